This design comes from an exercise in tuning for small area on the open sky130 flow, not from production work. RTL that was checked went through simulation tests only; none was proved equivalent to the original. The runs stand in the order in which they began. Some may have run side by side, so a run need not build on the results above it, and the first need not be the original design. Some runs may be left out. An edit can pass the tests and still lose a function that they never use. Function not checked in runs 4 to 7: the RTL went through the layout flow alone. No activity file was given, so power comes from the tool's default toggle rates.

### design.v
`timescale 1ns / 1ps
	module vending_machine(CARD_IN,VALID_TRAN,ITEM_CODE,KEY_PRESS,DOOR_OPEN,RELOAD,CLK,RESET,
	VEND,INVALID_SEL,FAILED_TRAN,COST
		 );
		input CARD_IN,VALID_TRAN,KEY_PRESS,DOOR_OPEN,RELOAD,CLK,RESET;
		input [3:0] ITEM_CODE;
		output reg VEND,INVALID_SEL,FAILED_TRAN;
		output reg [2:0] COST;
		reg [3:0] current_state,next_state;
		reg valid;
		reg [19:0][3:0] item_counter;  
		reg [19:0][3:0] item_counter_q;  
		reg VEND_q,INVALID_SEL_q,FAILED_TRAN_q;  
		reg [2:0] COST_q;
		integer i;
		reg [2:0] KEY_PRESS_counter,valid_counter,door_counter;  
		reg [3:0] key1_temp, key2_temp;  
		reg decrement_counter;  
		parameter idle=4'b0000,reloading=4'b0001,trans=4'b0010,read_key1=4'b0011,wait_key2=4'b0100;
		parameter read_key2=4'b0101,check_code=4'b0110,wait_trans=4'b0111,vending=4'b1000,check_door=4'b1001;
	always @ (posedge CLK)
	begin
		if (RESET)
		current_state<=idle;
		else
		current_state<=next_state;
	end
	always @ (*)
	begin
		next_state<=idle;
		case(current_state)
		idle: begin
		if (CARD_IN==1 && RELOAD==0) next_state<=trans;
			else if (RELOAD==1) next_state<=reloading;
		end
		reloading: begin
		if (RELOAD==1) next_state<=reloading;
			else next_state<=idle;
		end
		trans:begin
		if (KEY_PRESS_counter==0) next_state<=idle;
			else if (KEY_PRESS_counter>0 && KEY_PRESS==0) next_state<=trans;
			else if (KEY_PRESS==1) next_state<=read_key1;
		end
		read_key1:begin
		if (KEY_PRESS==1) next_state<=read_key1;
			else  next_state<=wait_key2;
		end
		wait_key2: begin
		if (KEY_PRESS_counter>0 && KEY_PRESS==0) next_state<=wait_key2;
			else if (KEY_PRESS_counter==0) next_state<=idle;
			else if (KEY_PRESS_counter>0 && KEY_PRESS==1) next_state<=read_key2;
		end
		read_key2: begin
		if (KEY_PRESS==1) next_state<=read_key2;
			else next_state<=check_code;
		end
		check_code:begin
		if (valid==0) next_state<=idle;
			else  next_state<=wait_trans;
		end
		wait_trans:begin
		if (valid_counter>0 && VALID_TRAN==0) next_state<=wait_trans;
			else if (valid_counter==0 && VALID_TRAN==0) next_state<=idle;
			else if(valid_counter>0 && VALID_TRAN==1) next_state<=vending;  
		end
		vending:begin
		if (door_counter==0 && DOOR_OPEN==0)  next_state<=idle;
			else if (door_counter>0 && DOOR_OPEN==0) next_state<=vending;
			else if (door_counter>0 && DOOR_OPEN==1)  next_state<=check_door;
		end
		check_door:begin
		if (DOOR_OPEN==1)  next_state<=check_door;
		else  next_state<=idle;
		end
		endcase
	end
	always @ (posedge CLK)
	begin
		if (current_state==read_key1) key1_temp<=ITEM_CODE;
		if (current_state==read_key2) key2_temp<=ITEM_CODE;
	end
	always @ (posedge CLK)
	begin
		if (RESET)
		decrement_counter<=0;
		else
		decrement_counter<=(current_state==wait_trans && next_state==vending);
	end
	always @ (*)
	begin
	valid=0;  
	if ((key1_temp==0 || key1_temp==1) && (key2_temp>=0 && key2_temp<=9)) 
	begin
		if (key1_temp==0 && key2_temp==0) if  (item_counter[0]>0) valid=1; else valid=0;
		else if(key1_temp==0 && key2_temp==1)  if  (item_counter[1]>0) valid=1; else valid=0;
		else if(key1_temp==0 && key2_temp==2)  if  (item_counter[2]>0) valid=1; else valid=0;
		else if(key1_temp==0 && key2_temp==3)  if  (item_counter[3]>0) valid=1; else valid=0;
		else if(key1_temp==0 && key2_temp==4)  if  (item_counter[4]>0) valid=1; else valid=0;
		else if(key1_temp==0 && key2_temp==5)  if  (item_counter[5]>0) valid=1; else valid=0;
		else if(key1_temp==0 && key2_temp==6)  if  (item_counter[6]>0) valid=1; else valid=0;
		else if(key1_temp==0 && key2_temp==7)  if  (item_counter[7]>0) valid=1; else valid=0;
		else if(key1_temp==0 && key2_temp==8)  if  (item_counter[8]>0) valid=1; else valid=0;
		else if(key1_temp==0 && key2_temp==9)  if  (item_counter[9]>0) valid=1; else valid=0;
		else if(key1_temp==1 && key2_temp==0)  if  (item_counter[10]>0) valid=1; else valid=0;
		else if(key1_temp==1 && key2_temp==1)  if  (item_counter[11]>0) valid=1; else valid=0;
		else if(key1_temp==1 && key2_temp==2)  if  (item_counter[12]>0) valid=1; else valid=0;
		else if(key1_temp==1 && key2_temp==3)  if  (item_counter[13]>0) valid=1; else valid=0;
		else if(key1_temp==1 && key2_temp==4)  if  (item_counter[14]>0) valid=1; else valid=0;
		else if(key1_temp==1 && key2_temp==5)  if  (item_counter[15]>0) valid=1; else valid=0;
		else if(key1_temp==1 && key2_temp==6)  if  (item_counter[16]>0) valid=1; else valid=0;
		else if(key1_temp==1 && key2_temp==7)  if  (item_counter[17]>0) valid=1; else valid=0;
		else if(key1_temp==1 && key2_temp==8)  if  (item_counter[18]>0) valid=1; else valid=0;
		else if(key1_temp==1 && key2_temp==9)  if  (item_counter[19]>0) valid=1; else valid=0;
	end
	else
	begin
		valid=0;
	end
	end
	always @ (posedge CLK)
	begin
	if (RESET)
	begin
		KEY_PRESS_counter<=4;
		valid_counter<=4;
		door_counter<=4;
	end
	else 
	begin
	case (current_state)
		idle: begin
		KEY_PRESS_counter<=4;
		valid_counter<=4;
		door_counter<=4;
		end
		trans:begin
		KEY_PRESS_counter<=KEY_PRESS_counter-1;  
		end
		read_key1:begin
		KEY_PRESS_counter<=4;  
		end
		wait_key2:begin
		KEY_PRESS_counter<=KEY_PRESS_counter-1;  
		end
		wait_trans: begin
		valid_counter<=valid_counter-1;  
		end
		vending: begin
		door_counter<=door_counter-1;  
		end
		endcase 
	end
	end
	always @ (posedge CLK)
	begin
		VEND_q<=VEND;
		INVALID_SEL_q<=INVALID_SEL;
		FAILED_TRAN_q<=FAILED_TRAN;
		COST_q<=COST;
		for (i=0; i<20; i=i+1) item_counter_q[i]<=item_counter[i];
	end
	always @(*)
	begin
		VEND=VEND_q;
		INVALID_SEL=INVALID_SEL_q;
		FAILED_TRAN=FAILED_TRAN_q;
		COST=COST_q;
		for (i=0; i<20; i=i+1) item_counter[i]=item_counter_q[i];
	if (RESET==1)
	begin
		VEND=0;
		INVALID_SEL=0;
		FAILED_TRAN=0;
		COST=0;
		item_counter[0]=0;
		item_counter[1]=0;
		item_counter[2]=0;
		item_counter[3]=0;
		item_counter[4]=0;
		item_counter[5]=0;
		item_counter[6]=0;
		item_counter[7]=0;
		item_counter[8]=0;
		item_counter[9]=0;
		item_counter[10]=0;
		item_counter[11]=0;
		item_counter[12]=0;
		item_counter[13]=0;
		item_counter[14]=0;
		item_counter[15]=0;
		item_counter[16]=0;
		item_counter[17]=0;
		item_counter[18]=0;
		item_counter[19]=0;
	end
	else begin
	case (current_state)
	idle:begin
		VEND=0;
		INVALID_SEL=0;
		FAILED_TRAN=0;
		COST=0;
	end
	wait_key2:begin
	if(KEY_PRESS_counter==0) INVALID_SEL=0;
	end
	reloading: begin
		item_counter[0]=10;
		item_counter[1]=10;
		item_counter[2]=10;
		item_counter[3]=10;
		item_counter[4]=10;
		item_counter[5]=10;
		item_counter[6]=10;
		item_counter[7]=10;
		item_counter[8]=10;
		item_counter[9]=10;
		item_counter[10]=10;
		item_counter[11]=10;
		item_counter[12]=10;
		item_counter[13]=10;
		item_counter[14]=10;
		item_counter[15]=10;
		item_counter[16]=10;
		item_counter[17]=10;
		item_counter[18]=10;
		item_counter[19]=10;
	end
	check_code:begin
	if (valid==0) INVALID_SEL=1;
	else begin
		if (key1_temp==0 && (key2_temp>=0 && key2_temp<=3)) COST=1;  		 
		else if (key1_temp==0 && (key2_temp>=4 && key2_temp<=7)) COST=2;  
		else if (key1_temp==0 && (key2_temp>=8 && key2_temp<=9)) COST=3;  
		else if (key1_temp==1 && (key2_temp>=0 && key2_temp<=1)) COST=3;  
		else if (key1_temp==1 && (key2_temp>=2 && key2_temp<=5)) COST=4;  
		else if (key1_temp==1 && (key2_temp>=6 && key2_temp<=7)) COST=5;  
		else if (key1_temp==1 && (key2_temp>=8 && key2_temp<=9)) COST=6;  
	end
	end 
	wait_trans: begin
	if (VALID_TRAN==0 &&  valid_counter==0) FAILED_TRAN=1;
	end
	vending: begin
	VEND=1;
	if (decrement_counter==1)
	begin
		if (key1_temp==0 && key2_temp==0) item_counter[0]=item_counter[0]-1;
		else if(key1_temp==0 && key2_temp==1) item_counter[1]=item_counter[1]-1;
		else if(key1_temp==0 && key2_temp==2) item_counter[2]=item_counter[2]-1;
		else if(key1_temp==0 && key2_temp==3) item_counter[3]=item_counter[3]-1;
		else if(key1_temp==0 && key2_temp==4) item_counter[4]=item_counter[4]-1;
		else if(key1_temp==0 && key2_temp==5) item_counter[5]=item_counter[5]-1;
		else if(key1_temp==0 && key2_temp==6) item_counter[6]=item_counter[6]-1;
		else if(key1_temp==0 && key2_temp==7) item_counter[7]=item_counter[7]-1;
		else if(key1_temp==0 && key2_temp==8) item_counter[8]=item_counter[8]-1;
		else if(key1_temp==0 && key2_temp==9) item_counter[9]=item_counter[9]-1;
		else if(key1_temp==1 && key2_temp==0) item_counter[10]=item_counter[10]-1;
		else if(key1_temp==1 && key2_temp==1) item_counter[11]=item_counter[11]-1;
		else if(key1_temp==1 && key2_temp==2) item_counter[12]=item_counter[12]-1;
		else if(key1_temp==1 && key2_temp==3) item_counter[13]=item_counter[13]-1;
		else if(key1_temp==1 && key2_temp==4) item_counter[14]=item_counter[14]-1;
		else if(key1_temp==1 && key2_temp==5) item_counter[15]=item_counter[15]-1;
		else if(key1_temp==1 && key2_temp==6) item_counter[16]=item_counter[16]-1;
		else if(key1_temp==1 && key2_temp==7) item_counter[17]=item_counter[17]-1;
		else if(key1_temp==1 && key2_temp==8) item_counter[18]=item_counter[18]-1;
		else if(key1_temp==1 && key2_temp==9) item_counter[19]=item_counter[19]-1;
		end
	end
	endcase
	end
	end
	endmodule
### config.mk
export PLATFORM = sky130hd
export DESIGN_NAME = vending_machine
export DESIGN_NICKNAME = vending_machine
export VERILOG_FILES = /design/flow/design.v
export SDC_FILE = /design/flow/constraint.sdc
export NUM_CORES = 4
export LEC_CHECK = 0
export CAP_MARGIN = 20
export CORE_MARGIN = 2
export CORE_UTILIZATION = 40
export SLEW_MARGIN = 20
### run.sh
#!/bin/bash
# synth_recipe.tcl (not shown) runs the flow's synth.tcl, then flattens the netlist and writes it again
# the make line also repeats each setting of config.mk as NAME=value (left out here)
make -C /OpenROAD-flow-scripts/flow DESIGN_CONFIG=/design/flow/config.mk WORK_HOME=/design/flow/orfs CLKGATE_MAP_FILE= SYNTH_SCRIPT=/design/flow/synth_recipe.tcl finish
### constraint.sdc
create_clock -name core_clock -period 10.0 [get_ports {CLK}]
set_input_delay 2.0000 -clock core_clock [delete_from_list [all_inputs] [get_ports {CLK}]]
set_output_delay 2.0000 -clock core_clock [all_outputs]
set_load 0.01 [all_outputs]
==> impl_results.md, run 1 <==
* Status: finished clean
* Clk pin slew, worst setup/hold paths at 0.08 ns
* # DRC at 0
* Combinational power share at 0.119
* DR vias/cell at ~6
* Average cell area after synthesis at ~8 um^2
* Post-synthesis cell count at 876
* P&R area growth vs syn at 9.16%
* Hold WC Path Type: reg2reg
* Final instance area at ~7600 um^2
* Least-Margin Pin Slew at 1.06 ns
* P_leak at roughly 2.6 nW
* Layout Skew at ~0.014 ns
* Die Y-Extent at around 140 um
* Reg-to-reg endpoint: INVALID_SEL_q
* Post-synthesis mux area share at 0.0327
* Fillers at around 1700
* Largest net degree at the start of global routing at 36
* Initial core utilization at 0.407
* Top FF cell, synth: dfxtp_1
* Max Cap Viol at 0
* Setup CP Type: reg2out
* Area of the multi-input gates at roughly 4300 um^2
* Maximum vdd drop at roughly 0.000096 V
* DR WL/cell at about 19 um
* Min Tclk post-route at 7.28 ns
* Pins over their slew limit at 0
* Sequential power share at 0.490
* Final setup violation count at 0
* Crit path DAT at between 5 and 6 ns
* Post-synthesis xor/xnor area fraction at 0.0287
* Crit end category: output pin
* Layout Nets at approximately 890
* Initial DRT Pass Iterations at 5
* CP startpoint: current_state[3]
* Register area share after synthesis at 0.320
* Number of port buffers at 16
* Adder-Cell Fraction of Synth Area at 0.0464
* Routability cong. at slightly below 0.9
* I/O pins at 17
* Clock Sinks at between 100 and 150
* Synthesized cell area at 7010 um^2
* Synth Register Bits at approximately 110
* Post-synth EDFFs at 8
* Reg2Reg Launch Point: current_state[3]
* Final wirelength at roughly 21000 um
* Rows at 48
* Via count at 6533
* Synth Area in Simple Gates at 0.284
* Worst-path fanout max at 29
* Synth Warn # at 1
* Cts repair resizes at 0
* Met3 GRT Util at 0.0459
* RSZ-0062 raised after global routing: false
* Ranking of synthesized cells by area: dfxtp_1 (29%), ha_1 (4.6%), a21oi_1 (4.2%), nor2_1 (3.8%), edfxtp_1 (3.4%)
* Sw Ratio at 0.273
* All-Layer GR Usage at 0.232
* Power density cells at approximately 120 nW/um^2
* Netlist cell types at 79
* # diodes at 0
* Area of the core at 17200 um^2
* Sw Pwr at about 260 uW
* GR Overflow Total at 0
* Crit share post-route at 0.728
* Worst Hold Depth at 1
* Max-slew headroom at 0.290
* Worst Reg-to-Reg Cells at 10
* Syn nets at just over 900
* Routing usage on met1 at 0.314
* Routed Antenna Nets at 0
* Post-route setup TNS at 0 ns
* Clock root buffer: clkbuf_16
* Layout cells sized above 1 at 0.0894
* Initial drt markers at ~440
* Total die area at 18600 um^2
* Final Hold Fails at 0
* Clk buf depth at 2
* Critical path launch point type: flop
* Largest family of logic cells by synthesized area: simple AND/OR/NAND/NOR gates
* FF-to-FF setup slack at ~5.5 ns
* CTS Hold Bufs at 0
* Critical Path RT at approximately 8.0 ns
* FF/Latch Area at about 2200 um^2
* Clock power frac at 0.392
* Met2 usage at 0.372
* H-tree levels at 3
* CTS tree: done
* Dpl hpwl at between 10000 and 15000 um
* Postcts setup bufs at 0
* Dpl cell area at about 7300 um^2
* Die X at between 100 and 150 um
* Setup crit end: COST[2]
* TritonCTS Buffers at 9
* Yosys top cell area share at 0.286
* P_int at 690 uW
* First-pass GRT wire length at 33300 um
* Most Used Layer, Global Route: met2
* Compound-Gate Fraction of Synth Area at 0.213
* Clock latency on the worst-skew pair at around 0.37 ns
* Synth area leader: dfxtp_1
* FMAX at 137 MHz
* Ys async rst share at 0
* Vias in the first global route at 6154
* Initial antenna violation count at 0
==> cell type report <==
| cell class | count | share of cell area |
|---|---|---|
| Inverter | 60 | 0.0294 |
| Tap cell | 225 | 0.0368 |
| Sequential cell | 108 | 0.293 |
| Multi-Input combinational cell | 637 | 0.558 |
| Clock buffer | 10 | 0.0299 |
| Clock inverter | 6 | 0.00851 |
| Timing Repair Buffer | 40 | 0.0438 |
==> cells in the mapped netlist (6+ instances only) <==
| master | count |
|---|---|
| or4b_1 | 8 |
| clkbuf_1 | 43 |
| ha_1 | 26 |
| or4_1 | 9 |
| nor3b_1 | 6 |
| nand2b_1 | 9 |
| inv_1 | 60 |
| edfxtp_1 | 8 |
| xor2_1 | 9 |
| and2_1 | 19 |
| nor3_1 | 37 |
| nand2_1 | 52 |
| o21ai_0 | 31 |
| xnor2_1 | 14 |
| a21oi_1 | 59 |
| a31oi_1 | 22 |
| or3_1 | 18 |
| nand4_1 | 18 |
| nor4_1 | 12 |
| nand3_1 | 43 |
| dfxtp_1 | 100 |
| a211oi_1 | 14 |
| buf_2 | 16 |
| nor2_1 | 71 |
| o31ai_1 | 10 |
| a311oi_1 | 11 |
| mux2i_1 | 15 |
| o21a_1 | 8 |
| o211ai_1 | 15 |
| and3_1 | 8 |
| buf_1 | 8 |
| mux2_2 | 7 |
==> cells by family (layout without fill, tap and decap cells) <==
logic type | Yosys count | after routing
compound gates | 218 | 218
xor+xnor | 23 | 23
fa+ha+maj | 26 | 26
buf+inv | 131 | 116
flops | 108 | 108
mux | 22 | 22
simple gates | 348 | 348
==> per-stage QoR <==
step	utilization	total power, mW	cells	hold WS [ns]	setup WS (ns)
2_1_floorplan	-	0.553	876	0.451	3.74
3_3_place_gp	0.426	0.586	1070	0.452	2.83
3_5_place_dp	0.426	0.586	1070	0.463	2.78
4_1_cts	0.443	0.957	1086	0.479	2.72
5_1_grt	0.444	0.986	1086	0.495	2.39
6_report	0.444	0.949	1086	0.472	2.72
==> flip-flops by register name, indices dropped and copies added, names as in the netlist <==
signal / cells
item_counter_q: 80
valid_counter: 3
COST_q: 3
door_counter: 3
key1_temp: 4
decrement_counter: 1
current_state: 4
FAILED_TRAN_q: 1
key2_temp: 4
INVALID_SEL_q: 1
VEND_q: 1
KEY_PRESS_counter: 3
==> worst min path at each step <==
stage / start / end / slack (ns)
6_report: FAILED_TRAN_q / FAILED_TRAN_q / 0.47
5_1_grt: FAILED_TRAN_q / FAILED_TRAN_q / 0.50
4_1_cts: FAILED_TRAN_q / FAILED_TRAN_q / 0.48
3_3_place_gp: FAILED_TRAN_q / FAILED_TRAN_q / 0.45
3_5_place_dp: FAILED_TRAN_q / FAILED_TRAN_q / 0.46
2_1_floorplan: valid_counter[2] / valid_counter[2] / 0.45
==> power groups by stage <==
stage / registers, mW / clock network [mW] / logic (mW)
after floorplan: 0.471 / 0 / 0.0828
after global placement: 0.475 / 0 / 0.111
after detailed placement: 0.475 / 0 / 0.111
after CTS: 0.465 / 0.380 / 0.112
after global routing: 0.467 / 0.393 / 0.126
final: 0.465 / 0.372 / 0.113
==> cell usage in the layout (no fill, tap or decap), drive strengths merged, types with 19 or more instances in the layout <==
cell	n
inv	60
a31oi	23
nor2	74
a21oi	59
buf	25
o21ai	31
dfxtp	100
nor3	38
nand3	43
and2	19
ha	26
nand2	52
==> worst max-delay path, stage by stage (launching register included) <==
cell	delay, ns
dfxtp_1	0.98
or4b_1	0.54
nor2_2	0.65
buf_4	0.37
nand2_1	0.11
or4_1	0.50
nand3_1	0.10
o21ai_0	0.08
a31oi_1	0.47
o2111ai_4	0.27
mux2i_1	0.25
clkdlybuf4s50_1	0.56
==> metal layers <==
layer / vias to the layer above / share of wire
met1: 3094 / 0.46
met2: 205 / 0.46
met3: 34 / 0.058
met5: - / 0
li1: 3200 / -
met4: 0 / 0.019
==> run 2: changes to the inputs <==
==> design.v (replaced) <==
`timescale 1ns / 1ps
module vending_machine(CARD_IN,VALID_TRAN,ITEM_CODE,KEY_PRESS,DOOR_OPEN,RELOAD,CLK,RESET,
	VEND,INVALID_SEL,FAILED_TRAN,COST);
	input CARD_IN,VALID_TRAN,KEY_PRESS,DOOR_OPEN,RELOAD,CLK,RESET;
	input [3:0] ITEM_CODE;
	output VEND,INVALID_SEL,FAILED_TRAN;
	output [2:0] COST;
	localparam [3:0] idle=4'd0, reloading=4'd1, trans=4'd2, read_key1=4'd3, wait_key2=4'd4,
		read_key2=4'd5, check_code=4'd6, wait_trans=4'd7, vending=4'd8, check_door=4'd9;
	reg [3:0] state, next_state;
	reg [2:0] timer;           
	reg k1_ok, k1_lsb;         
	reg [3:0] k2;              
	reg empty_all;             
	reg dec;                   
	reg [79:0] stock;
	wire t_zero = (timer == 3'd0);
	wire k2_ok = (k2 <= 4'd9);
	wire [19:0] sel;
	genvar gi;
	generate for (gi = 0; gi < 20; gi = gi + 1) begin : g_sel
		assign sel[gi] = (k1_lsb == (gi / 10)) && (k2 == (gi % 10));
	end endgenerate
	wire [19:0] nz;
	generate for (gi = 0; gi < 20; gi = gi + 1) begin : g_nz
		assign nz[gi] = stock[4*gi+3] | stock[4*gi];
	end endgenerate
	wire valid = !empty_all && k1_ok && k2_ok && |(sel & nz);
	always @(*) begin
		next_state = idle;
		case (state)
		idle:       if (RELOAD) next_state = reloading; else if (CARD_IN) next_state = trans;
		reloading:  if (RELOAD) next_state = reloading;
		trans:      if (!t_zero) next_state = KEY_PRESS ? read_key1 : trans;
		read_key1:  next_state = KEY_PRESS ? read_key1 : wait_key2;
		wait_key2:  if (!t_zero) next_state = KEY_PRESS ? read_key2 : wait_key2;
		read_key2:  next_state = KEY_PRESS ? read_key2 : check_code;
		check_code: if (valid) next_state = wait_trans;
		wait_trans: if (!t_zero) next_state = VALID_TRAN ? vending : wait_trans;
		vending:    if (!t_zero) next_state = DOOR_OPEN ? check_door : vending;
		check_door: if (DOOR_OPEN) next_state = check_door;
		default:    next_state = idle;
		endcase
	end
	wire counting = (state == trans) || (state == wait_key2) || (state == wait_trans) || (state == vending);
	always @(posedge CLK) begin
		if (RESET) state <= idle; else state <= next_state;
		if (counting && next_state == state) timer <= timer - 3'd1; else timer <= 3'd4;
		if (state == read_key1) begin k1_ok <= (ITEM_CODE[3:1] == 3'd0); k1_lsb <= ITEM_CODE[0]; end
		if (state == read_key2) k2 <= ITEM_CODE;
		if (RESET) empty_all <= 1'b1; else if (state == reloading) empty_all <= 1'b0;
		dec <= !RESET && state == wait_trans && next_state == vending;
	end
	wire reload = (state == reloading);
	generate for (gi = 0; gi < 20; gi = gi + 1) begin : g_stock
		wire [3:0] c = stock[4*gi+3:4*gi];
		always @(posedge CLK) begin
			if (reload) stock[4*gi+3:4*gi] <= 4'b1000;
			else if (dec && sel[gi]) stock[4*gi+3:4*gi] <= {c[2:0], ~(c[3] & c[0])};
		end
	end endgenerate
	reg [2:0] price;
	always @(*) begin
		case ({k1_lsb, k2})
		5'h00, 5'h01, 5'h02, 5'h03: price = 3'd1;
		5'h04, 5'h05, 5'h06, 5'h07: price = 3'd2;
		5'h08, 5'h09, 5'h10, 5'h11: price = 3'd3;
		5'h12, 5'h13, 5'h14, 5'h15: price = 3'd4;
		5'h16, 5'h17: price = 3'd5;
		5'h18, 5'h19: price = 3'd6;
		default: price = 3'bxxx;
		endcase
	end
	wire show_cost = (state == check_code && valid) || state == wait_trans || state == vending || state == check_door;
	assign VEND = !RESET && (state == vending || state == check_door);
	assign INVALID_SEL = !RESET && state == check_code && !valid;
	assign FAILED_TRAN = !RESET && state == wait_trans && t_zero && !VALID_TRAN;
	assign COST = (!RESET && show_cost) ? price : 3'd0;
endmodule
==> impl_results.md, run 2 <==
* First-pass GRT wire length at 14800 um
* DR WL/cell at 13.8 um
* CP Cell Sequence: clkdlybuf4s50_1, or3_1, a21oi_1, clkdlybuf4s50_1
* Post-synth EDFFs at 6
* Biggest regs: stock: 80 flops, k2: 4 flops, state: 4 flops
* Netlist cell types at 58
* Post-synthesis cell count at 500
* Rows at 37
* Register bank with the most flops: stock
* Via count at roughly 3400
* Total die area at 11400 um^2
* Synth Register Bits at 95
* Max-slew headroom at 0.507
* Power density cells at 141 nW/um^2
* Routability cong. at roughly 0.82
* P_leak at 1.61 nW
* Hold WC Path Type: reg2reg
* Clock root buffer: clkbuf_8
* Commonest non-fill, non-tap cell in the layout: dfxtp_1
* Pins over their slew limit at 0
* Cts repair resizes at 0
* CP max-delay cell: clkdlybuf4s50_1
* Dpl hpwl at about 6000 um
* CTS tree: done
* Die Y-Extent at around 110 um
* All-Layer GR Usage at 0.162
* Fillers at approximately 1000
* Routed Antenna Nets at 0
* Crit path DAT at 3.64 ns
* Final Core Density at 0.449
* P&R area growth vs syn at 9.49%
* Initial drt markers at about 150
* GR Overflow Total at 0
* Postcts setup bufs at 0
* # diodes at 0
* Crit end category: output pin
* Layout Skew at 0.00677 ns
* Average cell area after synthesis at 8.47 um^2
* Initial core utilization at 0.410
* Most common cell in the netlist: dfxtp_1
* Commonest non-fill, non-tap cells in the layout: dfxtp_1 (89), nor2_1 (71), nand2_1 (60)
* Ys async rst share at 0
* Register area share after synthesis at 0.463
* Final setup violation count at 0
* Delay-heaviest family, CP: buffers and inverters
* Critical Path Most Common Cell: clkdlybuf4s50_1
* Critical path launch point type: input port
* Top FF cell, synth: dfxtp_1
* Status: finished clean
* Min Tclk post-route at 5.64 ns
* TritonCTS Buffers at 9
* Area of the core at around 10000 um^2
* Synth area leader: dfxtp_1
* Worst-path fanout max at 8
* Max Cap Viol at 0
* H-tree levels at 3
* Number of port buffers at 16
* RSZ-0062 raised after global routing: false
* I/O pins at 17
* Maximum vdd drop at roughly 0.000075 V
* WP buf/inv at 2
* Die X at about 110 um
* Synthesized cell area at around 4200 um^2
* Final Non-Filler Cells at ~640
* # DRC at 0
* Yosys top cell area share at 0.421
* Syn nets at 514
* Final Hold Fails at 0
* Post-route setup TNS at 0 ns
* Clk pin slew, worst setup/hold paths at approximately 0.08 ns
* Hold_ws at between 0.4 and 0.5 ns
* Layout Nets at about 520
* Largest register FFs at 80
* Critical Path Max Stage Delay at approximately 0.57 ns
* Post-synth top cells: dfxtp_1 (89), nor2_1 (71), nand2_1 (60)
* Cells after DPL at between 600 and 700
* DR vias/cell at around 5.3
* CTS Hold Bufs at 0
* FMAX at around 180 MHz
* Critical Path RT at approximately 8.0 ns
* Clock latency on the worst-skew pair at roughly 0.35 ns
* Vias in the first global route at 3111
* Setup CP Type: in2out
* Least-Margin Pin Slew at between 0.7 and 0.8 ns
* Layout cells sized above 1 at 0.0531
* Clock Sinks at 95
* Crit share post-route at 0.564
* Ranking of synthesized cells by area: dfxtp_1 (42%), mux2i_1 (9.2%), nor2_1 (6.3%), nand2_1 (5.3%), nand3_1 (4.6%)
* Clk buf depth at 2
* Synth Warn # at 1
* Largest net degree at the start of global routing at 56
* Initial antenna violation count at 0
* Initial DRT Pass Iterations at 5
* Final wirelength at about 9000 um
[run 2: layout make-up]
class,count,area [um^2],area share
repair buffers,18,175,0.0378
flip-flops and latches,95,1960,0.423
inverters,11,41.3,0.00891
multi-input cells,368,2110,0.455
clock buffers,13,159,0.0343
well taps,136,170,0.0367
clock inverters,3,17.5,0.00378
[run 2: path summary, 6_finish.rpt]
kind,start,to,slack [ns],depth (start not counted)
worst max-delay path,RESET,COST[2],4.36,4
worst min-delay path,timer[0],timer[0],0.43,1
worst max register to register,k1_lsb,state[0],7.39,6
worst min register to register,timer[0],timer[0],0.43,1
[run 2: routing by layer]
layer  up-vias  global-route usage  part of all wire
li1       1773                   -                 -
met1      1618               0.222              0.50
met2        44               0.252              0.46
met3         7              0.0456             0.032
met4         0              0.0427             0.011
met5         -                   0                 0
[run 2: kinds of logic after synthesis]
family	Yosys count	share of synthesized area
compound gates	98	0.139
xor+xnor	1	0.00207
fa+ha+maj	3	0.00887
buf+inv	37	0.0396
flops	95	0.463
mux	39	0.0922
simple gates	227	0.254
[run 2: through the flow]
stage          power, mW  cell area (um^2)  setup WS (ns)
2_1_floorplan      0.421              4230           5.44
3_3_place_gp       0.432              4460           4.41
3_5_place_dp       0.432              4460           4.37
4_1_cts            0.663              4640           4.36
5_1_grt            0.681              4640           4.26
6_report           0.652              4640           4.36
[run 2: power breakdown]
part	total, mW	switching [mW]	leakage (nW)	internal (mW)
Sequential	0.389	0.00474	0.773	0.384
Combinational	0.0346	0.0216	0.750	0.0130
Clock	0.229	0.125	0.0894	0.104
Total	0.652	0.151	1.61	0.500
==> run 3: changes to the inputs <==
--- a/design.v
+++ b/design.v
@@ -13,18 +13,34 @@
 	reg [3:0] k2;              
 	reg empty_all;             
-	reg dec;                   
-	reg [79:0] stock;
+	reg pend;                  
+	reg sweep;                 
+	reg [2:0] phase;           
+	reg [19:0] ring [0:3];     
 	wire t_zero = (timer == 3'd0);
 	wire k2_ok = (k2 <= 4'd9);
-	wire [19:0] sel;
-	genvar gi;
-	generate for (gi = 0; gi < 20; gi = gi + 1) begin : g_sel
-		assign sel[gi] = (k1_lsb == (gi / 10)) && (k2 == (gi % 10));
-	end endgenerate
-	wire [19:0] nz;
-	generate for (gi = 0; gi < 20; gi = gi + 1) begin : g_nz
-		assign nz[gi] = stock[4*gi+3] | stock[4*gi];
-	end endgenerate
-	wire valid = !empty_all && k1_ok && k2_ok && |(sel & nz);
+	wire [1:0] r_sel = {k1_lsb, k2[0]};
+	wire [2:0] q_sel = k2[3:1];
+	reg [2:0] k_sel;
+	always @(*) begin
+		case (phase)
+		3'd0: k_sel = q_sel;
+		3'd1: k_sel = (q_sel == 3'd0) ? 3'd4 : q_sel - 3'd1;
+		3'd2: k_sel = (q_sel <= 3'd1) ? q_sel + 3'd3 : q_sel - 3'd2;
+		3'd3: k_sel = (q_sel <= 3'd2) ? q_sel + 3'd2 : q_sel - 3'd3;
+		default: k_sel = (q_sel <= 3'd3) ? q_sel + 3'd1 : 3'd0;
+		endcase
+	end
+	wire [19:0] rs = ring[r_sel];
+	reg [3:0] cs;
+	always @(*) begin
+		case (k_sel)
+		3'd0: cs = rs[3:0];
+		3'd1: cs = rs[7:4];
+		3'd2: cs = rs[11:8];
+		3'd3: cs = rs[15:12];
+		default: cs = rs[19:16];
+		endcase
+	end
+	wire valid = !empty_all && k1_ok && k2_ok && (cs[3] | cs[0]);
 	always @(*) begin
 		next_state = idle;
@@ -44,4 +60,6 @@
 	end
 	wire counting = (state == trans) || (state == wait_key2) || (state == wait_trans) || (state == vending);
+	wire reload = (state == reloading);
+	wire at_head = (phase == q_sel);
 	always @(posedge CLK) begin
 		if (RESET) state <= idle; else state <= next_state;
@@ -49,13 +67,17 @@
 		if (state == read_key1) begin k1_ok <= (ITEM_CODE[3:1] == 3'd0); k1_lsb <= ITEM_CODE[0]; end
 		if (state == read_key2) k2 <= ITEM_CODE;
-		if (RESET) empty_all <= 1'b1; else if (state == reloading) empty_all <= 1'b0;
-		dec <= !RESET && state == wait_trans && next_state == vending;
+		if (RESET) empty_all <= 1'b1; else if (reload) empty_all <= 1'b0;
+		pend <= !RESET && ((state == wait_trans && next_state == vending) || (pend && !at_head && !reload));
+		sweep <= reload || (sweep && phase != 3'd3);
+		phase <= (reload || phase == 3'd4) ? 3'd0 : phase + 3'd1;
 	end
-	wire reload = (state == reloading);
-	generate for (gi = 0; gi < 20; gi = gi + 1) begin : g_stock
-		wire [3:0] c = stock[4*gi+3:4*gi];
+	wire fill = reload || sweep;
+	genvar gr;
+	generate for (gr = 0; gr < 4; gr = gr + 1) begin : g_ring
+		wire [3:0] h = ring[gr][3:0];
+		wire take = pend && at_head && (r_sel == gr);
 		always @(posedge CLK) begin
-			if (reload) stock[4*gi+3:4*gi] <= 4'b1000;
-			else if (dec && sel[gi]) stock[4*gi+3:4*gi] <= {c[2:0], ~(c[3] & c[0])};
+			ring[gr][15:0] <= ring[gr][19:4];
+			ring[gr][19:16] <= fill ? 4'b1000 : take ? {h[2:0], ~(h[3] & h[0])} : h;
 		end
 	end endgenerate
==> impl_results.md, run 3 <==
* Maximum vdd drop at around 0.00012 V
* Compound-Gate Fraction of Synth Area at 0.139
* RSZ-0062 raised after global routing: false
* FF-to-FF setup slack at between 6 and 7 ns
* Max Cap Viol at 0
* Final setup violation count at 0
* Crit end category: output pin
* Synthesized cell area at 3670 um^2
* # DRC at 0
* Commonest non-fill, non-tap cell in the layout: dfxtp_1
* Min Tclk post-route at 5.84 ns
* Synth Area in Simple Gates at 0.151
* Worst-path fanout max at 10
* Rows at 34
* Clock power frac at 0.320
* Layout Nets at between 300 and 400
* Netlist cell types at slightly above 60
* First-pass GRT wire length at roughly 11000 um
* Adder-Cell Fraction of Synth Area at 0.0681
* I/O pins at 17
* Dpl hpwl at just under 5000 um
* Met2 usage at 0.228
* Setup CP Type: reg2out
* Postcts setup bufs at 0
* Most common cell in the netlist: dfxtp_1
* WP buf/inv at 2
* Layout Skew at roughly 0.01 ns
* Register bank with the most flops: ring
* Post-route setup TNS at 0 ns
* Largest net degree at the start of global routing at 26
* Placement Setup Slack at 4.43 ns
* Delay-heaviest family, CP: compound AO/OA/AOI/OAI gates
* Sequential power share at 0.547
* Clock Sinks at 99
* Total die area at around 10000 um^2
* Synth area leader: dfxtp_1
* Status: finished clean
* Commonest non-fill, non-tap cells in the layout: dfxtp_1 (93), nor2_1 (33), ha_1 (20)
* Combinational power share at 0.133
* Critical Path RT at 8.00 ns
* Final Hold Fails at 0
* Area of the core at between 8000 and 9000 um^2
* Crit path DAT at between 3 and 4 ns
* Initial DRT Pass Iterations at 4
* Post-synth EDFFs at 6
* Initial core utilization at 0.417
* CP Cell Sequence: inv_1, ha_1, and2b_1, a21oi_2, a2111oi_4, o22ai_1, a211oi_2, o31ai_2, a2111oi_2, clkdlybuf4s50_1
* TritonCTS Buffers at 9
* CTS tree: done
* Average cell area after synthesis at 10.8 um^2
* Yosys top cell area share at 0.507
* Critical path launch point type: flop
* Least-Margin Pin Slew at just over 0.8 ns
* Ys async rst share at 0
* All-Layer GR Usage at 0.141
* Power density cells at about 190 nW/um^2
* Biggest regs: ring: 80 flops, k2: 4 flops, state: 4 flops
* Pins over their slew limit at 0
* DR WL/cell at 14.2 um
* Largest family of logic cells by synthesized area: simple AND/OR/NAND/NOR gates
* Final wirelength at about 6700 um
* Final worst slack at 4.16 ns
* Crit share post-route at 0.584
* Post-synthesis mux area share at 0.0415
* CP max-delay cell: edfxtp_1
* P_leak at roughly 1.6 nW
* FMAX at 171 MHz
* Synth Register Bits at between 90 and 100
* Post-synth top cells: dfxtp_1 (93), nor2_1 (33), ha_1 (20)
* Dpl cell area at between 3000 and 4000 um^2
* Via count at 2440
* Clk buf depth at 2
* CTS Hold Bufs at 0
* Routing usage on met1 at 0.181
* Final instance area at between 4000 and 5000 um^2
* Vias in the first global route at 2356
* Met3 GRT Util at 0.0397
* Syn nets at 372
* Synth Warn # at 2
* Die Y-Extent at between 90 and 100 um
* Ranking of synthesized cells by area: dfxtp_1 (51%), ha_1 (6.8%), edfxtp_1 (4.9%), mux2i_1 (3.5%), nor2_1 (3.4%)
* Most Used Layer, Global Route: met2
* Largest register FFs at 80
* Cts repair resizes at 0
* Die X at between 90 and 100 um
* Sw Ratio at 0.275
* Clock root buffer: clkbuf_8
* Initial antenna violation count at 0
* H-tree levels at 3
* Sw Pwr at 210 uW
* P_int at approximately 560 uW
* Hold WC Path Type: reg2reg
* Clk pin slew, worst setup/hold paths at 0.09 ns
* Routed Antenna Nets at 0
* Top FF cell, synth: dfxtp_1
* Post-synthesis xor/xnor area fraction at 0.00953
* Initial drt markers at 65
* Post-synthesis cell count at around 340
* # diodes at 0
* Routability cong. at between 0.8 and 0.9
* Critical Path Max Stage Delay at ~0.6 ns
* Fillers at around 840
* Max-slew headroom at 0.449
* Layout cells sized above 1 at 0.0803
* DR vias/cell at 5.20
* GR Overflow Total at 0
* Register area share after synthesis at 0.556
* Number of port buffers at 16
* P&R area growth vs syn at 11.6%
* Clock latency on the worst-skew pair at about 0.36 ns
run 3: cell count changes after synthesis, sizes merged, moves of 7 or more:
cell,before,now
mux2i,39,13
nand3,40,4
nor2,71,33
ha,3,20
a31oi,8,1
o21ai,40,8
inv,11,18
nand2,60,19
a211oi,0,9
a21oi,25,13
clkbuf,14,7
buf,12,5
run 3: logic make-up (layout without fill, tap and decap cells):
| logic type | after synthesis | count (layout) |
|---|---|---|
| compound gates | 65 | 65 |
| xor+xnor | 4 | 4 |
| fa+ha+maj | 20 | 20 |
| buf+inv | 30 | 50 |
| flops | 99 | 99 |
| mux | 15 | 15 |
| simple gates | 108 | 108 |
run 3: power by group through the flow:
stage	registers, mW	clock network, mW	logic (mW)
2_1_floorplan	0.422	0	0.0828
3_3_place_gp	0.428	0	0.101
3_5_place_dp	0.428	0	0.102
4_1_cts	0.419	0.252	0.103
5_1_grt	0.421	0.267	0.114
6_report	0.419	0.245	0.102
run 3: metal layers:
metal / vias to the layer above / share of wire / wire, um
li1: 1232 / - / -
met1: 1152 / 0.49 / 3230
met2: 44 / 0.46 / 3060
met3: 12 / 0.038 / 251
met4: 0 / 0.017 / 113
met5: - / 0 / 0
run 3: final cells by class:
| class | count | area (um^2) | share of cell area |
|---|---|---|---|
| Clock buffer | 11 | 141 | 0.0345 |
| Clock inverter | 5 | 51.3 | 0.0125 |
| Inverter | 18 | 67.6 | 0.0165 |
| Multi-Input combinational cell | 212 | 1510 | 0.367 |
| Sequential cell | 99 | 2040 | 0.498 |
| Tap cell | 108 | 135 | 0.0329 |
| Timing Repair Buffer | 16 | 160 | 0.0390 |
run 3: worst paths after layout:
kind	startpoint	to	cells after the start
hold / removal	ring[2][18]	ring[2][14]	0
setup / recovery	k2[3]	COST[2]	10
hold reg to reg	ring[2][18]	ring[2][14]	0
setup reg to reg	k2[3]	state[0]	9
run 3: worst register-to-register path, stage by stage, from the launching register on:
cell and delay [ns]:
edfxtp_1 0.60, inv_1 0.25, ha_1 0.27, and2b_1 0.29
a21oi_2 0.11, a2111oi_4 0.38, o221ai_1 0.19, and4bb_1 0.25
o31ai_2 0.44, a21oi_1 0.12
run 3: metrics by stage:
stage	std cells	power (mW)	hold slack (ns)	util
floorplan	341	0.505	0.310	-
global placement	453	0.529	0.311	0.444
detailed placement	453	0.530	0.312	0.444
CTS	469	0.774	0.336	0.466
global route	469	0.803	0.341	0.466
finish	469	0.765	0.334	0.466
==> run 4: changes to the inputs <==
--- a/design.v
+++ b/design.v
@@ -21,26 +21,18 @@
 	wire [1:0] r_sel = {k1_lsb, k2[0]};
 	wire [2:0] q_sel = k2[3:1];
-	reg [2:0] k_sel;
+	reg [4:0] s_sel;
 	always @(*) begin
-		case (phase)
-		3'd0: k_sel = q_sel;
-		3'd1: k_sel = (q_sel == 3'd0) ? 3'd4 : q_sel - 3'd1;
-		3'd2: k_sel = (q_sel <= 3'd1) ? q_sel + 3'd3 : q_sel - 3'd2;
-		3'd3: k_sel = (q_sel <= 3'd2) ? q_sel + 3'd2 : q_sel - 3'd3;
-		default: k_sel = (q_sel <= 3'd3) ? q_sel + 3'd1 : 3'd0;
+		case ({phase, q_sel})
+		6'o00: s_sel = 5'b00001; 6'o01: s_sel = 5'b00010; 6'o02: s_sel = 5'b00100; 6'o03: s_sel = 5'b01000; 6'o04: s_sel = 5'b10000;
+		6'o10: s_sel = 5'b10000; 6'o11: s_sel = 5'b00001; 6'o12: s_sel = 5'b00010; 6'o13: s_sel = 5'b00100; 6'o14: s_sel = 5'b01000;
+		6'o20: s_sel = 5'b01000; 6'o21: s_sel = 5'b10000; 6'o22: s_sel = 5'b00001; 6'o23: s_sel = 5'b00010; 6'o24: s_sel = 5'b00100;
+		6'o30: s_sel = 5'b00100; 6'o31: s_sel = 5'b01000; 6'o32: s_sel = 5'b10000; 6'o33: s_sel = 5'b00001; 6'o34: s_sel = 5'b00010;
+		6'o40: s_sel = 5'b00010; 6'o41: s_sel = 5'b00100; 6'o42: s_sel = 5'b01000; 6'o43: s_sel = 5'b10000; 6'o44: s_sel = 5'b00001;
+		default: s_sel = 5'bxxxxx;
 		endcase
 	end
 	wire [19:0] rs = ring[r_sel];
-	reg [3:0] cs;
-	always @(*) begin
-		case (k_sel)
-		3'd0: cs = rs[3:0];
-		3'd1: cs = rs[7:4];
-		3'd2: cs = rs[11:8];
-		3'd3: cs = rs[15:12];
-		default: cs = rs[19:16];
-		endcase
-	end
-	wire valid = !empty_all && k1_ok && k2_ok && (cs[3] | cs[0]);
+	wire [4:0] nz_s = {rs[19] | rs[16], rs[15] | rs[12], rs[11] | rs[8], rs[7] | rs[4], rs[3] | rs[0]};
+	wire valid = !empty_all && k1_ok && k2_ok && |(s_sel & nz_s);
 	always @(*) begin
 		next_state = idle;
@@ -64,5 +56,9 @@
 	always @(posedge CLK) begin
 		if (RESET) state <= idle; else state <= next_state;
-		if (counting && next_state == state) timer <= timer - 3'd1; else timer <= 3'd4;
+		if (counting && next_state == state)
+			case (timer)
+			3'd4: timer <= 3'd3; 3'd3: timer <= 3'd2; 3'd2: timer <= 3'd1; default: timer <= 3'd0;
+			endcase
+		else timer <= 3'd4;
 		if (state == read_key1) begin k1_ok <= (ITEM_CODE[3:1] == 3'd0); k1_lsb <= ITEM_CODE[0]; end
 		if (state == read_key2) k2 <= ITEM_CODE;
@@ -70,5 +66,8 @@
 		pend <= !RESET && ((state == wait_trans && next_state == vending) || (pend && !at_head && !reload));
 		sweep <= reload || (sweep && phase != 3'd3);
-		phase <= (reload || phase == 3'd4) ? 3'd0 : phase + 3'd1;
+		if (reload) phase <= 3'd0;
+		else case (phase)
+			3'd0: phase <= 3'd1; 3'd1: phase <= 3'd2; 3'd2: phase <= 3'd3; 3'd3: phase <= 3'd4; default: phase <= 3'd0;
+		endcase
 	end
 	wire fill = reload || sweep;
--- a/config.mk
+++ b/config.mk
@@ -9,3 +9,5 @@
 export CORE_MARGIN = 2
 export CORE_UTILIZATION = 40
+export CTS_BUF_LIST = sky130_fd_sc_hd__clkbuf_4 sky130_fd_sc_hd__clkbuf_8
+export GPL_TIMING_DRIVEN = 0
 export SLEW_MARGIN = 20
==> impl_results.md, run 4 <==
* Status: finished clean
* Fillers at approximately 810
* Max-slew headroom at 0.656
* Critical path launch point type: input port
* Commonest non-fill, non-tap cells in the layout: dfxtp_1 (93), nor2_1 (32), nor3_1 (23)
* P&R area growth vs syn at 13.9%
* TritonCTS Buffers at 9
* Ranking of synthesized cells by area: dfxtp_1 (54%), edfxtp_1 (5.2%), mux2i_1 (4.0%), nor2_1 (3.5%), nor3_1 (3.3%)
* H-tree levels at 3
* Least-Margin Pin Slew at roughly 0.51 ns
* All-Layer GR Usage at 0.149
* Ys async rst share at 0
* Initial core utilization at 0.418
* DR WL/cell at roughly 14 um
* Max Cap Viol at 0
* Power density cells at a little under 200 nW/um^2
* Final wirelength at 6660 um
* Layout Skew at between 0.015 and 0.02 ns
* Rows at 33
* Register bank with the most flops: ring
* Post-route setup TNS at 0 ns
* Hold EP: ring[3][2]
* Synth area leader: dfxtp_1
* Commonest non-fill, non-tap cell in the layout: dfxtp_1
* M1 WL at about 3500 um
* Hold_ws at roughly 0.32 ns
* DR WL met2 at ~2900 um
* Setup CP Type: in2out
* # diodes at 0
* Crit end category: output pin
* Synth Register Bits at 99
* Min Tclk post-route at about 5.9 ns
* Clock root buffer: clkbuf_8
* GR Overflow Total at 0
* Yosys top cell area share at 0.537
* Post-synth EDFFs at 6
* Die Y-Extent at about 97 um
* Maximum vdd drop at about 0.000075 V
* FMAX at 170 MHz
* Crit share post-route at 0.589
* Clock latency on the worst-skew pair at between 0.3 and 0.4 ns
* Netlist cell types at 56
* Syn nets at roughly 340
* RSZ-0062 raised after global routing: false
* Final Hold Fails at 0
* Largest net degree at the start of global routing at 19
* # DRC at 0
* Postcts setup bufs at 0
* Crit path DAT at approximately 3.9 ns
* Post-synthesis cell count at 323
* Worst Hold Depth at 0
* CTS tree: done
* Routability cong. at about 0.87
* First-pass GRT wire length at roughly 11000 um
* CTS Hold Bufs at 0
* Clk buf depth at 2
* Routed Antenna Nets at 0
* Reg-to-reg endpoint: state[2]
* Die X at 97.1 um
* DR top layer: met4
* Largest register FFs at 80
* Final setup violation count at 0
* Layout Nets at approximately 370
* FF-to-FF setup slack at roughly 7.9 ns
* Critical Path RT at roughly 8.0 ns
* Vias in the first global route at around 2200
* Pins over their slew limit at 0
* Clock Sinks at a little under 100
* Synth Warn # at 2
* Worst hold start: ring[3][6]
* Metal3 WL at approximately 130 um
* Cts repair resizes at 0
* Area of the core at ~8300 um^2
* Hold WC Path Type: reg2reg
* DR vias/cell at 4.97
* Via count at 2287
* P_leak at between 1 and 1.5 nW
* Initial antenna violation count at 0
* Biggest regs: ring: 80 flops, k2: 4 flops, state: 4 flops
* Number of port buffers at 16
* Worst Reg-to-Reg Cells at 8
* Post-synth top cells: dfxtp_1 (93), nor2_1 (32), nor3_1 (23)
* Layout cells sized above 1 at 0.127
* Most common cell in the netlist: dfxtp_1
* Reg2Reg Launch Point: k2[2]
* Clk pin slew, worst setup/hold paths at around 0.10 ns
* Total die area at ~9400 um^2
* I/O pins at 17
* Top FF cell, synth: dfxtp_1
* Register area share after synthesis at 0.589
* Initial drt markers at 67
* Dpl hpwl at 4860 um
* Initial DRT Pass Iterations at 4
* Synthesized cell area at approximately 3500 um^2
* Average cell area after synthesis at roughly 11 um^2
* Worst-path fanout max at 6
[run 4: cell count changes in the layout (fill, tap and decap cells not counted), sizes merged, moves of 4 or more]
cell    change
a211oi      -6
and2        -4
buf        +13
ha         -16
inv        -13
nand2b      +4
nor2b       -4
nor3        +8
or3         +4
[run 4: how the worst max path moves through the flow]
stage	from	to	slack [ns]	cells past startpoint
6_report	RESET	COST[1]	4.11	6
5_1_grt	RESET	COST[1]	4.03	6
2_1_floorplan	RESET	COST[1]	5.19	4
4_1_cts	RESET	COST[2]	4.10	6
3_3_place_gp	RESET	COST[1]	4.12	6
3_5_place_dp	RESET	COST[2]	4.10	6
[run 4: routing by layer]
layer  track usage  up-vias
met5             0        -
met2         0.218       25
met3        0.0302        9
li1              -     1195
met1         0.213     1058
met4        0.0650        0
[run 4: final cells by class]
type                            count  area (um^2)  area share
Sequential cell                    99         2040       0.517
Inverter                            6         22.5     0.00570
Clock inverter                      6         53.8      0.0136
Clock buffer                       10          138      0.0349
Multi-Input combinational cell    203         1310       0.332
Timing Repair Buffer               16          160      0.0406
Tap cell                          105          131      0.0333
Buffer                             15         90.1      0.0228
[run 4: through the flow]
stage	std cells	power [mW]	utilization	worst slack, ns	cell area (um^2)
floorplan	323	0.512	-	5.19	3470
global placement	444	0.541	0.453	4.12	3760
detailed placement	444	0.541	0.453	4.10	3760
CTS	460	0.781	0.476	4.10	3950
global route	460	0.812	0.476	4.03	3950
finish	460	0.774	0.476	4.11	3950
[run 4: report_power, final]
part           internal (mW)  switching, mW
Clock                  0.102          0.139
Sequential             0.407        0.00797
Combinational         0.0479         0.0697
[run 4: cells by family after synthesis]
logic type               Yosys count  share of synthesized area
AO/OA/AOI/OAI                     54                      0.108
XOR/XNOR                           5                     0.0126
adder cells (fa/ha/maj)            4                     0.0144
buffers and inverters             21                     0.0325
flip-flops                        99                      0.589
multiplexers                      15                     0.0448
AND/OR/NAND/NOR                  125                      0.199
[run 4: critical path, cell delays in order]
cell	delay, ns
clkdlybuf4s50_1	0.51
or3_1	0.41
a31oi_1	0.19
a211oi_2	0.10
a21oi_1	0.13
clkdlybuf4s50_1	0.54
==> run 5: changes to the inputs <==
--- a/config.mk
+++ b/config.mk
@@ -9,5 +9,3 @@
 export CORE_MARGIN = 2
 export CORE_UTILIZATION = 40
-export CTS_BUF_LIST = sky130_fd_sc_hd__clkbuf_4 sky130_fd_sc_hd__clkbuf_8
-export GPL_TIMING_DRIVEN = 0
 export SLEW_MARGIN = 20
==> impl_results.md, run 5 <==
* CP Cell Sequence: clkdlybuf4s50_1, or3_1, a31oi_1, a211oi_2, a21oi_1, clkdlybuf4s50_1
* Least-Margin Pin Slew at 0.820 ns
* Pins over their slew limit at 0
* Worst hold start: ring[0][14]
* Layout cells sized above 1 at 0.0941
* GR Overflow Total at 0
* Post-synthesis cell count at between 300 and 400
* Largest register FFs at 80
* Initial drt markers at roughly 190
* Hold WC Path Type: reg2reg
* Number of port buffers at 16
* Routability cong. at slightly below 0.9
* Ranking of synthesized cells by area: dfxtp_1 (54%), edfxtp_1 (5.2%), mux2i_1 (4.0%), nor2_1 (3.5%), nor3_1 (3.3%)
* Critical path launch point type: input port
* Status: finished clean
* Commonest non-fill, non-tap cells in the layout: dfxtp_1 (93), nor2_1 (32), nor3_1 (23)
* Final setup violation count at 0
* Power density cells at ~200 nW/um^2
* Hold EP: ring[0][10]
* H-tree levels at 3
* Critical Path RT at about 8.0 ns
* Fillers at ~800
* Cells after DPL at ~430
* Clock Sinks at ~100
* Yosys top cell area share at 0.537
* Routing usage on met1 at 0.212
* TritonCTS Buffers at 9
* Max Cap Viol at 0
* Placement Setup Slack at about 4 ns
* Routed Antenna Nets at 0
* Crit path DAT at 4.12 ns
* Synth Register Bits at between 90 and 100
* Synth area leader: dfxtp_1
* # diodes at 0
* Clk pin slew, worst setup/hold paths at roughly 0.09 ns
* CTS tree: done
* RSZ-0062 raised after global routing: false
* Clock root buffer: clkbuf_8
* First-pass GRT wire length at 11000 um
* Biggest regs: ring: 80 flops, k2: 4 flops, state: 4 flops
* Largest net degree at the start of global routing at 21
* Post-synth EDFFs at 6
* Commonest non-fill, non-tap cell in the layout: dfxtp_1
* Initial core utilization at 0.418
* Worst Reg-to-Reg Cells at 6
* Reg2Reg Launch Point: k1_lsb
* Rows at 33
* Initial DRT Pass Iterations at 4
* P_leak at about 1.4 nW
* Critical Path Max Stage Delay at around 0.7 ns
* Delay-heaviest family, CP: buffers and inverters
* CTS Hold Bufs at 0
* Met2 usage at 0.215
* Min Tclk post-route at ~6.1 ns
* Final Hold Fails at 0
* Cts repair resizes at 0
* Die X at ~97 um
* All-Layer GR Usage at 0.148
* # DRC at 0
* Vias in the first global route at between 2000 and 2500
* Average cell area after synthesis at between 10 and 15 um^2
* Final wirelength at 6500 um
* Synth Warn # at 2
* Postcts setup bufs at 0
* Dpl hpwl at 4580 um
* Layout Skew at roughly 0.011 ns
* Register bank with the most flops: ring
* Total die area at roughly 9400 um^2
* FF-to-FF setup slack at between 7 and 8 ns
* Worst Hold Depth at 0
* DR WL/cell at roughly 15 um
* Ys async rst share at 0
* Final worst slack at ~3.9 ns
* Clk buf depth at 2
* Die Y-Extent at 97.1 um
* Post-route setup TNS at 0 ns
* WP buf/inv at 2
* Crit end category: output pin
* DR vias/cell at around 5
* Met3 GRT Util at 0.0475
* I/O pins at 17
* Initial antenna violation count at 0
* Reg-to-reg endpoint: state[2]
* Post-synth top cells: dfxtp_1 (93), nor2_1 (32), nor3_1 (23)
* FMAX at 163 MHz
* P&R area growth vs syn at 11.5%
* Critical Path Most Common Cell: clkdlybuf4s50_1
* Top FF cell, synth: dfxtp_1
* Maximum vdd drop at about 0.000093 V
* Clock latency on the worst-skew pair at approximately 0.35 ns
* Setup CP Type: in2out
* Netlist cell types at 56
* Register area share after synthesis at 0.589
* Max-slew headroom at 0.454
* Synthesized cell area at approximately 3500 um^2
* CP max-delay cell: clkdlybuf4s50_1
* Via count at 2287
* Layout Nets at 350
* Final Non-Filler Cells at ~450
* Most Used Layer, Global Route: met2
* Crit share post-route at 0.612
* Syn nets at around 340
* Area of the core at between 8000 and 9000 um^2
* Most common cell in the netlist: dfxtp_1
* Worst-path fanout max at 15
## run 5: cell counts after synthesis
Identical to the previous run, type by type.
## run 5: cell families after synthesis
logic type	synth area share
flops	0.589
fa+ha+maj	0.0144
mux	0.0448
simple gates	0.199
xor+xnor	0.0126
buf+inv	0.0325
compound gates	0.108
## run 5: area by class of cell
| type | instances | area, um^2 | share of cell area |
|---|---|---|---|
| flip-flops and latches | 99 | 2040 | 0.528 |
| multi-input cells | 203 | 1310 | 0.339 |
| repair buffers | 16 | 160 | 0.0415 |
| well taps | 105 | 131 | 0.0340 |
| clock buffers | 9 | 124 | 0.0321 |
| clock inverters | 7 | 72.6 | 0.0188 |
| inverters | 6 | 22.5 | 0.00583 |
## run 5: how the worst max path moves through the flow
stage,start,endpoint,depth (start not counted)
final,RESET,COST[1],6
after global routing,RESET,COST[1],6
after CTS,RESET,COST[1],6
after detailed placement,RESET,COST[1],6
after global placement,RESET,COST[1],6
after floorplan,RESET,COST[1],4
## run 5: per-layer routing
| layer | part of all wire | vias to the layer above |
|---|---|---|
| li1 | - | 1166 |
| met1 | 0.51 | 1063 |
| met2 | 0.43 | 52 |
| met3 | 0.051 | 6 |
| met4 | 0.0071 | 0 |
| met5 | 0 | - |
## run 5: stage by stage
step / area (um^2) / power (mW) / util / hold WS [ns]
6_report: 3860 / 0.777 / 0.466 / 0.328
5_1_grt: 3860 / 0.818 / 0.466 / 0.335
4_1_cts: 3860 / 0.787 / 0.466 / 0.329
3_5_place_dp: 3670 / 0.534 / 0.442 / 0.312
3_3_place_gp: 3670 / 0.532 / 0.442 / 0.310
2_1_floorplan: 3470 / 0.512 / - / 0.310
## run 5: power by group
part | switching, mW | internal, mW
sequential | 0.0252 | 0.407
combinational | 0.0518 | 0.0406
clock | 0.135 | 0.118
total | 0.212 | 0.565
==> run 6: changes to the inputs <==
--- a/config.mk
+++ b/config.mk
@@ -9,3 +9,5 @@
 export CORE_MARGIN = 2
 export CORE_UTILIZATION = 40
+export CTS_CLUSTER_DIAMETER = 200
+export CTS_CLUSTER_SIZE = 50
 export SLEW_MARGIN = 20
==> impl_results.md, run 6 <==
* Setup CP Type: in2out
* CP Cell Sequence: clkdlybuf4s50_1, or3_1, a31oi_1, a211oi_2, a21oi_1, clkdlybuf4s50_1
* Clock root buffer: clkbuf_8
* Cells after DPL at about 430
* Initial antenna violation count at 0
* Final Hold Fails at 0
* TritonCTS Buffers at 9
* Post-synthesis cell count at 323
* Average cell area after synthesis at about 11 um^2
* Final Core Density at 0.466
* Reg2Reg Launch Point: k1_lsb
* Worst Hold Depth at 0
* Max-slew headroom at 0.454
* Critical Path Max Stage Delay at around 0.7 ns
* Netlist cell types at 56
* DR vias/cell at 5.14
* Total die area at 9430 um^2
* Initial drt markers at 185
* Ranking of synthesized cells by area: dfxtp_1 (54%), edfxtp_1 (5.2%), mux2i_1 (4.0%), nor2_1 (3.5%), nor3_1 (3.3%)
* Hold_ws at 0.328 ns
* RSZ-0062 raised after global routing: false
* Crit end category: output pin
* Syn nets at 338
* Number of port buffers at 16
* # DRC at 0
* Reg-to-reg endpoint: state[2]
* Postcts setup bufs at 0
* Largest register FFs at 80
* P&R area growth vs syn at 11.5%
* Layout Nets at 350
* CTS tree: done
* Worst Reg-to-Reg Cells at 6
* Synth area leader: dfxtp_1
* Synth Register Bits at about 100
* DR WL/cell at 14.6 um
* Largest net degree at the start of global routing at 21
* Initial DRT Pass Iterations at 4
* Placement Setup Slack at just under 4 ns
* Yosys top cell area share at 0.537
* Final instance area at between 3000 and 4000 um^2
* WP buf/inv at 2
* P_leak at between 1 and 1.5 nW
* Commonest non-fill, non-tap cells in the layout: dfxtp_1 (93), nor2_1 (32), nor3_1 (23)
* Die X at around 97 um
* Pins over their slew limit at 0
* # diodes at 0
* Clk pin slew, worst setup/hold paths at around 0.09 ns
* Biggest regs: ring: 80 flops, k2: 4 flops, state: 4 flops
* Routability cong. at roughly 0.87
* Vias in the first global route at between 2000 and 2500
* Post-synth top cells: dfxtp_1 (93), nor2_1 (32), nor3_1 (23)
* Layout Skew at between 0.01 and 0.015 ns
* Register bank with the most flops: ring
* Most common cell in the netlist: dfxtp_1
* CP max-delay cell: clkdlybuf4s50_1
* Status: finished clean
* Register area share after synthesis at 0.589
* Rows at 33
* Worst hold start: ring[0][14]
* Crit path DAT at slightly above 4 ns
* Final worst slack at 3.88 ns
* Hold EP: ring[0][10]
* Hold WC Path Type: reg2reg
* Dpl cell area at about 3700 um^2
* Crit share post-route at 0.612
* Final Non-Filler Cells at ~450
* Post-route setup TNS at 0 ns
* Area of the core at 8300 um^2
* Initial core utilization at 0.418
* Ys async rst share at 0
* CTS Hold Bufs at 0
* Clk buf depth at 2
* Final setup violation count at 0
* Critical Path RT at 8.00 ns
* FF-to-FF setup slack at a little under 8 ns
* Dpl hpwl at roughly 4600 um
* Post-synth EDFFs at 6
* All-Layer GR Usage at 0.148
* FMAX at 163 MHz
* Commonest non-fill, non-tap cell in the layout: dfxtp_1
* Critical path launch point type: input port
* Delay-heaviest family, CP: buffers and inverters
* Max Cap Viol at 0
* Layout cells sized above 1 at 0.0941
* Clock Sinks at a little under 100
* GR Overflow Total at 0
* Final wirelength at about 6500 um
* I/O pins at 17
* Top FF cell, synth: dfxtp_1
* H-tree levels at 3
* Routed Antenna Nets at 0
* Fillers at just under 800
* Clock latency on the worst-skew pair at 0.35 ns
* First-pass GRT wire length at 11000 um
* Min Tclk post-route at between 6 and 7 ns
* Die Y-Extent at just under 100 um
* Critical Path Most Common Cell: clkdlybuf4s50_1
* Worst-path fanout max at 15
* Maximum vdd drop at between 0.00009 and 0.0001 V
* Synthesized cell area at roughly 3500 um^2
* Least-Margin Pin Slew at about 0.8 ns
* Via count at about 2300
* Total power at ~800 uW
* Power density cells at 201 nW/um^2
* Synth Warn # at 2
* Cts repair resizes at 0
## run 6: cell counts in the layout (fill, tap and decap cells not counted)
No cell type changed its count.
## run 6: worst max path at each step
stage	startpoint	endpoint	cells after the start
5_1_grt	RESET	COST[1]	6
3_5_place_dp	RESET	COST[1]	6
3_3_place_gp	RESET	COST[1]	6
6_report	RESET	COST[1]	6
2_1_floorplan	RESET	COST[1]	4
4_1_cts	RESET	COST[1]	6
## run 6: logic make-up (layout without fill, tap and decap cells)
group,Yosys count,after routing,share of synthesized area
XOR/XNOR,5,5,0.0126
adder cells (fa/ha/maj),4,4,0.0144
flip-flops,99,99,0.589
AO/OA/AOI/OAI,54,54,0.108
AND/OR/NAND/NOR,125,125,0.199
buffers and inverters,21,38,0.0325
multiplexers,15,15,0.0448
## run 6: routing by layer
layer	wire length, um	GRT usage	vias up
met1	3340	0.212	1063
met3	328	0.0475	6
met2	2780	0.215	52
met5	0	0	-
met4	46	0.0390	0
li1	-	-	1166
## run 6: layout make-up
class                           instances  area [um^2]  area share
Multi-Input combinational cell        203         1310       0.339
Timing Repair Buffer                   16          160      0.0415
Tap cell                              105          131      0.0340
Clock inverter                          7         72.6      0.0188
Clock buffer                            9          124      0.0321
Inverter                                6         22.5     0.00583
Sequential cell                        99         2040       0.528
## run 6: where the power goes
group          switching, mW  internal [mW]  total (mW)
Sequential            0.0252          0.407       0.432
Clock                  0.135          0.118       0.252
Combinational         0.0518         0.0406      0.0924
Total                  0.212          0.565       0.777
==> run 7: changes to the inputs <==
--- a/config.mk
+++ b/config.mk
@@ -10,4 +10,4 @@
 export CORE_UTILIZATION = 40
 export CTS_CLUSTER_DIAMETER = 200
-export CTS_CLUSTER_SIZE = 50
+export CTS_CLUSTER_SIZE = 30
 export SLEW_MARGIN = 20
==> impl_results.md, run 7 <==
* Most common cell in the netlist: dfxtp_1
* Post-route setup TNS at 0 ns
* Final setup violation count at 0
* Area of the core at 8300 um^2
* Critical path launch point type: input port
* Vias in the first global route at about 2200
* Post-synthesis cell count at about 320
* Maximum vdd drop at 0.0000929 V
* All-Layer GR Usage at 0.148
* Synthesized cell area at 3470 um^2
* Register bank with the most flops: ring
* Average cell area after synthesis at around 11 um^2
* Crit share post-route at 0.612
* Die Y-Extent at around 97 um
* Number of port buffers at 16
* Syn nets at about 340
* GR Overflow Total at 0
* Initial core utilization at 0.418
* P_leak at 1.39 nW
* Worst Hold Depth at 0
* DR vias/cell at 5.14
* Layout Skew at around 0.011 ns
* Setup CP Type: in2out
* Ys async rst share at 0
* Clock root buffer: clkbuf_8
* Power density cells at 201 nW/um^2
* Max Cap Viol at 0
* Worst-path fanout max at 15
* Layout Nets at 350
* Critical Path RT at roughly 8.0 ns
* Routability cong. at a little under 0.9
* Min Tclk post-route at roughly 6 ns
* Initial antenna violation count at 0
* DR WL/cell at 14.6 um
* Final Hold Fails at 0
* Post-synth EDFFs at 6
* Post-synth top cells: dfxtp_1 (93), nor2_1 (32), nor3_1 (23)
* Total die area at 9430 um^2
* RSZ-0062 raised after global routing: false
* Rows at 33
* Netlist cell types at between 50 and 60
* Clk buf depth at 2
* Layout cells sized above 1 at 0.0941
* CTS Hold Bufs at 0
* Synth area leader: dfxtp_1
* Commonest non-fill, non-tap cells in the layout: dfxtp_1 (93), nor2_1 (32), nor3_1 (23)
* Register area share after synthesis at 0.589
* Synth Register Bits at 99
* Final Core Density at 0.466
* Dpl hpwl at about 4600 um
* Ranking of synthesized cells by area: dfxtp_1 (54%), edfxtp_1 (5.2%), mux2i_1 (4.0%), nor2_1 (3.5%), nor3_1 (3.3%)
* Via count at 2287
* Crit path DAT at approximately 4.1 ns
* Synth Warn # at 2
* Least-Margin Pin Slew at 0.820 ns
* Crit end category: output pin
* Yosys top cell area share at 0.537
* Clock Sinks at 99
* # diodes at 0
* Biggest regs: ring: 80 flops, k2: 4 flops, state: 4 flops
* Largest net degree at the start of global routing at 21
* Max-slew headroom at 0.454
* Postcts setup bufs at 0
* Initial drt markers at between 150 and 200
* Die X at approximately 97 um
* Hold WC Path Type: reg2reg
* P&R area growth vs syn at 11.5%
* H-tree levels at 3
* Cts repair resizes at 0
* I/O pins at 17
* Initial DRT Pass Iterations at 4
* Worst Reg-to-Reg Cells at 6
* First-pass GRT wire length at about 11000 um
* Routed Antenna Nets at 0
* Top FF cell, synth: dfxtp_1
* Clock latency on the worst-skew pair at about 0.35 ns
* Pins over their slew limit at 0
* CTS tree: done
* TritonCTS Buffers at 9
* Status: finished clean
* # DRC at 0
* FMAX at ~160 MHz
* Clk pin slew, worst setup/hold paths at roughly 0.090 ns
* Largest register FFs at 80
* Commonest non-fill, non-tap cell in the layout: dfxtp_1
* Final wirelength at 6500 um
* Fillers at 795
run 7: cell counts after synthesis:
Identical to the previous run, type by type.
run 7: path summary, 6_finish.rpt:
kind | slack [ns] | endpoint | start
max reg2reg | 7.75 | state[2] | k1_lsb
max | 3.88 | COST[1] | RESET
min reg2reg | 0.33 | ring[0][10] | ring[0][14]
min | 0.33 | ring[0][10] | ring[0][14]
run 7: final cells by class:
class / instances / area (um^2) / share of cell area
tap: 105 / 131 / 0.0340
clock inverter: 7 / 72.6 / 0.0188
inverter: 6 / 22.5 / 0.00583
clock buffer: 9 / 124 / 0.0321
sequential: 99 / 2040 / 0.528
multi-input combinational: 203 / 1310 / 0.339
timing repair buffer: 16 / 160 / 0.0415
run 7: logic make-up (layout without fill, tap and decap cells):
group,after synthesis,count (layout),share of synthesized area
mux,15,15,0.0448
simple gates,125,125,0.199
fa+ha+maj,4,4,0.0144
xor+xnor,5,5,0.0126
buf+inv,21,38,0.0325
flops,99,99,0.589
compound gates,54,54,0.108
run 7: report_power, final:
group / total (mW) / switching (mW) / internal, mW
Sequential: 0.432 / 0.0252 / 0.407
Clock: 0.252 / 0.135 / 0.118
Combinational: 0.0924 / 0.0518 / 0.0406
Total: 0.777 / 0.212 / 0.565
run 7: stage by stage:
stage	cells	instance area, um^2	total power [mW]	hold WS, ns	setup WS (ns)
3_3_place_gp	429	3670	0.532	0.310	3.94
4_1_cts	445	3860	0.787	0.329	3.90
3_5_place_dp	429	3670	0.534	0.312	3.90
6_report	445	3860	0.777	0.328	3.88
5_1_grt	445	3860	0.818	0.335	3.72
2_1_floorplan	323	3470	0.512	0.310	5.19
run 7: critical path, stage by stage:
cell	delay, ns
clkdlybuf4s50_1	0.68
or3_1	0.48
a31oi_1	0.19
a211oi_2	0.10
a21oi_1	0.13
clkdlybuf4s50_1	0.54
run 7: metal layers:
layer	GRT usage	vias up	wire length [um]
met5	0	-	0
met4	0.0390	0	46
met3	0.0475	6	328
met2	0.215	52	2780
met1	0.212	1063	3340
li1	-	1166	-
==> run 8: changes to the inputs <==
==> design.v (replaced) <==
`timescale 1ns / 1ps
module vending_machine(CARD_IN,VALID_TRAN,ITEM_CODE,KEY_PRESS,DOOR_OPEN,RELOAD,CLK,RESET,
	VEND,INVALID_SEL,FAILED_TRAN,COST);
	input CARD_IN,VALID_TRAN,KEY_PRESS,DOOR_OPEN,RELOAD,CLK,RESET;
	input [3:0] ITEM_CODE;
	output VEND,INVALID_SEL,FAILED_TRAN;
	output [2:0] COST;
	reg [2:0] f;
	reg y;
	reg [2:0] timer;           
	reg k1_ok, k1_lsb;         
	reg [3:0] k2;              
	reg empty_all;             
	reg pend;                  
	reg sweep;                 
	reg [2:0] phase;           
	reg [19:0] ring [0:3];     
	wire t_zero = timer[2] & ~timer[0];   
	wire k2_ok = (k2 <= 4'd9);
	wire [1:0] r_sel = {k1_lsb, k2[0]};
	wire [2:0] q_sel = k2[3:1];
	wire [4:0] s_sel;
	assign s_sel[0] = (~phase[2] & ~phase[1] & ~phase[0] & ~q_sel[2] & ~q_sel[1] & ~q_sel[0]) | (~phase[1] & phase[0] & ~q_sel[1] & q_sel[0]) | (phase[1] & ~phase[0] & q_sel[1] & ~q_sel[0]) | (phase[1] & phase[0] & q_sel[1] & q_sel[0]) | (phase[2] & q_sel[2]);
	assign s_sel[1] = (phase[2] & ~q_sel[2] & ~q_sel[1] & ~q_sel[0]) | (~phase[2] & ~phase[1] & ~phase[0] & ~q_sel[1] & q_sel[0]) | (~phase[1] & phase[0] & q_sel[1] & ~q_sel[0]) | (phase[1] & ~phase[0] & q_sel[1] & q_sel[0]) | (phase[1] & phase[0] & q_sel[2]);
	assign s_sel[2] = (phase[2] & ~q_sel[1] & q_sel[0]) | (phase[1] & phase[0] & ~q_sel[2] & ~q_sel[1] & ~q_sel[0]) | (~phase[2] & ~phase[1] & ~phase[0] & q_sel[1] & ~q_sel[0]) | (~phase[1] & phase[0] & q_sel[1] & q_sel[0]) | (phase[1] & ~phase[0] & q_sel[2]);
	assign s_sel[3] = (phase[1] & ~phase[0] & ~q_sel[2] & ~q_sel[1] & ~q_sel[0]) | (phase[1] & phase[0] & ~q_sel[1] & q_sel[0]) | (phase[2] & q_sel[1] & ~q_sel[0]) | (~phase[2] & ~phase[1] & ~phase[0] & q_sel[1] & q_sel[0]) | (~phase[1] & phase[0] & q_sel[2]);
	assign s_sel[4] = (phase[1] & ~phase[0] & ~q_sel[1] & q_sel[0]) | (~phase[1] & phase[0] & ~q_sel[2] & ~q_sel[1] & ~q_sel[0]) | (phase[1] & phase[0] & q_sel[1] & ~q_sel[0]) | (phase[2] & q_sel[1] & q_sel[0]) | (~phase[2] & ~phase[1] & ~phase[0] & q_sel[2]);
	wire at_head = s_sel[0];
	wire [19:0] rs = ring[r_sel];
	wire [4:0] nz_s = {rs[19] | rs[16], rs[15] | rs[12], rs[11] | rs[8], rs[7] | rs[4], rs[3] | rs[0]};
	wire valid = !empty_all && k1_ok && k2_ok && |(s_sel & nz_s);
	wire st_p0 = !f[2] & !f[0];    
	wire st_p1 = !f[1] & f[0];     
	wire st_p2 = !f[2] & f[1];     
	wire st_cc = f[2] & f[0];      
	wire st_wt = f[1] & !f[0];     
	wire st_p3 = f[2] & !f[1];     
	wire advance = (st_p0 & !y & CARD_IN & !RELOAD) | ((st_p1 | st_p2) & y & !KEY_PRESS) | (st_cc & valid)
		| (st_wt & VALID_TRAN & !t_zero) | (st_p3 & y & !DOOR_OPEN);
	wire to_idle = ((st_p1 | st_p2 | st_p3) & !y & t_zero) | (st_cc & !valid) | (st_wt & t_zero);
	wire y_next = (st_p0 & RELOAD) | ((st_p1 | st_p2) & KEY_PRESS & !t_zero) | (st_p3 & DOOR_OPEN & !t_zero);
	wire stay = ((st_p1 | st_p2) & !y & !KEY_PRESS) | (st_wt & !VALID_TRAN) | (st_p3 & !y & !DOOR_OPEN);
	wire reload = st_p0 & y;
	always @(posedge CLK) begin
		if (RESET || to_idle) f <= 3'b000; else if (advance) f <= {f[1:0], ~f[2]};
		y <= !RESET && y_next;
		timer <= stay ? {timer[1:0], ~timer[2]} : 3'b000;
		if (st_p1 & y) begin k1_ok <= (ITEM_CODE[3:1] == 3'd0); k1_lsb <= ITEM_CODE[0]; end
		if (st_p2 & y) k2 <= ITEM_CODE;
		if (RESET) empty_all <= 1'b1; else if (reload) empty_all <= 1'b0;
		pend <= !RESET && ((st_wt && VALID_TRAN && !t_zero) || (pend && !at_head && !reload));
		sweep <= reload || (sweep && phase != 3'd3);
		if (reload) phase <= 3'd0;
		else case (phase)
			3'd0: phase <= 3'd1; 3'd1: phase <= 3'd2; 3'd2: phase <= 3'd3; 3'd3: phase <= 3'd4; default: phase <= 3'd0;
		endcase
	end
	wire fill = reload || sweep;
	genvar gr;
	generate for (gr = 0; gr < 4; gr = gr + 1) begin : g_ring
		wire [3:0] h = ring[gr][3:0];
		wire take = pend && at_head && (r_sel == gr);
		always @(posedge CLK) begin
			ring[gr][15:0] <= ring[gr][19:4];
			ring[gr][19:16] <= fill ? 4'b1000 : take ? {h[2:0], ~(h[3] & h[0])} : h;
		end
	end endgenerate
	reg [2:0] price;
	always @(*) begin
		case ({k1_lsb, k2})
		5'h00, 5'h01, 5'h02, 5'h03: price = 3'd1;
		5'h04, 5'h05, 5'h06, 5'h07: price = 3'd2;
		5'h08, 5'h09, 5'h10, 5'h11: price = 3'd3;
		5'h12, 5'h13, 5'h14, 5'h15: price = 3'd4;
		5'h16, 5'h17: price = 3'd5;
		5'h18, 5'h19: price = 3'd6;
		default: price = 3'bxxx;
		endcase
	end
	wire show_cost = (st_cc & valid) | st_wt | st_p3;
	assign VEND = !RESET & st_p3;
	assign INVALID_SEL = !RESET & st_cc & !valid;
	assign FAILED_TRAN = !RESET & st_wt & t_zero & !VALID_TRAN;
	assign COST = (!RESET && show_cost) ? price : 3'd0;
endmodule
--- a/config.mk
+++ b/config.mk
@@ -9,5 +9,3 @@
 export CORE_MARGIN = 2
 export CORE_UTILIZATION = 40
-export CTS_CLUSTER_DIAMETER = 200
-export CTS_CLUSTER_SIZE = 30
 export SLEW_MARGIN = 20
==> impl_results.md, run 8 <==
* Vias in the first global route at about 2000
* Crit path DAT at 3.50 ns
* Min Tclk post-route at about 5.5 ns
* Post-synth EDFFs at 6
* Syn nets at 315
* P_int at 558 uW
* Commonest non-fill, non-tap cell in the layout: dfxtp_1
* Clock power frac at 0.299
* Register bank with the most flops: ring
* Hold WC Path Type: reg2reg
* Clk buf depth at 2
* TritonCTS Buffers at 9
* Rows at 32
* Critical Path RT at ~8.0 ns
* Ys async rst share at 0
* Sw Pwr at around 230 uW
* Clk pin slew, worst setup/hold paths at roughly 0.10 ns
* Final setup violation count at 0
* Routed Antenna Nets at 0
* Synth Warn # at 2
* Cells after DPL at a little over 400
* CTS tree: done
* Top FF cell, synth: dfxtp_1
* Layout Nets at between 300 and 400
* Crit share post-route at 0.550
* Max-slew headroom at 0.543
* P&R area growth vs syn at 12.2%
* Max Cap Viol at 0
* Synth Register Bits at 99
* H-tree levels at 3
* Final Core Density at 0.468
* Status: finished clean
* Clock Sinks at between 90 and 100
* Initial core utilization at 0.418
* Yosys top cell area share at 0.571
* I/O pins at 17
* CP Cell Sequence: clkdlybuf4s50_1, nor4_1, clkdlybuf4s50_1
* Initial antenna violation count at 0
* Total die area at 8890 um^2
* Combinational power share at 0.138
* First-pass GRT wire length at 9480 um
* Sequential power share at 0.563
* Ranking of synthesized cells by area: dfxtp_1 (57%), edfxtp_1 (5.5%), mux2i_1 (5.2%), nor2_1 (4.4%), nor3_1 (2.3%)
* Worst-path fanout max at 10
* # diodes at 0
* Dpl cell area at 3470 um^2
* Cts repair resizes at 0
* FMAX at between 150 and 200 MHz
* Clock latency on the worst-skew pair at between 0.3 and 0.4 ns
* Die Y-Extent at 94.3 um
* CTS Hold Bufs at 0
* Initial drt markers at approximately 120
* Setup CP Type: in2out
* Post-synthesis cell count at 303
* Post-route setup TNS at 0 ns
* Clock root buffer: clkbuf_8
* Pins over their slew limit at 0
* Largest register FFs at 80
* Dpl hpwl at about 3900 um
* Power density cells at approximately 220 nW/um^2
* Largest net degree at the start of global routing at 22
* All-Layer GR Usage at 0.140
* Commonest non-fill, non-tap cells in the layout: dfxtp_1 (93), nor2_1 (38), nand2_1 (18)
* Biggest regs: ring: 80 flops, k2: 4 flops
* Routability cong. at just under 0.8
* Most common cell in the netlist: dfxtp_1
* Final Non-Filler Cells at around 420
* Crit end category: output pin
* Synthesized cell area at 3260 um^2
* DR vias/cell at 5.00
* Hold_ws at 0.330 ns
* # DRC at 0
* CP max-delay cell: clkdlybuf4s50_1
* Critical Path Most Common Cell: clkdlybuf4s50_1
* Critical Path Max Stage Delay at about 0.58 ns
* Maximum vdd drop at ~0.00011 V
* Sw Ratio at 0.292
* GR Overflow Total at 0
* Via count at roughly 2100
* Post-synth top cells: dfxtp_1 (93), nor2_1 (38), nand2_1 (18)
* Average cell area after synthesis at ~11 um^2
* Die X at 94.3 um
* Layout Skew at around 0.014 ns
* DR WL/cell at 13.3 um
* Register area share after synthesis at 0.626
* Final instance area at 3660 um^2
* Critical path launch point type: input port
* Postcts setup bufs at 0
* Final wirelength at about 5600 um
* Number of port buffers at 16
* Layout cells sized above 1 at 0.0688
* P_leak at 1.44 nW
* Netlist cell types at between 40 and 50
* Area of the core at 7810 um^2
* Initial DRT Pass Iterations at 4
* Least-Margin Pin Slew at ~0.7 ns
* Final Hold Fails at 0
* RSZ-0062 raised after global routing: false
* Synth area leader: dfxtp_1
-- run 8: final cells by class --
class | instances | area [um^2]
fillers | 764 | 4150
flip-flops and latches | 99 | 2040
multi-input cells | 184 | 1120
repair buffers | 16 | 160
clock buffers | 10 | 128
well taps | 102 | 128
clock inverters | 6 | 56.3
inverters | 5 | 18.8
-- run 8: worst paths after layout --
| check | start | to | slack (ns) | depth (start not counted) |
|---|---|---|---|---|
| min reg2reg | ring[3][9] | ring[3][5] | 0.33 | 0 |
| max | RESET | FAILED_TRAN | 4.50 | 3 |
| max reg2reg | phase[0] | ring[2][17] | 7.71 | 6 |
| min | ring[3][9] | ring[3][5] | 0.33 | 0 |
-- run 8: through the flow --
| step | setup slack, ns | power (mW) |
|---|---|---|
| after floorplan | 5.35 | 0.535 |
| after global placement | 4.52 | 0.561 |
| after detailed placement | 4.50 | 0.562 |
| after CTS | 4.49 | 0.798 |
| after global routing | 4.40 | 0.828 |
| final | 4.50 | 0.788 |
-- run 8: logic make-up (layout without fill, tap and decap cells) --
family | Yosys count | in the layout | synth area share
buffers and inverters | 20 | 37 | 0.0288
multiplexers | 18 | 18 | 0.0591
AND/OR/NAND/NOR | 116 | 116 | 0.180
XOR/XNOR | 2 | 2 | 0.00537
adder cells (fa/ha/maj) | 1 | 1 | 0.00384
flip-flops | 99 | 99 | 0.626
AO/OA/AOI/OAI | 47 | 47 | 0.0971
-- run 8: worst max-delay path, delay by kind of cell --
family        cells  cell delay, ns
buf+inv           2            1.15
simple gates      1            0.34
-- run 8: routing by layer --
layer / up-vias / global-route usage / share of wire
met4: 0 / 0.0471 / 0.013
met3: 8 / 0.0490 / 0.045
met5: - / 0 / 0
li1: 1081 / - / -
met2: 29 / 0.198 / 0.43
met1: 993 / 0.199 / 0.51
-- run 8: power by group through the flow --
| stage | clock network (mW) | registers (mW) | logic [mW] |
|---|---|---|---|
| after CTS | 0.245 | 0.443 | 0.110 |
| final | 0.235 | 0.444 | 0.109 |
| after detailed placement | 0 | 0.452 | 0.110 |
| after floorplan | 0 | 0.430 | 0.104 |
| after global routing | 0.258 | 0.448 | 0.121 |
| after global placement | 0 | 0.453 | 0.108 |
==> run 9: changes to the inputs <==
==> flow/run.sh (new file) <==
#!/bin/bash
# Layout flow: the standard ORFS flow (standard.sh, unchanged synthesis,
# floorplan, power grid and tap cells) with two settings changed:
#  - the input and output ports are buffered with buf_1 instead of the
#    default buffer that buffer_ports picks (clkdlybuf4s50_1);
#  - clock tree synthesis does not add dummy loads.
# Each tool's full output is in orfs/logs/...; standard.sh's own output is in
# standard.log in this folder.
set -o pipefail
export BUFFER_PORTS_ARGS="-buffer_cell sky130_fd_sc_hd__buf_1"
export CTS_ARGS="-sink_clustering_enable -repair_clock_nets -dont_use_dummy_load"
bash standard.sh > standard.log 2>&1
status=$?
# keep copies of the ORFS logs next to standard.log
if [[ -d orfs/logs ]]; then cp -r orfs/logs orfs_logs; fi
exit $status
==> standard.sh (new file) <==
#!/bin/bash
# synth_recipe.tcl (not shown) runs the flow's synth.tcl, then flattens the netlist and writes it again
# the make line also repeats each setting of config.mk as NAME=value (left out here)
make -C /OpenROAD-flow-scripts/flow DESIGN_CONFIG=/design/flow/config.mk WORK_HOME=/design/flow/orfs CLKGATE_MAP_FILE= SYNTH_SCRIPT=/design/flow/synth_recipe.tcl "${@:-finish}"
removed: run.sh
==> impl_results.md, run 9 <==
* Maximum vdd drop at roughly 0.00010 V
* All-Layer GR Usage at 0.141
* DR WL/cell at 13.3 um
* Post-route setup TNS at 0 ns
* Clock root buffer: clkbuf_8
* GR Overflow Total at 0
* P_int at approximately 540 uW
* Layout cells sized above 1 at 0.0511
* Final Non-Filler Cells at roughly 420
* First-pass GRT wire length at around 9400 um
* Synth Warn # at 2
* FF-to-FF setup slack at between 7 and 8 ns
* Cts repair resizes at 0
* Worst Hold Depth at 0
* Fillers at about 780
* Layout Nets at approximately 330
* Hold EP: ring[2][13]
* Adder-Cell Fraction of Synth Area at 0.00384
* Via count at 2048
* Yosys top cell area share at 0.571
* Critical Path Max Stage Delay at 0.33 ns
* Placement Setup Slack at around 5.3 ns
* Clk buf depth at 2
* I/O pins at 17
* Setup CP Type: in2out
* CP max-delay cell: nor4_1
* Reg2Reg Launch Point: phase[0]
* Dpl hpwl at a little under 4000 um
* Commonest non-fill, non-tap cell in the layout: dfxtp_1
* Initial DRT Pass Iterations at 4
* Crit path DAT at 2.72 ns
* Least-Margin Pin Slew at 0.642 ns
* Largest register FFs at 80
* Netlist cell types at 48
* Final setup violation count at 0
* Hold WC Path Type: reg2reg
* Commonest non-fill, non-tap cells in the layout: dfxtp_1 (93), nor2_1 (38), nand2_1 (18)
* Final worst slack at 5.28 ns
* Critical path launch point type: input port
* Initial antenna violation count at 0
* Synth Register Bits at 99
* Register area share after synthesis at 0.626
* Status: finished clean
* CTS Hold Bufs at 0
* RSZ-0062 raised after global routing: false
* Top FF cell, synth: dfxtp_1
* CP startpoint: RESET
* Clk pin slew, worst setup/hold paths at approximately 0.090 ns
* TritonCTS Buffers at 9
* Total die area at roughly 8900 um^2
* Clock Sinks at 99
* P_leak at about 1.4 nW
* Crit end category: output pin
* Synthesized cell area at 3260 um^2
* Final Hold Fails at 0
* Sw Pwr at 200 uW
* Worst-path fanout max at 10
* Post-synthesis xor/xnor area fraction at 0.00537
* Ys async rst share at 0
* Crit share post-route at 0.472
* Worst Reg-to-Reg Cells at 6
* Hold_ws at 0.315 ns
* Combinational power share at 0.142
* Routed Antenna Nets at 0
* Sequential power share at 0.601
* Initial drt markers at 118
* Min Tclk post-route at roughly 4.7 ns
* Biggest regs: ring: 80 flops, k2: 4 flops
* Register bank with the most flops: ring
* Clock latency on the worst-skew pair at 0.35 ns
* Power density cells at roughly 210 nW/um^2
* FMAX at roughly 210 MHz
* Die X at between 90 and 100 um
* Synth Area in Simple Gates at 0.180
* # DRC at 0
* Cells after DPL at 406
* Max Cap Viol at 0
* H-tree levels at 3
* # diodes at 0
* Most common cell in the netlist: dfxtp_1
* Final wirelength at 5530 um
* DR vias/cell at roughly 5
* Worst hold start: ring[2][17]
* CP Cell Sequence: buf_1, nor4_1, buf_1
* Critical Path Most Common Cell: buf_1
* Ranking of synthesized cells by area: dfxtp_1 (57%), edfxtp_1 (5.5%), mux2i_1 (5.2%), nor2_1 (4.4%), nor3_1 (2.3%)
* Largest net degree at the start of global routing at 22
* Post-synthesis mux area share at 0.0591
* Rows at 32
* Critical Path RT at ~8.0 ns
* Compound-Gate Fraction of Synth Area at 0.0971
* Reg-to-reg endpoint: ring[3][17]
* Initial core utilization at 0.418
* Syn nets at roughly 320
* P&R area growth vs syn at 7.25%
* Layout Skew at approximately 0.027 ns
* Largest family of logic cells by synthesized area: simple AND/OR/NAND/NOR gates
* Routability cong. at 0.835
* Average cell area after synthesis at 10.8 um^2
* Die Y-Extent at between 90 and 100 um
* CTS tree: done
* Sw Ratio at 0.271
* Clock power frac at 0.257
* Area of the core at roughly 8000 um^2
* Postcts setup bufs at 0
* Pins over their slew limit at 0
* Vias in the first global route at 1936
* Post-synth top cells: dfxtp_1 (93), nor2_1 (38), nand2_1 (18)
* Number of port buffers at 16
* Post-synthesis cell count at between 300 and 400
* Delay-heaviest family, CP: buffers and inverters
* Synth area leader: dfxtp_1
* Post-synth EDFFs at 6
* Max-slew headroom at 0.572
* Final Core Density at 0.448
* WP buf/inv at 2
==> run 9: changes by cell type in the layout (fill, tap and decap cells not counted) <==
cell	delta
buf_1	+16
clkdlybuf4s50_1	-16
clkinv_4	-2
inv_8	-2
clkbuf_1	-1
clkinvlp_4	-1
inv_6	-1
==> run 9: worst max-delay path by stage <==
| stage | endpoint | slack, ns | cells after the start |
|---|---|---|---|
| detailed placement | COST[2] | 5.29 | 3 |
| global route | COST[0] | 5.12 | 7 |
| CTS | COST[2] | 5.29 | 3 |
| global placement | COST[1] | 5.33 | 3 |
| floorplan | COST[0] | 5.35 | 2 |
| finish | COST[2] | 5.28 | 3 |
==> run 9: worst register-to-register path, delay by kind of cell, from the launching register on <==
family	cells	cell delay (ns)
flops	1	0.64
mux	1	0.29
simple gates	3	0.59
compound gates	2	0.58
==> run 9: metal layers <==
metal  up-vias  routed length (um)  global-route usage
met5         -                   0                   0
met4         0                  53              0.0471
met3         4                 212              0.0538
met2        25                2350               0.195
met1       948                2910               0.201
li1       1071                   -                   -
==> run 9: layout make-up <==
type,instances,area [um^2],area share
Clock buffer,9,124,0.0354
Timing Repair Buffer,16,60.1,0.0172
Sequential cell,99,2040,0.584
Multi-Input combinational cell,184,1120,0.322
Tap cell,102,128,0.0365
Inverter,5,18.8,0.00537
==> run 9: kinds of logic after synthesis <==
| kind of cell | count (synthesis) |
|---|---|
| AOI/OAI and AO/OA | 47 |
| and+or+nand+nor | 116 |
| xor gates and xnor gates | 2 |
| DFF | 99 |
| muxes | 18 |
| adders and majority gates | 1 |
| buffers and inverters | 20 |
==> run 9: power by group through the flow <==
stage	registers, mW	logic (mW)	clock network [mW]
after floorplan	0.430	0.104	0
after global placement	0.453	0.102	0
after detailed placement	0.453	0.104	0
after CTS	0.443	0.106	0.200
after global routing	0.449	0.121	0.216
final	0.444	0.105	0.190
==> run 9: metrics by stage <==
step,total power [mW],instance area [um^2]
final,0.739,3500
after global routing,0.786,3500
after CTS,0.749,3500
after detailed placement,0.557,3370
after global placement,0.555,3370
after floorplan,0.535,3260
==> run 10: changes to the inputs <==
==> flow/run.sh (replaced) <==
#!/bin/bash
# Layout flow: the standard ORFS flow (standard.sh) with these changes:
#  1. after the standard synthesis, OpenROAD's `restructure -target area`
#     remaps the combinational logic for area (registers untouched);
#  2. the input and output ports are buffered with buf_1 instead of the
#     buffer_ports default (clkdlybuf4s50_1);
#  3. clock tree synthesis adds no dummy loads.
# Logs: standard_synth.log, restructure.log, standard.log in this folder;
# each ORFS step's own log under orfs/logs (copied to orfs_logs/).
set -o pipefail
here=$(pwd)
export BUFFER_PORTS_ARGS="-buffer_cell sky130_fd_sc_hd__buf_1"
export CTS_ARGS="-sink_clustering_enable -repair_clock_nets -dont_use_dummy_load"
bash standard.sh synth > standard_synth.log 2>&1 || exit 1
export RES_DIR=$here/orfs/results/$FLOW_PLATFORM/vending_machine/base
export RS_WORK=$here/restructure_work
mkdir -p "$RS_WORK"
# the platform's don't-use list
export DONT_USE_LIST=$(make -s -f - <<'MK' print
include $(FLOW_HOME)/platforms/$(FLOW_PLATFORM)/config.mk
print:
	@echo $(DONT_USE_CELLS)
MK
)
cp "$RES_DIR/1_synth.odb" "$RES_DIR/1_synth_standard.odb"
openroad -no_init -no_splash -exit flow/restructure.tcl > restructure.log 2>&1 || exit 1
touch "$RES_DIR/1_synth.sdc"
bash standard.sh > standard.log 2>&1
status=$?
if [[ -d orfs/logs ]]; then cp -r orfs/logs orfs_logs; fi
exit $status
==> flow/restructure.tcl (new file) <==
# Area recovery on the standard synthesis netlist: OpenROAD's restructure
# (ABC, area target) remaps the combinational logic; registers are untouched.
set plat $::env(FLOW_HOME)/platforms/$::env(FLOW_PLATFORM)
set res $::env(RES_DIR)
set lib [glob $plat/lib/sky130_fd_sc_hd__tt_025C_1v80.lib]
read_lef $plat/lef/sky130_fd_sc_hd.tlef
read_lef $plat/lef/sky130_fd_sc_hd_merged.lef
read_liberty $lib
read_db $res/1_synth_standard.odb
read_sdc $res/1_synth.sdc
source $plat/setRC.tcl
set_dont_use $::env(DONT_USE_LIST)
report_design_area
restructure -target area -liberty_file $lib \
  -tielo_port sky130_fd_sc_hd__conb_1/LO -tiehi_port sky130_fd_sc_hd__conb_1/HI \
  -work_dir $::env(RS_WORK) -abc_logfile $::env(RS_WORK)/abc.log
report_design_area
# refuse to continue if a don't-use cell appeared
foreach inst [[ord::get_db_block] getInsts] {
  set m [[$inst getMaster] getName]
  if { [lsearch -exact $::env(DONT_USE_LIST) $m] >= 0 } { error "don't-use cell $m after restructure" }
}
write_db $res/1_synth.odb
==> impl_results.md, run 10 <==
* Least-Margin Pin Slew at 0.655 ns
* Register bank with the most flops: ring
* Postcts setup bufs at 0
* Status: finished clean
* H-tree levels at 3
* First-pass GRT wire length at slightly above 9000 um
* Clk pin slew, worst setup/hold paths at 0.08 ns
* Critical Path Most Common Cell: o221ai_1
* Post-synthesis cell count at 272
* TritonCTS Buffers at 9
* RSZ-0062 raised after global routing: false
* Commonest non-fill, non-tap cells in the layout: dfxtp_1 (93), nor3_1 (35), clkinv_1 (30)
* Number of port buffers at 16
* Min Tclk post-route at between 5 and 6 ns
* Synthesized cell area at around 3000 um^2
* Vias in the first global route at approximately 1900
* # diodes at 0
* Die Y-Extent at 90.7 um
* Clock latency on the worst-skew pair at about 0.35 ns
* Hold WC Path Type: reg2reg
* Clock Sinks at between 90 and 100
* P_leak at roughly 1.1 nW
* Synth Warn # at 2
* Worst-path fanout max at 12
* Setup CP Type: reg2out
* Syn nets at around 280
* DR vias/cell at 5.24
* Final Hold Fails at 0
* Rows at 31
* Final Non-Filler Cells at roughly 400
* Final wirelength at between 5000 and 6000 um
* CTS Hold Bufs at 0
* Crit share post-route at 0.512
* Clk buf depth at 2
* Post-route setup TNS at 0 ns
* Average cell area after synthesis at roughly 11 um^2
* Routed Antenna Nets at 0
* Total die area at roughly 8000 um^2
* Initial antenna violation count at 0
* Critical Path Max Stage Delay at just over 0.6 ns
* Initial DRT Pass Iterations at 6
* Crit path DAT at approximately 3.1 ns
* I/O pins at 17
* Maximum vdd drop at slightly above 0.00009 V
* Largest register FFs at 80
* CTS tree: done
* P&R area growth vs syn at 10.3%
* Power density cells at 220 nW/um^2
* # DRC at 0
* Area of the core at just over 7000 um^2
* Cells after DPL at between 300 and 400
* Initial drt markers at about 230
* Critical path launch point type: flop
* Critical Path RT at approximately 8 ns
* Layout Skew at about 0.027 ns
* Commonest non-fill, non-tap cell in the layout: dfxtp_1
* Crit end category: output pin
* Final setup violation count at 0
* Initial core utilization at 0.414
* Max Cap Viol at 0
* Largest net degree at the start of global routing at 18
* CP max-delay cell: edfxtp_1
* Routability cong. at 0.850
* CP Cell Sequence: clkinv_1, nor3_1, o32a_1, o221ai_1, a311oi_1, nand2_1, o221ai_1, a221oi_1, buf_1
* Pins over their slew limit at 0
* Max-slew headroom at 0.563
* DR WL/cell at about 14 um
* All-Layer GR Usage at 0.143
* GR Overflow Total at 0
* Layout Nets at 310
* Biggest regs: ring: 80 flops, k2: 4 flops
* Dpl hpwl at ~3800 um
* Clock root buffer: clkbuf_8
* Layout cells sized above 1 at 0.0337
* Cts repair resizes at 0
* FMAX at 195 MHz
* Via count at 2075
* Die X at just over 90 um
==> run 10: per-stage QoR <==
stage	cell area [um^2]	setup WS, ns	total power, mW	utilization	hold WS, ns
2_1_floorplan	3000	5.46	0.517	-	0.310
3_3_place_gp	3190	5.18	0.548	0.440	0.311
3_5_place_dp	3190	5.15	0.547	0.440	0.312
4_1_cts	3310	4.86	0.738	0.457	0.324
5_1_grt	3310	4.57	0.768	0.457	0.331
6_report	3310	4.88	0.729	0.457	0.322
==> run 10: final timing paths <==
| kind | from | end | slack [ns] | cells after the start |
|---|---|---|---|---|
| min reg2reg | ring[2][9] | ring[2][5] | 0.32 | 0 |
| max | k2[0] | COST[0] | 4.88 | 9 |
| min | ring[2][9] | ring[2][5] | 0.32 | 0 |
| max reg2reg | phase[0] | ring[2][17] | 7.24 | 9 |
==> run 10: area by class of cell <==
type                    instances  area (um^2)
repair buffers                 16         60.1
clock buffers                   9          124
inverters                      30          113
well taps                      99          124
multi-input cells             143          852
flip-flops and latches         99         2040
fillers                       694         3940
==> run 10: worst max-delay path, delay by kind of cell, from the launching register on <==
| kind | cells | cell delay (ns) |
|---|---|---|
| buffers and inverters | 2 | 0.54 |
| AOI/OAI and AO/OA | 5 | 1.15 |
| DFF | 1 | 0.62 |
| and+or+nand+nor | 2 | 0.46 |
==> run 10: power by group <==
group / switching (mW) / internal (mW)
Combinational: 0.0686 / 0.0409
Sequential: 0.0173 / 0.413
Clock: 0.109 / 0.0808
==> run 10: metal layers <==
metal | wire length (um) | part of all wire | vias up | GRT usage
li1 | - | - | 1049 | -
met1 | 2700 | 0.50 | 968 | 0.192
met2 | 2360 | 0.44 | 50 | 0.209
met3 | 282 | 0.052 | 8 | 0.0534
met4 | 65 | 0.012 | 0 | 0.0526
met5 | 0 | 0 | - | 0

-- separate check: timing with driven ports --
How much do the figures lean on ideal ports? The routed layouts below were timed once more, with nothing changed but the port constraints.
Step 1: set_driving_cell puts a clkbuf_16 on CLK and a buf_2 on each other input, an assumption about the parent block.
Step 2 also shifts input and output timing later by t, the mid clock arrival at the registers, as if the neighbouring blocks saw the same clock.
a / b / c = no drivers / after step 1 / after step 2; a / b = the first two.
| run | t, ns | slack for setup (ns) | latest minus earliest clock arrival (ns) |
|---|---|---|---|
| run 1 | 0.411 | 2.719 / 2.673 / 2.715 | 0.015 / 0.014 |
| run 2 | 0.386 | 4.361 / 4.339 / 4.339 | 0.009 / 0.009 |
| run 3 | 0.384 | 4.156 / 4.128 / 4.382 | 0.010 / 0.010 |
| run 4 | 0.385 | 4.108 / 4.088 / 4.088 | 0.015 / 0.016 |
| run 5 | 0.378 | 3.883 / 3.862 / 3.862 | 0.011 / 0.012 |
| run 6 | 0.378 | 3.883 / 3.862 / 3.862 | 0.011 / 0.012 |
| run 7 | 0.378 | 3.883 / 3.862 / 3.862 | 0.011 / 0.012 |
| run 8 | 0.381 | 4.500 / 4.477 / 4.477 | 0.013 / 0.013 |
| run 9 | 0.369 | 5.282 / 5.262 / 5.262 | 0.027 / 0.027 |
| run 10 | 0.366 | 4.881 / 4.851 / 5.130 | 0.027 / 0.027 |
After both steps every run listed still meets setup and hold. The setup slack of run 8, which loses most, moves by -0.023 ns with the drivers and by -0.023 ns with both steps.
